This design comes from an exercise in tuning for small area on the open sky130 flow, not from production work.
At most, simulation tests tie the RTL to the original design; equivalence was not proved.
Runs are listed by start time; runs that overlapped did not see each other's results, and the first one shown may already differ from the original design.
Some runs may be left out. An edit can pass the tests and still lose a function that they never use.
Only the layout flow was run in runs 4 to 6; the RTL was not checked for function there.
The flow treats the clock pin as an ideal source, which a real chip does not have.
Power and IR drop assume default switching activity.

File: flow/design.v
module adctest
(
	input         clk,
	input         reset,
	input         scandouble,
	input  [23:0] adc_value,
	input         range,
	output reg    ce_pix,
	output reg    HBlank,
	output reg    HSync,
	output reg    VBlank,
	output reg    VSync,
	output reg [7:0] video_r,
	output reg [7:0] video_g,
	output reg [7:0] video_b
);
reg   [9:0] hc;
reg   [9:0] vc;
reg [12*256-1:0] adc_sr_l;						 
reg [12*256-1:0] adc_sr_r;
wire [11:0] adc_val_l_0   = adc_sr_l[11:0];
wire [11:0] adc_val_l_1   = adc_sr_l[23:12];
wire [11:0] adc_val_l_255 = adc_sr_l[12*255 +: 12];
wire [11:0] adc_val_r_0   = adc_sr_r[11:0];
wire [11:0] adc_val_r_1   = adc_sr_r[23:12];
wire [11:0] adc_val_r_255 = adc_sr_r[12*255 +: 12];
reg [20:0] adc_total_l;
reg [20:0] adc_total_r;
reg [11:0] adc_avg_l;
reg [11:0] adc_avg_r;
localparam [8:0] left_edge_3v3 = 9'd159;
localparam [8:0] limit_3v3 = 9'd208;
localparam [8:0] pervolt_3v3 = 9'd63;
reg [8:0] start_l_3v3;
reg [8:0] end_l_3v3;
reg [8:0] start_r_3v3;
reg [8:0] end_r_3v3;
localparam [8:0] left_edge_audio = 9'd106;
localparam [8:0] red_zone_l_audio = 9'd152;
localparam [8:0] red_zone_r_audio = 9'd378;
localparam [8:0] limit_audio = 9'd318;
localparam [8:0] half_limit_audio = 9'd159;
reg [9:0] start_l_line;
reg [9:0] end_l_line;
reg [9:0] start_r_line;
reg [9:0] end_r_line;
reg[8:0] left_edge;
reg[8:0] limit;
always @(posedge clk) begin
	if(reset) ce_pix <= 0;
	else if(scandouble) ce_pix <= 1;
		else ce_pix <= ~ce_pix;
	if(reset) begin
		hc <= 0;
		vc <= 0;
		adc_sr_l <= 0;
		adc_sr_r <= 0;
		adc_total_l <= 0;
		adc_total_r <= 0;
		adc_avg_l <= 0;
		adc_avg_r <= 0;
	end
	else if(ce_pix) begin
		if(hc == 637) begin									 
			adc_total_l  <= adc_total_l - adc_val_l_255 + adc_value[11:0];
			adc_total_r  <= adc_total_r - adc_val_r_255 + adc_value[23:12];
			adc_sr_l <= {adc_sr_l[12*255-1:0], adc_value[11:0]};
			adc_sr_r <= {adc_sr_r[12*255-1:0], adc_value[23:12]};
			hc <= 0;
			if(vc == (scandouble ? 523 : 261)) begin
				vc <= 0;
				adc_avg_l <= adc_total_l[19:8];			 
				adc_avg_r <= adc_total_r[19:8];			 
			end
			else begin
				vc <= vc + 1'd1;
			end
		end
		else begin
			hc <= hc + 1'd1;
		end
	end
end
always @(posedge clk) begin
	if (reset) begin
		HBlank <= 0;
		HSync <= 0;
		VBlank <= 0;
		VSync <= 0;
		video_r <= 0;
		video_g <= 0;
		video_b <= 0;
		left_edge <= 0;
		limit <= 0;
		start_l_3v3 <= 0;
		end_l_3v3 <= 0;
		start_r_3v3 <= 0;
		end_r_3v3 <= 0;
		start_l_line <= 0;
		end_l_line <= 0;
		start_r_line <= 0;
		end_r_line <= 0;
	end
	else begin
	if (hc == 529)
		HBlank <= 1;
	else if (hc == 0)
		HBlank <= 0;
	if (hc == 544) begin
		HSync <= 1;
		if(vc == (scandouble ? 490 : 245)) VSync <= 1;
			else if (vc == (scandouble ? 496 : 248)) VSync <= 0;
		if(vc == (scandouble ? 480 : 240)) VBlank <= 1;
			else if (vc == 0) VBlank <= 0;
	end
	video_r <= 0;
	video_g <= 0;
	video_b <= 0;
	if (hc == 2) begin								 
		if (range == 0) begin
			limit			<= limit_3v3;
			left_edge	<= left_edge_3v3;
		end else begin
			limit			<= limit_audio;
			left_edge	<= left_edge_audio;
		end
	end
	if (hc == 3) begin								 
		start_l_3v3 <= adc_val_l_0[11:4] + left_edge_3v3;
		end_l_3v3   <= adc_val_l_1[11:4] + left_edge_3v3;
	   start_r_3v3 <= adc_val_r_0[11:4] + left_edge_3v3;
		end_r_3v3   <= adc_val_r_1[11:4] + left_edge_3v3;
		if (adc_val_l_0 > adc_avg_l) begin
			if (adc_val_l_0[11:2] - adc_avg_l[11:2] > half_limit_audio)
				start_l_line <= limit_audio + left_edge_audio;
			else
				start_l_line <= left_edge_audio + adc_val_l_0[11:2] - adc_avg_l[11:2] + half_limit_audio;
		end else begin
			if (adc_avg_l[11:2] - adc_val_l_0[11:2] > half_limit_audio)
				start_l_line <= left_edge_audio;
			else
				start_l_line <= left_edge_audio + adc_val_l_0[11:2] - adc_avg_l[11:2] + half_limit_audio;
		end
		if (adc_val_l_1 > adc_avg_l) begin
			if (adc_val_l_1[11:2] - adc_avg_l[11:2] > half_limit_audio)
				end_l_line <= limit_audio + left_edge_audio;
			else
				end_l_line <= left_edge_audio + adc_val_l_1[11:2] - adc_avg_l[11:2] + half_limit_audio;
		end else begin
			if (adc_avg_l[11:2] - adc_val_l_1[11:2] > half_limit_audio)
				end_l_line <= left_edge_audio;
			else
				end_l_line <= left_edge_audio + adc_val_l_1[11:2] - adc_avg_l[11:2] + half_limit_audio;
		end
		if (adc_val_r_0 > adc_avg_r) begin
			if (adc_val_r_0[11:2] - adc_avg_r[11:2] > half_limit_audio)
				start_r_line <= limit_audio + left_edge_audio;
			else
				start_r_line <= left_edge_audio + adc_val_r_0[11:2] - adc_avg_r[11:2] + half_limit_audio;
		end else begin
			if (adc_avg_r[11:2] - adc_val_r_0[11:2] > half_limit_audio)
				start_r_line <= left_edge_audio;
			else
				start_r_line <= left_edge_audio + adc_val_r_0[11:2] - adc_avg_r[11:2] + half_limit_audio;
		end
		if (adc_val_r_1 > adc_avg_r) begin
			if (adc_val_r_1[11:2] - adc_avg_r[11:2] > half_limit_audio)
				end_r_line <= limit_audio + left_edge_audio;
			else
				end_r_line <= left_edge_audio + adc_val_r_1[11:2] - adc_avg_r[11:2] + half_limit_audio;
		end else begin
			if (adc_avg_r[11:2] - adc_val_r_1[11:2] > half_limit_audio)
				end_r_line <= left_edge_audio;
			else
				end_r_line <= left_edge_audio + adc_val_r_1[11:2] - adc_avg_r[11:2] + half_limit_audio;
		end
	end
	if (hc == 4) begin						 
		if (start_l_3v3 > (left_edge_3v3 + limit_3v3))
		   start_l_3v3 <= (left_edge_3v3 + limit_3v3);
		if (end_l_3v3 > (left_edge_3v3 + limit_3v3))
		   end_l_3v3 <= (left_edge_3v3 + limit_3v3);
		if (start_r_3v3 > (left_edge_3v3 + limit_3v3))
		   start_r_3v3 <= (left_edge_3v3 + limit_3v3);
		if (end_r_3v3 > (left_edge_3v3 + limit_3v3))
		   end_r_3v3 <= (left_edge_3v3 + limit_3v3);		
	end
	if (hc == 5) begin						 
		if (start_l_3v3 > end_l_3v3) begin
			start_l_3v3 <= end_l_3v3;
			end_l_3v3   <= start_l_3v3;
		end
		if (start_r_3v3 > end_r_3v3) begin
			start_r_3v3 <= end_r_3v3;
			end_r_3v3   <= start_r_3v3;
		end
		if (start_l_line > end_l_line) begin
			end_l_line		<= start_l_line;
			start_l_line	<= end_l_line;
		end
		if (start_r_line > end_r_line) begin
			end_r_line		<= start_r_line;
			start_r_line	<= end_r_line;
		end
	end
	if (range == 0) begin				 
		if ((hc == left_edge_3v3 + pervolt_3v3) ||
			 (hc == left_edge_3v3 + (pervolt_3v3 << 1)) ||
			 (hc == left_edge_3v3 + (pervolt_3v3 << 1) + pervolt_3v3))							 
		begin
			video_r <= 8'h00;
			video_g <= 8'h3F;
			video_b <= 8'h00;
		end
		if (vc & 2) begin
			if ((hc == left_edge_3v3 + (pervolt_3v3 >> 1)) ||
			    (hc == left_edge_3v3 + pervolt_3v3 + (pervolt_3v3 >> 1)) ||
				 (hc == left_edge_3v3 + (pervolt_3v3 << 1) + (pervolt_3v3 >> 1)) )			 
			begin
				video_r <= 8'h00;
				video_g <= 8'h1F;
				video_b <= 8'h00;
			end
		end
		if (hc == (left_edge_3v3 + adc_avg_l[11:4])) begin											 
			video_r <= 8'h4F;
			video_g <= 8'h4F;
			video_b <= 8'h4F;
		end
		if (hc == (left_edge_3v3 + adc_avg_r[11:4])) begin											 
			video_r <= 8'h7F;
			video_g <= 8'h00;
			video_b <= 8'h00;
		end
		if ((hc >= start_l_3v3) && (hc <= end_l_3v3)) begin										 
			video_r <= 8'hBF;
			video_g <= 8'hBF;
			video_b <= 8'hBF;
		end
		if ((hc >= start_r_3v3) && (hc <= end_r_3v3)) begin										 
			video_r <= 8'hFF;
			video_g <= 8'h00;
			video_b <= 8'h00;
		end
	end
	else begin								 
		if ((vc & 2) && (hc == left_edge + (limit >> 1)) ) begin									 
			video_r <= 8'h00;
			video_g <= 8'h3F;
			video_b <= 8'h00;
		end
		if ((hc >= left_edge_audio) && (hc <= red_zone_l_audio)) begin							 
			video_r <= 8'h1F;
			video_g <= 8'h00;
			video_b <= 8'h00;
		end
		if ((hc >= red_zone_r_audio) && (hc <= (left_edge_audio + limit_audio))) begin	 
			video_r <= 8'h1F;
			video_g <= 8'h00;
			video_b <= 8'h00;
		end
		if ((hc >= start_l_line) && (hc <= end_l_line))														 
		begin
			video_r <= 8'hBF;
			video_g <= 8'hBF;
			video_b <= 8'hBF;
		end
		if ((hc >= start_r_line) && (hc <= end_r_line))														 
		begin
			video_r <= 8'hFF;
			video_g <= 8'h00;
			video_b <= 8'h00;
		end
	end
	if (hc == left_edge) begin				 
		video_r <= 8'hFF;
		video_g <= 8'hFF;
		video_b <= 8'h00;
	end
	if (hc == left_edge + limit) begin	 
		video_r <= 8'hFF;
		video_g <= 8'hFF;
		video_b <= 8'h00;
	end
	if (hc == 590) HSync <= 0;
	end
end
endmodule
File: flow/run.sh
#!/bin/bash
# synth_recipe.tcl (not shown) runs the flow's synth.tcl, then flattens the netlist and writes it again
# the make line also repeats each setting of config.mk as NAME=value (left out here)
make -C /OpenROAD-flow-scripts/flow DESIGN_CONFIG=/design/flow/config.mk WORK_HOME=/design/flow/orfs CLKGATE_MAP_FILE= SYNTH_SCRIPT=/design/flow/synth_recipe.tcl finish
File: flow/config.mk
export PLATFORM = sky130hd
export DESIGN_NAME = adctest
export DESIGN_NICKNAME = adctest
export VERILOG_FILES = /design/flow/design.v
export SDC_FILE = /design/flow/constraint.sdc
export NUM_CORES = 4
export LEC_CHECK = 0
export CAP_MARGIN = 20
export CORE_MARGIN = 2
export CORE_UTILIZATION = 45
export PLACE_DENSITY = 0.6
export SLEW_MARGIN = 20
File: flow/constraint.sdc
create_clock -name core_clock -period 10.0 [get_ports {clk}]
set_input_delay 2.0000 -clock core_clock [delete_from_list [all_inputs] [get_ports {clk}]]
set_output_delay 2.0000 -clock core_clock [all_outputs]
set_load 0.01 [all_outputs]
==> results.toml, run 1 <==
[run_status]
status = "finished clean"

[die]
placement_rows = 261
die_area_sq_mm = 0.513
die_extent_in_x_um = 716
io_pins = 57
core_sq_mm = 0.505
chipHeight_um = 716
initial_utilization = 0.452

[clock_tree]
clock_latency_ns = 1.07
postCtsSetupBuffers = 0
tritoncts.num_buffers = 651
cts.reportedPaths.clkPinSlew_ns = 0.06
cts_resized = 0
cts_max_level = 6
clk_path_buf_depth = 4
clock_tree_from_tritoncts = "built"
cts_sinks = 6325
ctsRootBufferMaster = "clkbuf_16"
cts-hold-fix-buffers = 0

[synth]
synth.yosys.warnings = 1
synth_top_flop_cell = "dfxtp_1"
synth_async_sr_flop_share = 0
netlist-cell-type-count = 87
synth-seq-cells = 6325
synth_edf_count = 0
synthesis.area_sq_mm = 0.228
portion_of_the_post_synthesis_area_used_by_sequential_elements = 0.555
postSynthNetCount = 29626
synthCells = 29232
avgSynthCellArea_sq_um = 7.81

[worst_setup_path]
crit-reg2reg-capture = "adc_sr_l[1457]"
critical_path.reg2reg.startpoint = "ce_pix"
worst_setup_path_start_kind = "primary input"
critPathCaptureType = "flip-flop"
critPathArrivalTime_ns = 5.71
worst-path-max-fanout = 3
critPathRequiredTime_ns = 10.98
setup.worst_path.class = "in -> reg"
ff2ff_path_depth = 7
timing.reg2reg.setup_slack_ns = 5.60

[final_layout]
layout.nets = 28337
final_area_sq_mm = 0.253
area_growth_syn_to_layout_pct = 10.7
final.fill_count = 48414
layout-drive-gt1-share = 0.0431

[sta]
finalCriticalPeriod_ns = 4.73
fmaxAchievable_ghz = 0.211
tightest_slew_ns = 1.23
setup_tns_ns = 0
post-route-worst-setup-slack_ns = 5.27
slew_headroom = 0.177
clock_skew_ns = 0.0576
grt_setup_unrepaired = "no"
setup_viol = 0
finalHoldViolations = 0
drv_slew = 0
post-route-period-util = 0.473

[grt]
grt_pass1_wl_um = 738000
grt_antenna_before_repair = 2
groute.usage.overall = 0.159
grt_start_max_net_pins = 253
number_of_global_route_vias_before_repair = 161041
grt_remaining_overflow = 0

[placement]
placement.cell_area_sq_mm = 0.231
numPortBuffers = 56
dp_worst_setup_slack_ns = 4.15
place_hpwl_um = 223000
weighted_congestion_reported_at_the_end_of_routability_driven_placement = 0.828

[worst_hold_path]
whs_endpoint = "adc_sr_l[1613]"
hold_path.startpoint = "adc_sr_l[1601]"
min_delay_path_depth = 2
hp-class = "reg -> reg"

[detailed_routing]
finalWirelength_um = 425000
drcViolationCount = 0
drt-vias-per-instance = 4.96
drt-wirelength-per-cell_um = 12.1
drt_iter0_drc = 12629
drt-pass1-iter-count = 6
via_count = 174538
ant_nets = 0

[pwr]
static-leakage-power_uw = 0.0809
vdd_drop_max_mv = 0.180
p_per_area_mw_per_mm2 = 199

[flow_run]
timing.max_cap.violations = 0
## worst max-delay path by stage
stage / end / slack, ns / from
2_1_floorplan: adc_total_l[18] / 5.18 / adc_value[1]
3_3_place_gp: adc_total_r[16] / 4.10 / adc_value[13]
3_5_place_dp: adc_total_r[16] / 4.15 / adc_value[13]
4_1_cts: adc_total_r[16] / 5.31 / adc_value[13]
5_1_grt: adc_total_r[16] / 5.06 / adc_value[13]
6_report: adc_total_r[16] / 5.27 / adc_value[13]
## logic make-up after synthesis
group / after synthesis / synth area share
flip-flops: 6325 / 0.555
adder cells (fa/ha/maj): 366 / 0.0222
AO/OA/AOI/OAI: 6823 / 0.155
buffers and inverters: 2503 / 0.0441
XOR/XNOR: 147 / 0.00564
AND/OR/NAND/NOR: 13057 / 0.218
multiplexers: 11 / 0.000504
## synth_stat cells, types with 8 or more instances
library cell  count  area, sq um
inv_1           325         1220
a211oi_1         68          510
clkbuf_1       1576         5920
o31ai_1          16          120
nor4_1           15         93.8
o21bai_1         13         97.6
or3_1            24          150
xnor2_1          93          815
a21oi_1        6346        31800
a41oi_1           8         70.1
and3_1           19          119
nand4_1          39          244
buf_1            83          312
nand2_1       12529        47000
xor2_1           54          473
a31oi_1          27          169
a221oi_1         14          123
nor2_1          170          638
inv_2            10         37.5
nor2b_1          31          194
o211ai_1         40          300
a211o_1          11         96.3
nand3_1          61          305
fa_1             64         1280
mux2i_1          10          100
ha_1            302         3780
and2_1           10         62.6
o21ai_1          30          150
buf_4            15          113
a21o_1           51          383
o21ai_0          59          295
nor3_1           80          400
dfxtp_1        6325       127000
nor4b_1          10         87.6
nand2b_1         30          188
buf_2           492         2460
o22ai_1          17          106
o21a_1           20          150
o2111ai_1        17          149
## metrics by stage
stage | instances | hold WS [ns] | util | power [uW]
3_5_place_dp | 33995 | 0.443 | 0.457 | 26500
2_1_floorplan | 29232 | 0.432 | - | 26300
3_3_place_gp | 33995 | 0.438 | 0.457 | 26500
5_1_grt | 35170 | 0.434 | 0.500 | 52200
4_1_cts | 35168 | 0.414 | 0.500 | 51200
6_report | 35170 | 0.415 | 0.500 | 50300
## critical path, stage by stage
cell             delay, ns
clkdlybuf4s50_1       0.70
inv_1                 0.15
fa_1                  0.55
fa_1                  0.45
nand2b_1              0.19
a21oi_1               0.27
o221ai_1              0.25
o21ai_1               0.28
a211oi_1              0.15
o31ai_1               0.30
xnor2_1               0.16
nand2_1               0.06
a21oi_1               0.17
## area by class of cell
class | instances | area [sq um] | share of cell area
diodes | 1 | 2.50 | 0.00000990
clock buffers | 972 | 19300 | 0.0762
clock inverters | 201 | 2690 | 0.0107
inverters | 337 | 1270 | 0.00502
multi-input cells | 20404 | 91600 | 0.363
flip-flops and latches | 6325 | 127000 | 0.501
well taps | 6706 | 8390 | 0.0332
repair buffers | 224 | 2850 | 0.0113
## registers in the layout, indices dropped and copies added (netlist names), 3 cells and up
| signal | count |
|---|---|
| left_edge | 3 |
| start_r_line | 10 |
| start_r_3v3 | 9 |
| end_r_line | 10 |
| adc_sr_r | 3072 |
| video_b | 3 |
| adc_total_l | 20 |
| hc | 10 |
| adc_avg_r | 12 |
| adc_avg_l | 12 |
| video_r | 5 |
| vc | 10 |
| end_r_3v3 | 9 |
| start_l_line | 10 |
| end_l_line | 10 |
| video_g | 5 |
| start_l_3v3 | 9 |
| adc_sr_l | 3072 |
| end_l_3v3 | 9 |
| adc_total_r | 20 |
## cell usage in the layout, fill, tap and decap left out, types with 64 or more instances in the layout
master,n
xnor2_1,93
nor3_1,80
a211oi_1,68
nand2_1,12528
dfxtp_1,6325
clkbuf_1,154
clkinv_2,97
nor2_1,169
a21oi_1,6346
ha_1,302
fa_1,64
clkbuf_16,659
clkbuf_8,159
buf_12,79
inv_1,325
buf_4,87
## layer usage
layer,share of wire,vias up,GRT usage,wire (um)
met5,0,-,0,0
met2,0.45,1790,0.269,190000
li1,-,91472,-,-
met3,0.035,694,0.0229,14800
met1,0.49,80582,0.211,209000
met4,0.025,0,0.0430,10600
## power breakdown
part | total (uW) | switching [uW] | leakage (uW) | internal [uW]
Sequential | 25200 | 17.8 | 0.0509 | 25200
Combinational | 753 | 576 | 0.0192 | 176
Clock | 24400 | 10000 | 0.0108 | 14300
==> run 2: changes to the inputs <==
--- a/flow/design.v
+++ b/flow/design.v
@@ -16,16 +16,12 @@
 );
 reg   [9:0] hc;
 reg   [9:0] vc;
-reg [12*256-1:0] adc_sr_l;						 
-reg [12*256-1:0] adc_sr_r;
-wire [11:0] adc_val_l_0   = adc_sr_l[11:0];
-wire [11:0] adc_val_l_1   = adc_sr_l[23:12];
-wire [11:0] adc_val_l_255 = adc_sr_l[12*255 +: 12];
-wire [11:0] adc_val_r_0   = adc_sr_r[11:0];
-wire [11:0] adc_val_r_1   = adc_sr_r[23:12];
-wire [11:0] adc_val_r_255 = adc_sr_r[12*255 +: 12];
-reg [20:0] adc_total_l;
-reg [20:0] adc_total_r;
+reg [11:0] adc_val_l_0;
+reg [11:0] adc_val_l_1;
+reg [11:0] adc_val_r_0;
+reg [11:0] adc_val_r_1;
+reg [19:0] adc_total_l;
+reg [19:0] adc_total_r;
 reg [11:0] adc_avg_l;
 reg [11:0] adc_avg_r;
 localparam [8:0] left_edge_3v3 = 9'd159;
@@ -53,19 +49,26 @@
 	if(reset) begin
 		hc <= 0;
 		vc <= 0;
-		adc_sr_l <= 0;
-		adc_sr_r <= 0;
-		adc_total_l <= 0;
-		adc_total_r <= 0;
+		adc_val_l_0 <= 0;
+		adc_val_l_1 <= 0;
+		adc_val_r_0 <= 0;
+		adc_val_r_1 <= 0;
 		adc_avg_l <= 0;
 		adc_avg_r <= 0;
 	end
 	else if(ce_pix) begin
 		if(hc == 637) begin									 
-			adc_total_l  <= adc_total_l - adc_val_l_255 + adc_value[11:0];
-			adc_total_r  <= adc_total_r - adc_val_r_255 + adc_value[23:12];
-			adc_sr_l <= {adc_sr_l[12*255-1:0], adc_value[11:0]};
-			adc_sr_r <= {adc_sr_r[12*255-1:0], adc_value[23:12]};
+			if(vc == 5 || vc == 267) begin
+				adc_total_l <= adc_value[11:0];
+				adc_total_r <= adc_value[23:12];
+			end else begin
+				adc_total_l <= adc_total_l + adc_value[11:0];
+				adc_total_r <= adc_total_r + adc_value[23:12];
+			end
+			adc_val_l_0 <= adc_value[11:0];
+			adc_val_l_1 <= adc_val_l_0;
+			adc_val_r_0 <= adc_value[23:12];
+			adc_val_r_1 <= adc_val_r_0;
 			hc <= 0;
 			if(vc == (scandouble ? 523 : 261)) begin
 				vc <= 0;
==> results.toml, run 2 <==
[run_status]
status = "finished clean"

[worst_setup_path]
critPathRequiredTime_ns = 10.30
timing.critical_path.slowest_stage_cell = "clkdlybuf4s50_1"
ff2ff_path_depth = 8
timing.reg2reg.setup_slack_ns = 6.04
critical_path.reg2reg.startpoint = "hc[8]"
critPathArrivalTime_ns = 4.87
setup.worst_path.class = "in -> reg"
critical_path.cell_chain = "clkdlybuf4s50_1 -> ha_1 -> inv_1 -> fa_1 -> nor2b_1 -> o21ai_0 -> a21boi_0 -> o211ai_1 -> a31oi_1 -> nand3_1 -> xor2_1 -> nor2_1"
crit-reg2reg-capture = "start_r_line[5]"
critical_path.max_stage_delay_ns = 0.51
worst-path-max-fanout = 4
critPathCaptureType = "flip-flop"
worst_setup_path_start_kind = "primary input"

[sta]
setup_viol = 0
fmaxAchievable_ghz = 0.219
hold_ws_ns = 0.452
slew_headroom = 0.268
drv_slew = 0
grt_setup_unrepaired = "no"
finalHoldViolations = 0
clock_skew_ns = 0.0127
setup_tns_ns = 0
finalCriticalPeriod_ns = 4.56
tightest_slew_ns = 1.09
post-route-period-util = 0.456

[final_layout]
layout-drive-gt1-share = 0.0428
regs_by_ff_count = "adc_total_l x20, adc_total_r x20"
count_of_antenna_diodes_in_the_layout = 0
layout.nets = 2906
most-common-layout-cells = "ha_1 (287), nand2_1 (272), inv_1 (227)"
fin_cells = 3168
commonest_non_fill_non_tap_cell_in_the_layout = "ha_1"
area_growth_syn_to_layout_pct = 9.50

[detailed_routing]
drt-wirelength-per-cell_um = 18.5
drt_iter0_drc = 1282
uppermost_routed_layer = "met4"
met2WireLength_um = 25700
route.layer.met1.wl_um = 28000
finalWirelength_um = 58600
met3_wire_length_um = 3990
drcViolationCount = 0
ant_nets = 0
via_count = 18263
drt-vias-per-instance = 5.76
drt-pass1-iter-count = 7

[clock_tree]
ctsRootBufferMaster = "clkbuf_16"
tritoncts.num_buffers = 29
cts_max_level = 1
cts-hold-fix-buffers = 0
cts_sinks = 229
cts.reportedPaths.clkPinSlew_ns = 0.06
clk_path_buf_depth = 3
postCtsSetupBuffers = 0
clock_latency_ns = 0.57
clock_tree_from_tritoncts = "built"
cts_resized = 0

[placement]
weighted_congestion_reported_at_the_end_of_routability_driven_placement = 0.907
placed_cells_incl_taps = 3118
numPortBuffers = 56
place_hpwl_um = 44300

[die]
initial_utilization = 0.455
chipHeight_um = 218
die_area_sq_mm = 0.0474
die_extent_in_x_um = 218
io_pins = 57
placement_rows = 78
core_sq_mm = 0.0452

[flow_run]
timing.max_cap.violations = 0

[synth]
yosys.area.top_type = "dfxtp_1"
synth_largest_type_area_fraction = 0.184
synth_top_cells_by_count = "ha_1 (287), nand2_1 (273), inv_1 (227)"
synthesis.area_sq_mm = 0.0205
synth_async_sr_flop_share = 0
synthCells = 2562
avgSynthCellArea_sq_um = 8.02
synth.most_common_cell = "ha_1"
post_synth_main_area_contributors = "dfxtp_1 (18%), ha_1 (17%), edfxtp_1 (5.8%), a21oi_1 (5.4%), nand2_1 (5.0%)"
synth.yosys.warnings = 1
portion_of_the_post_synthesis_area_used_by_sequential_elements = 0.243
synth_top_flop_cell = "dfxtp_1"
postSynthNetCount = 2919
netlist-cell-type-count = 84
synth-seq-cells = 229
synth_edf_count = 40

[grt]
grt_start_max_net_pins = 76
groute.usage.overall = 0.245
grt_pass1_wl_um = 94100
grt_antenna_before_repair = 0
grt_remaining_overflow = 0
number_of_global_route_vias_before_repair = 17517

[worst_hold_path]
min_delay_path_depth = 2
hp-class = "reg -> reg"
whs_endpoint = "adc_val_l_1[0]"
hold_path.startpoint = "adc_val_l_1[0]"

[pwr]
totalPowerFinal_uw = 2350
p_per_area_mw_per_mm2 = 104
vdd_drop_max_mv = 0.115
static-leakage-power_uw = 0.00897
[run 2: cell count changes in the layout (fill, tap and decap cells not counted), moves of 147 or more]
cell       change
nand2_1    -12256
dfxtp_1     -6136
a21oi_1     -6124
clkbuf_16    -630
clkbuf_8     -153
clkbuf_1     -147
[run 2: area by class of cell]
cell class,instances,area [sq um]
Tap cell,600,751
Multi-Input combinational cell,1983,14300
Sequential cell,229,4980
Inverter,229,860
Timing Repair Buffer,77,719
Fill cell,4435,22700
Clock inverter,8,100
Clock buffer,42,835
[run 2: critical path: cells and delay by family]
family | cells | cell delay, ns
AOI/OAI and AO/OA | 4 | 1.20
xor gates and xnor gates | 1 | 0.17
buffers and inverters | 2 | 0.57
adders and majority gates | 2 | 0.57
and+or+nand+nor | 3 | 0.34
[run 2: cell families after synthesis]
group / count (synthesis) / synth area share
buffers and inverters: 350 / 0.0666
adders and majority gates: 329 / 0.216
DFF: 229 / 0.243
muxes: 23 / 0.0114
AOI/OAI and AO/OA: 667 / 0.210
and+or+nand+nor: 807 / 0.187
xor gates and xnor gates: 157 / 0.0669
[run 2: layer usage]
metal	GRT usage	up-vias
met5	0	-
met3	0.0410	64
met2	0.388	502
met1	0.351	8683
met4	0.0454	0
li1	-	9014
[run 2: worst max-delay path by stage]
| stage | from | to | slack [ns] | depth (start not counted) |
|---|---|---|---|---|
| floorplan | reset | adc_total_l[0] | 5.11 | 5 |
| global placement | adc_value[12] | adc_total_r[16] | 5.00 | 12 |
| detailed placement | adc_value[12] | adc_total_r[16] | 4.90 | 12 |
| CTS | adc_value[12] | adc_total_r[16] | 5.50 | 12 |
| global route | adc_value[13] | adc_total_r[19] | 5.19 | 10 |
| finish | adc_value[12] | adc_total_r[16] | 5.44 | 12 |
[run 2: power breakdown]
group	internal [uW]	switching, uW	total, uW
registers	960	21.5	982
clock network	624	418	1040
logic	144	179	323
total	1730	619	2350
[run 2: stage by stage]
stage               setup WS, ns   util  area [sq um]
floorplan                   5.11      -         20500
global placement            5.00  0.477         21600
detailed placement          4.90  0.477         21600
CTS                         5.50  0.498         22500
global route                5.19  0.498         22500
finish                      5.44  0.498         22500
==> run 3: changes to the inputs <==
==> flow/design.v (replaced) <==
module adctest
(
	input         clk,
	input         reset,
	input         scandouble,
	input  [23:0] adc_value,
	input         range,
	output reg    ce_pix,
	output reg    HBlank,
	output reg    HSync,
	output reg    VBlank,
	output reg    VSync,
	output reg [7:0] video_r,
	output reg [7:0] video_g,
	output reg [7:0] video_b
);
function [12:0] add13(input [12:0] a, input [12:0] b);
	integer i;
	reg c;
	begin
		c = 1'b0;
		for (i = 0; i < 13; i = i + 1) begin
			add13[i] = a[i] ^ b[i] ^ c;
			c = (a[i] & b[i]) | (a[i] & c) | (b[i] & c);
		end
	end
endfunction
function [19:0] add20(input [19:0] a, input [11:0] b);
	integer i;
	reg c, bb;
	begin
		c = 1'b0;
		for (i = 0; i < 20; i = i + 1) begin
			bb = (i < 12) ? b[i] : 1'b0;
			add20[i] = a[i] ^ bb ^ c;
			c = (a[i] & bb) | (a[i] & c) | (bb & c);
		end
	end
endfunction
function [9:0] inc10(input [9:0] a);
	integer i;
	reg c;
	begin
		c = 1'b1;
		for (i = 0; i < 10; i = i + 1) begin
			inc10[i] = a[i] ^ c;
			c = a[i] & c;
		end
	end
endfunction
function ge12(input [11:0] a, input [11:0] b);
	integer i;
	reg br;
	begin
		br = 1'b0;
		for (i = 0; i < 12; i = i + 1)
			br = (~a[i] & b[i]) | (~(a[i] ^ b[i]) & br);
		ge12 = ~br;
	end
endfunction
reg  [9:0] hc;
reg  [9:0] vc;
wire hc_end = (hc == 10'd637);
wire samp   = ce_pix & hc_end;				 
wire vc_end = (vc == (scandouble ? 10'd523 : 10'd261));
reg [19:0] acc_l;
reg [19:0] acc_r;
wire acc_restart = (vc == 10'd5) | (vc == 10'd267);
reg  [9:0] avg_l;
reg  [9:0] avg_r;
reg  [9:0] s0_l, s1_l, s0_r, s1_r;
always @(posedge clk) begin
	if (reset) ce_pix <= 1'b0;
	else ce_pix <= scandouble | ~ce_pix;
	if (reset) begin
		hc <= 10'd0;
		vc <= 10'd0;
		avg_l <= 10'd0;
		avg_r <= 10'd0;
		s0_l <= 10'd0;
		s1_l <= 10'd0;
		s0_r <= 10'd0;
		s1_r <= 10'd0;
	end
	else if (ce_pix) begin
		if (hc_end) begin
			hc <= 10'd0;
			if (vc_end) begin
				vc <= 10'd0;
				avg_l <= acc_l[19:10];
				avg_r <= acc_r[19:10];
			end
			else vc <= inc10(vc);
			s0_l <= adc_value[11:2];
			s1_l <= s0_l;
			s0_r <= adc_value[23:14];
			s1_r <= s0_r;
		end
		else hc <= inc10(hc);
	end
	if (samp) begin
		acc_l <= add20(acc_restart ? 20'd0 : acc_l, adc_value[11:0]);
		acc_r <= add20(acc_restart ? 20'd0 : acc_r, adc_value[23:12]);
	end
end
reg le_set;
reg le_aud;
always @(posedge clk) begin
	if (reset) begin
		le_set <= 1'b0;
		le_aud <= 1'b0;
	end
	else if (hc == 10'd2) begin
		le_set <= 1'b1;
		le_aud <= range;
	end
end
wire [12:0] pb   = range ? ({3'b000, hc} + 13'd759) : ({1'b0, hc, 2'b00} + 13'd391);
wire [12:0] xb_l = add13(pb, {3'b000, avg_l & {10{range}}});
wire [12:0] xb_r = add13(pb, {3'b000, avg_r & {10{range}}});
wire s_lt_l = ~ge12({2'b00, s0_l}, {2'b00, s1_l});
wire s_lt_r = ~ge12({2'b00, s0_r}, {2'b00, s1_r});
wire [9:0] mn_l = s_lt_l ? s0_l : s1_l;
wire [9:0] mx_l = s_lt_l ? s1_l : s0_l;
wire [9:0] mn_r = s_lt_r ? s0_r : s1_r;
wire [9:0] mx_r = s_lt_r ? s1_r : s0_r;
wire [9:0] mxo_l = mx_l | {8'd0, {2{~range}}};
wire [9:0] mxo_r = mx_r | {8'd0, {2{~range}}};
wire ge_l = ~xb_l[12] & ge12(xb_l[11:0], {2'b01, mn_l});
wire le_l =  ~xb_l[12] & ge12({2'b01, mxo_l}, xb_l[11:0]);
wire ge_r = ~xb_r[12] & ge12(xb_r[11:0], {2'b01, mn_r});
wire le_r =  ~xb_r[12] & ge12({2'b01, mxo_r}, xb_r[11:0]);
wire seg_ok   = range ? (hc >= 10'd106 && hc <= 10'd424) : (hc <= 10'd367);
wire seg_hi   = range ? (hc == 10'd424) : (hc == 10'd367);
wire seg_lo   = range & (hc == 10'd106);
wire draw_l = seg_ok & (seg_hi | ge_l) & (seg_lo | le_l);
wire draw_r = seg_ok & (seg_hi | ge_r) & (seg_lo | le_r);
wire [9:0] y = hc - 10'd159;
wire mark_l = (y == {2'b00, avg_l[9:2]});
wire mark_r = (y == {2'b00, avg_r[9:2]});
wire [8:0] left_edge = le_set ? (le_aud ? 9'd106 : 9'd159) : 9'd0;
wire [8:0] limit     = le_set ? (le_aud ? 9'd318 : 9'd208) : 9'd0;
always @(posedge clk) begin
	if (reset) begin
		HBlank <= 0;
		HSync <= 0;
		VBlank <= 0;
		VSync <= 0;
		video_r <= 0;
		video_g <= 0;
		video_b <= 0;
	end
	else begin
	HBlank <= (hc >= 10'd529);
	HSync  <= (hc >= 10'd544) && (hc < 10'd590);
	if (hc == 544) begin
		if(vc == (scandouble ? 490 : 245)) VSync <= 1;
			else if (vc == (scandouble ? 496 : 248)) VSync <= 0;
		if(vc == (scandouble ? 480 : 240)) VBlank <= 1;
			else if (vc == 0) VBlank <= 0;
	end
	video_r <= 0;
	video_g <= 0;
	video_b <= 0;
	if (range == 0) begin
		if ((hc == 222) || (hc == 285) || (hc == 348)) begin
			video_r <= 8'h00;
			video_g <= 8'h3F;
			video_b <= 8'h00;
		end
		if (vc[1]) begin
			if ((hc == 190) || (hc == 253) || (hc == 316)) begin
				video_r <= 8'h00;
				video_g <= 8'h1F;
				video_b <= 8'h00;
			end
		end
		if (mark_l) begin
			video_r <= 8'h4F;
			video_g <= 8'h4F;
			video_b <= 8'h4F;
		end
		if (mark_r) begin
			video_r <= 8'h7F;
			video_g <= 8'h00;
			video_b <= 8'h00;
		end
	end
	else begin
		if (vc[1] && (hc == left_edge + (limit >> 1))) begin
			video_r <= 8'h00;
			video_g <= 8'h3F;
			video_b <= 8'h00;
		end
		if ((hc >= 106 && hc <= 152) || (hc >= 378 && hc <= 424)) begin
			video_r <= 8'h1F;
			video_g <= 8'h00;
			video_b <= 8'h00;
		end
	end
	if (draw_l) begin
		video_r <= 8'hBF;
		video_g <= 8'hBF;
		video_b <= 8'hBF;
	end
	if (draw_r) begin
		video_r <= 8'hFF;
		video_g <= 8'h00;
		video_b <= 8'h00;
	end
	if ((hc == left_edge) || (hc == left_edge + limit)) begin
		video_r <= 8'hFF;
		video_g <= 8'hFF;
		video_b <= 8'h00;
	end
	end
end
endmodule
--- a/flow/config.mk
+++ b/flow/config.mk
@@ -5,6 +5,7 @@
 export SDC_FILE = /design/flow/constraint.sdc
 export NUM_CORES = 4
 export LEC_CHECK = 0
+export ABC_AREA = 1
 export CAP_MARGIN = 20
 export CORE_MARGIN = 2
 export CORE_UTILIZATION = 45
==> results.toml, run 3 <==
[pwr]
p_int_uw = 1020
switchingPower_uw = 439
switching_power_as_a_share_of_total_power = 0.301
p_clk_frac = 0.430
totalPowerFinal_uw = 1460
vdd_drop_max_mv = 0.0957
power.combinational.fraction = 0.151
static-leakage-power_uw = 0.00499
p_per_area_mw_per_mm2 = 132
share_seq_of_total_power = 0.419

[worst_setup_path]
critPathArrivalTime_ns = 8.34
crit_top_cell = "fa_1"
critPathCaptureType = "flip-flop"
timing.critical_path.slowest_stage_cell = "clkdlybuf4s50_1"
critical_path.cell_chain = "clkdlybuf4s50_1 -> ha_1 -> fa_1 -> fa_1 -> fa_1 -> fa_1 -> fa_1 -> fa_1 -> fa_1 -> fa_1 -> fa_1 -> fa_1 -> fa_1 -> ha_1 -> ha_1 -> ha_1 -> ha_1 -> ha_1 -> ha_1 -> ha_1 -> xnor2_1"
path_buf_inv = 1
setup.worst_path.class = "in -> reg"
critical_path.max_stage_delay_ns = 0.41
critical-path-top-delay-family = "adder cells"
critPathRequiredTime_ns = 10.18
critical_path.reg2reg.startpoint = "vc[4]"
worst_setup_path_start_kind = "primary input"
crit_start = "adc_value[0]"
worst-path-max-fanout = 1

[placement]
numPortBuffers = 56
place_hpwl_um = 17800
weighted_congestion_reported_at_the_end_of_routability_driven_placement = 0.917

[synth]
postSynthNetCount = 1453
yosys.area.top_type = "dfxtp_1"
synth_edf_count = 40
avgSynthCellArea_sq_um = 7.61
synth-seq-cells = 140
netlist-cell-type-count = 41
synth.most_common_cell = "nand2_1"
synth_async_sr_flop_share = 0
post_synth_main_area_contributors = "dfxtp_1 (20%), ha_1 (13%), edfxtp_1 (12%), nand2_1 (10%), inv_1 (9.1%)"
synth_top_cells_by_count = "nand2_1 (269), inv_1 (237), nor2_1 (132)"
synthCells = 1284
synth.yosys.warnings = 1
portion_of_the_post_synthesis_area_used_by_sequential_elements = 0.328
synth_top_flop_cell = "dfxtp_1"
synthesis.area_sq_mm = 0.00978
synth_largest_type_area_fraction = 0.205

[grt]
grt_remaining_overflow = 0
number_of_global_route_vias_before_repair = 7369
grt_start_max_net_pins = 47
grt_antenna_before_repair = 0
grt_pass1_wl_um = 38500
groute.usage.overall = 0.218

[clock_tree]
clk_path_buf_depth = 2
ctsRootBufferMaster = "clkbuf_16"
clock_latency_ns = 0.43
postCtsSetupBuffers = 0
cts_max_level = 4
cts_resized = 0
cts_sinks = 140
cts.reportedPaths.clkPinSlew_ns = 0.07
cts-hold-fix-buffers = 0
tritoncts.num_buffers = 17
clock_tree_from_tritoncts = "built"

[sta]
finalCriticalPeriod_ns = 8.16
fmaxAchievable_ghz = 0.123
clock_skew_ns = 0.0117
grt_setup_unrepaired = "no"
setup_viol = 0
post-route-period-util = 0.816
setup_tns_ns = 0
slew_headroom = 0.332
tightest_slew_ns = 1.00
finalHoldViolations = 0
drv_slew = 0

[final_layout]
area_growth_syn_to_layout_pct = 13.1
commonest_non_fill_non_tap_cell_in_the_layout = "nand2_1"
count_of_antenna_diodes_in_the_layout = 0
layout-drive-gt1-share = 0.0424
most-common-layout-cells = "nand2_1 (268), inv_1 (237), nor2_1 (130)"
layout.nets = 1477
regs_by_ff_count = "acc_l x20, acc_r x20"
final.fill_count = 2090

[die]
io_pins = 57
initial_utilization = 0.462
die_extent_in_x_um = 151
die_area_sq_mm = 0.0229
chipHeight_um = 151
core_sq_mm = 0.0212
placement_rows = 53

[detailed_routing]
ant_nets = 0
drt-vias-per-instance = 5.04
drt-wirelength-per-cell_um = 14.7
finalWirelength_um = 23500
via_count = 8050
drcViolationCount = 0
drt_iter0_drc = 618
drt-pass1-iter-count = 5

[worst_hold_path]
hp-class = "reg -> reg"
hold_path.startpoint = "VSync"

[run_status]
status = "finished clean"

[flow_run]
timing.max_cap.violations = 0
[run 3: cell types whose count changed after synthesis, sizes merged, moves of 27 or more]
cell,previous run,this run
a21oi,222,22
dfxtp,189,100
a31oi,29,2
xnor2,90,10
nor2,198,133
a21o,32,0
nor3,69,17
a211oi,66,28
o21a,28,0
clkbuf,90,39
ha,287,101
nor2b,46,0
xor2,67,18
[run 3: stage by stage]
| step | worst slack, ns | utilization | cells | hold slack (ns) | cell area, sq um |
|---|---|---|---|---|---|
| floorplan | 2.08 | - | 1284 | 0.472 | 9780 |
| global placement | 1.44 | 0.495 | 1564 | 0.471 | 10500 |
| detailed placement | 1.37 | 0.495 | 1564 | 0.475 | 10500 |
| CTS | 1.82 | 0.523 | 1596 | 0.484 | 11100 |
| global route | 1.61 | 0.523 | 1596 | 0.506 | 11100 |
| finish | 1.84 | 0.523 | 1596 | 0.484 | 11100 |
[run 3: logic make-up (layout without fill, tap and decap cells)]
group | count (synthesis) | in the layout | share of synthesized area
simple gates | 498 | 498 | 0.210
fa+ha+maj | 141 | 141 | 0.211
xor+xnor | 28 | 28 | 0.0251
buf+inv | 299 | 336 | 0.119
compound gates | 178 | 178 | 0.107
flops | 140 | 140 | 0.328
[run 3: final timing paths]
check	endpoint	slack (ns)	depth (start not counted)
worst min-delay path	VSync	0.48	2
worst max register to register	acc_l[19]	2.18	24
worst max-delay path	acc_l[19]	1.84	21
worst min register to register	VSync	0.48	2
[run 3: power by group through the flow]
stage	clock, uW	combinational, uW	sequential [uW]
after global routing	670	249	612
after detailed placement	0	221	623
after CTS	643	222	610
after floorplan	0	143	617
after global placement	0	218	623
final	627	219	611
[run 3: worst register-to-register path, cell delays in order, from the launching register on]
cell,delay [ns]
dfxtp_1,0.34
nor4_1,0.58
nand2_1,0.19
inv_1,0.44
nor2_1,0.09
ha_1,0.21
fa_1,0.39
fa_1,0.39
fa_1,0.39
fa_1,0.39
fa_1,0.39
fa_1,0.40
fa_1,0.40
fa_1,0.39
fa_1,0.40
fa_1,0.39
fa_1,0.39
ha_1,0.20
ha_1,0.18
ha_1,0.18
ha_1,0.18
ha_1,0.18
ha_1,0.18
ha_1,0.19
xnor2_1,0.12
[run 3: metal layers]
layer  GRT usage  share of wire  wire (um)
met1       0.332           0.51      11900
met2       0.323           0.43      10100
met3      0.0268          0.049       1140
met4      0.0636          0.014        329
met5           0              0          0
[run 3: final cells by class]
type                    count  area (sq um)  share of cell area
clock buffers              17           425              0.0385
clock inverters            15           151              0.0137
inverters                 241           905              0.0818
multi-input cells         845          5420               0.490
flip-flops and latches    140          3200               0.290
well taps                 275           344              0.0311
repair buffers             63           608              0.0550
==> run 4: changes to the inputs <==
--- a/flow/design.v
+++ b/flow/design.v
@@ -25,18 +25,6 @@
 		end
 	end
 endfunction
-function [19:0] add20(input [19:0] a, input [11:0] b);
-	integer i;
-	reg c, bb;
-	begin
-		c = 1'b0;
-		for (i = 0; i < 20; i = i + 1) begin
-			bb = (i < 12) ? b[i] : 1'b0;
-			add20[i] = a[i] ^ bb ^ c;
-			c = (a[i] & bb) | (a[i] & c) | (bb & c);
-		end
-	end
-endfunction
 function [9:0] inc10(input [9:0] a);
 	integer i;
 	reg c;
@@ -54,7 +42,7 @@
 	begin
 		br = 1'b0;
 		for (i = 0; i < 12; i = i + 1)
-			br = (~a[i] & b[i]) | (~(a[i] ^ b[i]) & br);
+			br = (~a[i] & b[i]) | (~a[i] & br) | (b[i] & br);
 		ge12 = ~br;
 	end
 endfunction
@@ -63,20 +51,31 @@
 wire hc_end = (hc == 10'd637);
 wire samp   = ce_pix & hc_end;				 
 wire vc_end = (vc == (scandouble ? 10'd523 : 10'd261));
-reg [19:0] acc_l;
-reg [19:0] acc_r;
-wire acc_restart = (vc == 10'd5) | (vc == 10'd267);
 reg  [9:0] avg_l;
 reg  [9:0] avg_r;
 reg  [9:0] s0_l, s1_l, s0_r, s1_r;
+reg  [1:0] s0lo_l, s0lo_r;
+reg  [4:0] ph;
+reg        pend;			 
+reg        act;				 
+reg        snp;				 
+reg [19:0] ring_l, ring_r;
+reg        cy_l, cy_r;
+wire ph_last = (ph == 5'd19);
+wire snap_now = act & snp & (ph == 5'd0);
+wire restart = (vc == 10'd6) | (vc == 10'd268);		 
+wire [11:0] smp_l = {s0_l, s0lo_l};
+wire [11:0] smp_r = {s0_r, s0lo_r};
+wire sb_l = (ph < 5'd12) & smp_l[ph[3:0]];
+wire sb_r = (ph < 5'd12) & smp_r[ph[3:0]];
+wire ra_l = ring_l[0] & ~(act & restart);
+wire ra_r = ring_r[0] & ~(act & restart);
 always @(posedge clk) begin
 	if (reset) ce_pix <= 1'b0;
 	else ce_pix <= scandouble | ~ce_pix;
 	if (reset) begin
 		hc <= 10'd0;
 		vc <= 10'd0;
-		avg_l <= 10'd0;
-		avg_r <= 10'd0;
 		s0_l <= 10'd0;
 		s1_l <= 10'd0;
 		s0_r <= 10'd0;
@@ -85,11 +84,7 @@
 	else if (ce_pix) begin
 		if (hc_end) begin
 			hc <= 10'd0;
-			if (vc_end) begin
-				vc <= 10'd0;
-				avg_l <= acc_l[19:10];
-				avg_r <= acc_r[19:10];
-			end
+			if (vc_end) vc <= 10'd0;
 			else vc <= inc10(vc);
 			s0_l <= adc_value[11:2];
 			s1_l <= s0_l;
@@ -99,9 +94,39 @@
 		else hc <= inc10(hc);
 	end
 	if (samp) begin
-		acc_l <= add20(acc_restart ? 20'd0 : acc_l, adc_value[11:0]);
-		acc_r <= add20(acc_restart ? 20'd0 : acc_r, adc_value[23:12]);
-	end
+		s0lo_l <= adc_value[1:0];
+		s0lo_r <= adc_value[13:12];
+	end
+	if (reset) begin
+		ph <= 5'd0;
+		pend <= 1'b0;
+		act <= 1'b0;
+		snp <= 1'b0;
+		cy_l <= 1'b0;
+		cy_r <= 1'b0;
+		avg_l <= 10'd0;
+		avg_r <= 10'd0;
+	end
+	else begin
+		ph <= ph_last ? 5'd0 : ph + 5'd1;
+		if (samp) begin
+			pend <= 1'b1;
+			snp <= vc_end;
+		end
+		else begin
+			if (ph_last) pend <= 1'b0;
+			if (snap_now) snp <= 1'b0;
+		end
+		if (ph_last) act <= pend;
+		cy_l <= act & ((ra_l & sb_l) | (ra_l & cy_l) | (sb_l & cy_l));
+		cy_r <= act & ((ra_r & sb_r) | (ra_r & cy_r) | (sb_r & cy_r));
+		if (snap_now) begin
+			avg_l <= ring_l[19:10];
+			avg_r <= ring_r[19:10];
+		end
+	end
+	ring_l <= {act ? (ra_l ^ sb_l ^ cy_l) : ring_l[0], ring_l[19:1]};
+	ring_r <= {act ? (ra_r ^ sb_r ^ cy_r) : ring_r[0], ring_r[19:1]};
 end
 reg le_set;
 reg le_aud;
==> results.toml, run 4 <==
[sta]
grt_setup_unrepaired = "no"
drv_slew = 0
setup_viol = 0
hold_ws_ns = 0.319
finalCriticalPeriod_ns = 7.86
post-route-period-util = 0.786
fmaxAchievable_ghz = 0.127
tightest_slew_ns = 0.980
clock_skew_ns = 0.0126
setup_tns_ns = 0
finalHoldViolations = 0
post-route-worst-setup-slack_ns = 2.14
slew_headroom = 0.345

[synth]
postSynthNetCount = 1314
synth_top_flop_cell = "dfxtp_1"
post_synth_main_area_contributors = "dfxtp_1 (34%), nand2_1 (11%), inv_1 (8.2%), o21ai_0 (6.4%), nand3_1 (4.8%)"
synth_edf_count = 4
synth_top_cells_by_count = "nand2_1 (268), inv_1 (190), dfxtp_1 (150)"
synth_async_sr_flop_share = 0
yosys.area.top_type = "dfxtp_1"
synth_largest_type_area_fraction = 0.343
avgSynthCellArea_sq_um = 7.07
synth.yosys.warnings = 1
synthesis.area_sq_mm = 0.00875
synthCells = 1237
synth.most_common_cell = "nand2_1"
portion_of_the_post_synthesis_area_used_by_sequential_elements = 0.357
netlist-cell-type-count = 53
synth-seq-cells = 154

[worst_setup_path]
critical_path.max_stage_delay_ns = 0.90
timing.reg2reg.setup_slack_ns = 3.26
crit_start = "range"
critical-path-top-delay-family = "adder cells"
wp_depth = 25
critical_path.reg2reg.startpoint = "hc[0]"
worst-path-max-fanout = 22
crit-reg2reg-capture = "video_r[3]"
worst_setup_path_start_kind = "primary input"
timing.critical_path.to = "video_r[3]"
ff2ff_path_depth = 25
critPathRequiredTime_ns = 10.36
critPathCaptureType = "flip-flop"
timing.critical_path.slowest_stage_cell = "clkdlybuf4s50_1"
crit_top_cell = "fa_1"
critPathArrivalTime_ns = 8.22
path_buf_inv = 5
setup.worst_path.class = "in -> reg"

[detailed_routing]
drt_iter0_drc = 578
drt-pass1-iter-count = 5
ant_nets = 0
drcViolationCount = 0
via_count = 8124
drt-vias-per-instance = 5.29
finalWirelength_um = 23800
drt-wirelength-per-cell_um = 15.5

[pwr]
share_seq_of_total_power = 0.427
static-leakage-power_uw = 0.00443
p_per_area_mw_per_mm2 = 151
switchingPower_uw = 431
vdd_drop_max_mv = 0.124
p_int_uw = 1080
p_clk_frac = 0.436
switching_power_as_a_share_of_total_power = 0.285
totalPowerFinal_uw = 1510
power.combinational.fraction = 0.137

[grt]
groute.usage.overall = 0.239
grt_remaining_overflow = 0
grt.busiest_layer = "met2"
grt_antenna_before_repair = 0
grtUsageMet1 = 0.332
global_route.usage.met3 = 0.0373
grt_pass1_wl_um = 38300
grt_start_max_net_pins = 64
number_of_global_route_vias_before_repair = 7518
gr-usage-met2 = 0.381

[placement]
weighted_congestion_reported_at_the_end_of_routability_driven_placement = 0.994
dp_worst_setup_slack_ns = 1.70
numPortBuffers = 56
place_hpwl_um = 17300

[clock_tree]
cts-hold-fix-buffers = 0
cts_max_level = 4
cts_sinks = 154
clock_tree_from_tritoncts = "built"
cts_resized = 0
clock_latency_ns = 0.42
tritoncts.num_buffers = 17
cts.reportedPaths.clkPinSlew_ns = 0.07
postCtsSetupBuffers = 0
clk_path_buf_depth = 2
ctsRootBufferMaster = "clkbuf_16"

[final_layout]
commonest_non_fill_non_tap_cell_in_the_layout = "nand2_1"
most-common-layout-cells = "nand2_1 (268), inv_1 (190), dfxtp_1 (150)"
layout.nets = 1340
regs_by_ff_count = "ring_l x20, ring_r x20"
layout-drive-gt1-share = 0.0525
area_growth_syn_to_layout_pct = 14.4
count_of_antenna_diodes_in_the_layout = 0

[worst_hold_path]
hp-class = "reg -> reg"

[die]
placement_rows = 50
initial_utilization = 0.463
io_pins = 57
core_sq_mm = 0.0189
die_area_sq_mm = 0.0206
chipHeight_um = 143
die_extent_in_x_um = 143

[flow_run]
timing.max_cap.violations = 0

[run_status]
status = "finished clean"
## run 4: cell count changes after synthesis, sizes merged, moves of 32 or more
cell    before  now
nor2       133   82
inv        239  200
nand3       46   85
ha         101   29
dfxtp      100  150
o21ai       90  127
a21oi       22   54
edfxtp      40    4
## run 4: metal layers
layer	share of wire	up-vias	wire, um
met5	0	-	0
met4	0.024	0	561
met3	0.053	35	1250
met2	0.44	243	10500
li1	-	4113	-
met1	0.48	3733	11500
## run 4: layout make-up
class	count	area (sq um)
fillers	1867	8880
multi-input cells	825	4590
flip-flops and latches	154	3120
inverters	203	762
repair buffers	62	606
clock buffers	19	454
well taps	260	325
clock inverters	13	150
## run 4: logic make-up after synthesis
kind of cell / count (synthesis) / share of synthesized area
compound gates: 271 / 0.180
simple gates: 488 / 0.240
buf+inv: 258 / 0.119
flops: 154 / 0.357
fa+ha+maj: 49 / 0.0872
xor+xnor: 17 / 0.0170
## run 4: how the worst min path moves through the flow
| stage | startpoint | to | cells past startpoint |
|---|---|---|---|
| 5_1_grt | ring_r[8] | ring_r[7] | 0 |
| 6_report | ring_r[8] | ring_r[7] | 0 |
| 2_1_floorplan | ring_l[1] | ring_l[0] | 0 |
| 3_3_place_gp | ring_l[6] | ring_l[5] | 0 |
| 3_5_place_dp | ring_r[3] | ring_r[2] | 0 |
| 4_1_cts | ring_r[8] | ring_r[7] | 0 |
## run 4: power by group through the flow
stage	Sequential (uW)	Clock, uW	Combinational (uW)
final	647	659	207
after floorplan	654	0	138
after global routing	648	700	231
after global placement	661	0	205
after CTS	646	673	206
after detailed placement	660	0	205
## run 4: worst reg2reg max path, stage by stage, from the launching register on
cell	delay [ns]
dfxtp_1	0.76
inv_1	0.34
ha_1	0.61
nand2_1	0.11
inv_1	0.13
fa_1	0.19
inv_1	0.06
fa_1	0.40
fa_1	0.40
fa_1	0.40
fa_1	0.39
fa_1	0.40
fa_1	0.40
fa_1	0.40
fa_1	0.38
ha_1	0.19
ha_1	0.18
xor2_1	0.18
inv_1	0.06
nor2_1	0.09
nand2_1	0.08
a21boi_2	0.14
nand2_2	0.13
nand2_2	0.10
nand2_2	0.08
nand4_1	0.11
## run 4: through the flow
stage                     utilization  area, sq um  instances
after global placement          0.498         9400       1504
after floorplan                     -         8750       1237
after detailed placement        0.498         9400       1504
final                           0.530        10000       1536
after CTS                       0.530        10000       1536
after global routing            0.530        10000       1536
==> run 5: changes to the inputs <==
--- a/flow/design.v
+++ b/flow/design.v
@@ -10,17 +10,17 @@
 	output reg    HSync,
 	output reg    VBlank,
 	output reg    VSync,
-	output reg [7:0] video_r,
-	output reg [7:0] video_g,
-	output reg [7:0] video_b
+	output     [7:0] video_r,
+	output     [7:0] video_g,
+	output     [7:0] video_b
 );
-function [12:0] add13(input [12:0] a, input [12:0] b);
+function [11:0] add12(input [11:0] a, input [11:0] b);
 	integer i;
 	reg c;
 	begin
 		c = 1'b0;
-		for (i = 0; i < 13; i = i + 1) begin
-			add13[i] = a[i] ^ b[i] ^ c;
+		for (i = 0; i < 12; i = i + 1) begin
+			add12[i] = a[i] ^ b[i] ^ c;
 			c = (a[i] & b[i]) | (a[i] & c) | (b[i] & c);
 		end
 	end
@@ -140,9 +140,9 @@
 		le_aud <= range;
 	end
 end
-wire [12:0] pb   = range ? ({3'b000, hc} + 13'd759) : ({1'b0, hc, 2'b00} + 13'd391);
-wire [12:0] xb_l = add13(pb, {3'b000, avg_l & {10{range}}});
-wire [12:0] xb_r = add13(pb, {3'b000, avg_r & {10{range}}});
+wire [11:0] pb   = range ? ({2'b00, hc} + 12'd759) : ({hc, 2'b00} + 12'd391);
+wire [11:0] xb_l = add12(pb, {2'b00, avg_l & {10{range}}});
+wire [11:0] xb_r = add12(pb, {2'b00, avg_r & {10{range}}});
 wire s_lt_l = ~ge12({2'b00, s0_l}, {2'b00, s1_l});
 wire s_lt_r = ~ge12({2'b00, s0_r}, {2'b00, s1_r});
 wire [9:0] mn_l = s_lt_l ? s0_l : s1_l;
@@ -151,29 +151,53 @@
 wire [9:0] mx_r = s_lt_r ? s1_r : s0_r;
 wire [9:0] mxo_l = mx_l | {8'd0, {2{~range}}};
 wire [9:0] mxo_r = mx_r | {8'd0, {2{~range}}};
-wire ge_l = ~xb_l[12] & ge12(xb_l[11:0], {2'b01, mn_l});
-wire le_l =  ~xb_l[12] & ge12({2'b01, mxo_l}, xb_l[11:0]);
-wire ge_r = ~xb_r[12] & ge12(xb_r[11:0], {2'b01, mn_r});
-wire le_r =  ~xb_r[12] & ge12({2'b01, mxo_r}, xb_r[11:0]);
+wire ge_l = ge12(xb_l, {2'b01, mn_l});
+wire le_l = ge12({2'b01, mxo_l}, xb_l);
+wire ge_r = ge12(xb_r, {2'b01, mn_r});
+wire le_r = ge12({2'b01, mxo_r}, xb_r);
 wire seg_ok   = range ? (hc >= 10'd106 && hc <= 10'd424) : (hc <= 10'd367);
 wire seg_hi   = range ? (hc == 10'd424) : (hc == 10'd367);
 wire seg_lo   = range & (hc == 10'd106);
 wire draw_l = seg_ok & (seg_hi | ge_l) & (seg_lo | le_l);
 wire draw_r = seg_ok & (seg_hi | ge_r) & (seg_lo | le_r);
-wire [9:0] y = hc - 10'd159;
-wire mark_l = (y == {2'b00, avg_l[9:2]});
-wire mark_r = (y == {2'b00, avg_r[9:2]});
+wire mark_l = (pb[11:2] == {2'b01, avg_l[9:2]});
+wire mark_r = (pb[11:2] == {2'b01, avg_r[9:2]});
 wire [8:0] left_edge = le_set ? (le_aud ? 9'd106 : 9'd159) : 9'd0;
 wire [8:0] limit     = le_set ? (le_aud ? 9'd318 : 9'd208) : 9'd0;
+localparam [3:0] C_K  = 4'd0,		 
+                 C_G3 = 4'd1,		 
+                 C_G1 = 4'd2,		 
+                 C_GR = 4'd3,		 
+                 C_R7 = 4'd4,		 
+                 C_W  = 4'd5,		 
+                 C_RF = 4'd6,		 
+                 C_RZ = 4'd7,		 
+                 C_Y  = 4'd8;		 
+reg [3:0] col;
+reg [23:0] rgb;
+always @* begin
+	case (col)
+		C_G3:    rgb = 24'h003F00;
+		C_G1:    rgb = 24'h001F00;
+		C_GR:    rgb = 24'h4F4F4F;
+		C_R7:    rgb = 24'h7F0000;
+		C_W:     rgb = 24'hBFBFBF;
+		C_RF:    rgb = 24'hFF0000;
+		C_RZ:    rgb = 24'h1F0000;
+		C_Y:     rgb = 24'hFFFF00;
+		default: rgb = 24'h000000;
+	endcase
+end
+assign video_r = rgb[23:16];
+assign video_g = rgb[15:8];
+assign video_b = rgb[7:0];
 always @(posedge clk) begin
 	if (reset) begin
 		HBlank <= 0;
 		HSync <= 0;
 		VBlank <= 0;
 		VSync <= 0;
-		video_r <= 0;
-		video_g <= 0;
-		video_b <= 0;
+		col <= C_K;
 	end
 	else begin
 	HBlank <= (hc >= 10'd529);
@@ -184,60 +208,29 @@
 		if(vc == (scandouble ? 480 : 240)) VBlank <= 1;
 			else if (vc == 0) VBlank <= 0;
 	end
-	video_r <= 0;
-	video_g <= 0;
-	video_b <= 0;
+	col <= C_K;
 	if (range == 0) begin
-		if ((hc == 222) || (hc == 285) || (hc == 348)) begin
-			video_r <= 8'h00;
-			video_g <= 8'h3F;
-			video_b <= 8'h00;
-		end
-		if (vc[1]) begin
-			if ((hc == 190) || (hc == 253) || (hc == 316)) begin
-				video_r <= 8'h00;
-				video_g <= 8'h1F;
-				video_b <= 8'h00;
-			end
-		end
-		if (mark_l) begin
-			video_r <= 8'h4F;
-			video_g <= 8'h4F;
-			video_b <= 8'h4F;
-		end
-		if (mark_r) begin
-			video_r <= 8'h7F;
-			video_g <= 8'h00;
-			video_b <= 8'h00;
-		end
+		if ((hc == 222) || (hc == 285) || (hc == 348))
+			col <= C_G3;
+		if (vc[1] && ((hc == 190) || (hc == 253) || (hc == 316)))
+			col <= C_G1;
+		if (mark_l)
+			col <= C_GR;
+		if (mark_r)
+			col <= C_R7;
 	end
 	else begin
-		if (vc[1] && (hc == left_edge + (limit >> 1))) begin
-			video_r <= 8'h00;
-			video_g <= 8'h3F;
-			video_b <= 8'h00;
-		end
-		if ((hc >= 106 && hc <= 152) || (hc >= 378 && hc <= 424)) begin
-			video_r <= 8'h1F;
-			video_g <= 8'h00;
-			video_b <= 8'h00;
-		end
-	end
-	if (draw_l) begin
-		video_r <= 8'hBF;
-		video_g <= 8'hBF;
-		video_b <= 8'hBF;
-	end
-	if (draw_r) begin
-		video_r <= 8'hFF;
-		video_g <= 8'h00;
-		video_b <= 8'h00;
-	end
-	if ((hc == left_edge) || (hc == left_edge + limit)) begin
-		video_r <= 8'hFF;
-		video_g <= 8'hFF;
-		video_b <= 8'h00;
-	end
+		if (vc[1] && (hc == left_edge + (limit >> 1)))
+			col <= C_G3;
+		if ((hc >= 106 && hc <= 152) || (hc >= 378 && hc <= 424))
+			col <= C_RZ;
+	end
+	if (draw_l)
+		col <= C_W;
+	if (draw_r)
+		col <= C_RF;
+	if ((hc == left_edge) || (hc == left_edge + limit))
+		col <= C_Y;
 	end
 end
 endmodule
--- a/flow/config.mk
+++ b/flow/config.mk
@@ -9,5 +9,6 @@
 export CAP_MARGIN = 20
 export CORE_MARGIN = 2
 export CORE_UTILIZATION = 45
+export CTS_BUF_LIST = sky130_fd_sc_hd__clkbuf_8
 export PLACE_DENSITY = 0.6
 export SLEW_MARGIN = 20
==> results.toml, run 5 <==
[detailed_routing]
via_count = 8017
finalWirelength_um = 23200
drt_iter0_drc = 557
drcViolationCount = 0
drt-vias-per-instance = 5.18
drt-wirelength-per-cell_um = 15.0
ant_nets = 0
drt-pass1-iter-count = 5

[worst_setup_path]
timing.critical_path.to = "col[2]"
worst-path-max-fanout = 39
critical-path-top-delay-family = "adder cells"
critPathRequiredTime_ns = 10.38
critical_path.max_stage_delay_ns = 0.54
timing.reg2reg.setup_slack_ns = 3.59
critPathCaptureType = "flip-flop"
timing.critical_path.slowest_stage_cell = "fa_1"
critPathArrivalTime_ns = 7.82
crit_top_cell = "fa_1"
worst_setup_path_start_kind = "primary input"
crit-reg2reg-capture = "col[2]"
wp_depth = 20
path_buf_inv = 3
crit_start = "range"
critical_path.cell_chain = "clkdlybuf4s50_1 -> buf_4 -> inv_1 -> a21oi_1 -> o21ai_0 -> o21ai_0 -> fa_1 -> fa_1 -> fa_1 -> fa_1 -> fa_1 -> fa_1 -> fa_1 -> fa_1 -> ha_1 -> xnor2_1 -> nor2_1 -> a21boi_1 -> nand2_1 -> a21oi_1"
ff2ff_path_depth = 20
critical_path.reg2reg.startpoint = "hc[0]"
setup.worst_path.class = "in -> reg"

[clock_tree]
ctsRootBufferMaster = "clkbuf_8"
cts_sinks = 145
clock_tree_from_tritoncts = "built"
cts_max_level = 4
cts_resized = 0
clock_latency_ns = 0.45
tritoncts.num_buffers = 17
postCtsSetupBuffers = 0
clk_path_buf_depth = 2
cts.reportedPaths.clkPinSlew_ns = 0.10
cts-hold-fix-buffers = 0

[die]
chipHeight_um = 143
core_sq_mm = 0.0188
io_pins = 57
die_area_sq_mm = 0.0204
placement_rows = 50
die_extent_in_x_um = 143
initial_utilization = 0.461

[worst_hold_path]
hp-class = "reg -> reg"
hold_path.startpoint = "ring_l[6]"

[synth]
postSynthNetCount = 1328
synth_simple_gate_area_frac = 0.229
synth.yosys.warnings = 1
synthCells = 1249
netlist-cell-type-count = 55
synth_edf_count = 4
adder_cell_area_share_of_the_yosys_netlist = 0.0909
synth_largest_type_area_fraction = 0.325
synth-seq-cells = 145
post_synth_main_area_contributors = "dfxtp_1 (33%), nand2_1 (11%), inv_1 (9.0%), o21ai_0 (6.1%), fa_1 (4.6%)"
synth_top_family_by_area = "simple AND/OR/NAND/NOR gates"
synth_compound_gate_area_share = 0.191
synth_xor_xnor_area_share = 0.0192
portion_of_the_post_synthesis_area_used_by_sequential_elements = 0.339
synth_top_flop_cell = "dfxtp_1"
yosys.area.top_type = "dfxtp_1"
avgSynthCellArea_sq_um = 6.95
synth_top_cells_by_count = "nand2_1 (261), inv_1 (209), dfxtp_1 (141)"
synthesis.area_sq_mm = 0.00867
synth_async_sr_flop_share = 0
synthMuxAreaShare = 0
synth.most_common_cell = "nand2_1"

[placement]
place_hpwl_um = 17300
weighted_congestion_reported_at_the_end_of_routability_driven_placement = 0.967
numPortBuffers = 56
placed_cells_incl_taps = 1516

[grt]
grt_pass1_wl_um = 38600
grt_remaining_overflow = 0
grt_antenna_before_repair = 2
grt_start_max_net_pins = 55
groute.usage.overall = 0.239
number_of_global_route_vias_before_repair = 7612

[final_layout]
area_growth_syn_to_layout_pct = 12.1
layout-drive-gt1-share = 0.0489
layout.nets = 1354
commonest_non_fill_non_tap_cell_in_the_layout = "nand2_1"
regs_by_ff_count = "ring_l x20, ring_r x20"
fin_cells = 1548
count_of_antenna_diodes_in_the_layout = 0
most-common-layout-cells = "nand2_1 (261), inv_1 (209), dfxtp_1 (141)"

[sta]
post-route-period-util = 0.744
clock_skew_ns = 0.0191
tightest_slew_ns = 0.808
drv_slew = 0
finalHoldViolations = 0
grt_setup_unrepaired = "no"
setup_tns_ns = 0
fmaxAchievable_ghz = 0.134
setup_viol = 0
finalCriticalPeriod_ns = 7.44
slew_headroom = 0.456

[run_status]
status = "finished clean"

[pwr]
p_per_area_mw_per_mm2 = 135
static-leakage-power_uw = 0.00429
vdd_drop_max_mv = 0.108

[flow_run]
timing.max_cap.violations = 0
run 5: cell count changes after synthesis, sizes merged, moves of 3 or more:
cell	before	now
a21oi	54	63
buf	23	27
clkbuf	32	28
dfxtp	150	141
inv	200	217
nand2	276	266
nand3	85	76
nand3b	4	1
nor2	82	90
o21a	1	4
o22ai	40	43
xor2	13	16
run 5: final cells by class:
type                            instances  area [sq um]
Clock buffer                           17           234
Clock inverter                         15           173
Fill cell                            1909          9110
Inverter                              222           833
Multi-Input combinational cell        827          4610
Sequential cell                       145          2940
Tap cell                              260           325
Timing Repair Buffer                   62           606
run 5: power breakdown:
part	internal (uW)	total (uW)	switching, uW
Sequential	586	605	18.7
Combinational	93.2	227	133
Clock	211	477	267
Total	890	1310	418
run 5: metrics by stage:
step | setup WS, ns | utilization | power [uW] | hold WS, ns | instance area, sq um
finish | 2.56 | 0.516 | 1310 | 0.321 | 9720
CTS | 2.58 | 0.516 | 1320 | 0.331 | 9710
global route | 2.16 | 0.516 | 1370 | 0.336 | 9720
floorplan | 2.79 | - | 762 | 0.310 | 8670
detailed placement | 2.05 | 0.494 | 843 | 0.312 | 9310
global placement | 2.21 | 0.494 | 844 | 0.311 | 9310
run 5: worst min-delay path by stage:
stage | cells past startpoint | slack (ns) | endpoint
floorplan | 0 | 0.31 | ring_l[0]
global placement | 0 | 0.31 | ring_l[1]
detailed placement | 0 | 0.31 | ring_l[8]
CTS | 0 | 0.33 | ring_l[5]
global route | 0 | 0.34 | ring_l[5]
finish | 0 | 0.32 | ring_l[5]
run 5: worst register-to-register path, delay by kind of cell (launching register included):
kind | cells | cell delay (ns)
AND/OR/NAND/NOR | 2 | 0.18
AO/OA/AOI/OAI | 5 | 0.88
flip-flops | 1 | 0.75
adder cells (fa/ha/maj) | 10 | 3.83
XOR/XNOR | 1 | 0.20
buffers and inverters | 2 | 0.50
run 5: kinds of logic (layout without fill, tap and decap cells):
| logic type | after synthesis | count (layout) |
|---|---|---|
| fa+ha+maj | 51 | 51 |
| compound gates | 285 | 285 |
| flops | 145 | 145 |
| xor+xnor | 19 | 19 |
| buf+inv | 277 | 316 |
| simple gates | 472 | 472 |
run 5: per-layer routing:
metal  track usage  vias up  part of all wire
met5             0        -           0.00052
met4        0.0631        2             0.017
met3        0.0490       29             0.056
met2         0.402      193              0.47
met1         0.315     3683              0.46
li1              -     4110                 -
==> run 6: changes to the inputs <==
--- a/flow/config.mk
+++ b/flow/config.mk
@@ -9,6 +9,6 @@
 export CAP_MARGIN = 20
 export CORE_MARGIN = 2
 export CORE_UTILIZATION = 45
-export CTS_BUF_LIST = sky130_fd_sc_hd__clkbuf_8
+export CTS_BUF_LIST = sky130_fd_sc_hd__clkbuf_4 sky130_fd_sc_hd__clkbuf_8
 export PLACE_DENSITY = 0.6
 export SLEW_MARGIN = 20
==> results.toml, run 6 <==
[placement]
dp_worst_setup_slack_ns = 2.05
placed_cells_incl_taps = 1516
placement.cell_area_sq_mm = 0.00931
numPortBuffers = 56
place_hpwl_um = 17300
weighted_congestion_reported_at_the_end_of_routability_driven_placement = 0.967

[synth]
synthesis.area_sq_mm = 0.00867
synthMuxAreaShare = 0
synth_compound_gate_area_share = 0.191
yosys.area.top_type = "dfxtp_1"
synth.most_common_cell = "nand2_1"
synth_simple_gate_area_frac = 0.229
synth_top_flop_cell = "dfxtp_1"
adder_cell_area_share_of_the_yosys_netlist = 0.0909
post_synth_main_area_contributors = "dfxtp_1 (33%), nand2_1 (11%), inv_1 (9.0%), o21ai_0 (6.1%), fa_1 (4.6%)"
synth_largest_type_area_fraction = 0.325
netlist-cell-type-count = 55
avgSynthCellArea_sq_um = 6.95
synth_top_cells_by_count = "nand2_1 (261), inv_1 (209), dfxtp_1 (141)"
synth-seq-cells = 145
synth_xor_xnor_area_share = 0.0192
synth_edf_count = 4
synth_async_sr_flop_share = 0
synth_top_family_by_area = "simple AND/OR/NAND/NOR gates"
synth.yosys.warnings = 1
synthCells = 1249
postSynthNetCount = 1328
portion_of_the_post_synthesis_area_used_by_sequential_elements = 0.339

[die]
chipHeight_um = 143
placement_rows = 50
io_pins = 57
die_area_sq_mm = 0.0204
initial_utilization = 0.461
die_extent_in_x_um = 143
core_sq_mm = 0.0188

[detailed_routing]
drt-wirelength-per-cell_um = 15.0
drt-vias-per-instance = 5.18
drt_iter0_drc = 557
uppermost_routed_layer = "met5"
finalWirelength_um = 23200
ant_nets = 0
drt-pass1-iter-count = 5
via_count = 8017
route.layer.met1.wl_um = 10600
drcViolationCount = 0
met2WireLength_um = 10900
met3_wire_length_um = 1300

[final_layout]
finish.utilization = 0.516
most-common-layout-cells = "nand2_1 (261), inv_1 (209), dfxtp_1 (141)"
regs_by_ff_count = "ring_l x20, ring_r x20"
layout-drive-gt1-share = 0.0489
fin_cells = 1548
final_area_sq_mm = 0.00972
count_of_antenna_diodes_in_the_layout = 0
area_growth_syn_to_layout_pct = 12.1
commonest_non_fill_non_tap_cell_in_the_layout = "nand2_1"
layout.nets = 1354

[sta]
grt_setup_unrepaired = "no"
slew_headroom = 0.456
fmaxAchievable_ghz = 0.134
setup_tns_ns = 0
finalHoldViolations = 0
drv_slew = 0
finalCriticalPeriod_ns = 7.44
post-route-worst-setup-slack_ns = 2.56
tightest_slew_ns = 0.808
clock_skew_ns = 0.0191
post-route-period-util = 0.744
setup_viol = 0

[clock_tree]
tritoncts.num_buffers = 17
cts_max_level = 4
postCtsSetupBuffers = 0
clk_path_buf_depth = 2
clock_tree_from_tritoncts = "built"
cts-hold-fix-buffers = 0
cts.reportedPaths.clkPinSlew_ns = 0.10
ctsRootBufferMaster = "clkbuf_8"
clock_latency_ns = 0.45
cts_resized = 0
cts_sinks = 145

[worst_hold_path]
hp-class = "reg -> reg"

[worst_setup_path]
worst-path-max-fanout = 39
critPathRequiredTime_ns = 10.38
timing.reg2reg.setup_slack_ns = 3.59
ff2ff_path_depth = 20
timing.critical_path.slowest_stage_cell = "fa_1"
timing.critical_path.to = "col[2]"
setup.worst_path.class = "in -> reg"
crit_start = "range"
crit-reg2reg-capture = "col[2]"
critical_path.max_stage_delay_ns = 0.54
worst_setup_path_start_kind = "primary input"
critPathArrivalTime_ns = 7.82
critical_path.reg2reg.startpoint = "hc[0]"
critical_path.cell_chain = "clkdlybuf4s50_1 -> buf_4 -> inv_1 -> a21oi_1 -> o21ai_0 -> o21ai_0 -> fa_1 -> fa_1 -> fa_1 -> fa_1 -> fa_1 -> fa_1 -> fa_1 -> fa_1 -> ha_1 -> xnor2_1 -> nor2_1 -> a21boi_1 -> nand2_1 -> a21oi_1"
crit_top_cell = "fa_1"
critPathCaptureType = "flip-flop"

[pwr]
share_seq_of_total_power = 0.462
switching_power_as_a_share_of_total_power = 0.320
vdd_drop_max_mv = 0.108
p_clk_frac = 0.365
p_int_uw = 890
power.combinational.fraction = 0.173
switchingPower_uw = 418
static-leakage-power_uw = 0.00429
p_per_area_mw_per_mm2 = 135

[grt]
grt_start_max_net_pins = 55
grt_antenna_before_repair = 2
grt_pass1_wl_um = 38600
grt_remaining_overflow = 0
number_of_global_route_vias_before_repair = 7612
groute.usage.overall = 0.239

[flow_run]
timing.max_cap.violations = 0

[run_status]
status = "finished clean"
[run 6: final cells by class]
type	count	area, sq um
repair buffers	62	606
flip-flops and latches	145	2940
multi-input cells	827	4610
well taps	260	325
inverters	222	833
fillers	1909	9110
clock buffers	17	234
clock inverters	15	173
[run 6: power groups by stage]
stage          registers [uW]  logic (uW)  clock network [uW]
6_report                  605         227                 477
5_1_grt                   606         255                 514
4_1_cts                   604         227                 489
3_5_place_dp              618         225                   0
3_3_place_gp              618         226                   0
2_1_floorplan             606         156                   0
[run 6: how the worst min path moves through the flow]
| stage | startpoint | end | slack (ns) | cells past startpoint |
|---|---|---|---|---|
| after global placement | ring_l[2] | ring_l[1] | 0.31 | 0 |
| after global routing | ring_l[6] | ring_l[5] | 0.34 | 0 |
| after floorplan | ring_l[1] | ring_l[0] | 0.31 | 0 |
| after CTS | ring_l[6] | ring_l[5] | 0.33 | 0 |
| final | ring_l[6] | ring_l[5] | 0.32 | 0 |
| after detailed placement | ring_l[9] | ring_l[8] | 0.31 | 0 |
[run 6: per-layer routing]
layer	vias up	track usage
li1	4110	-
met3	29	0.0490
met4	2	0.0631
met5	-	0
met1	3683	0.315
met2	193	0.402
[run 6: cell families after synthesis]
| logic type | Yosys count |
|---|---|
| AND/OR/NAND/NOR | 472 |
| AO/OA/AOI/OAI | 285 |
| buffers and inverters | 277 |
| flip-flops | 145 |
| adder cells (fa/ha/maj) | 51 |
| XOR/XNOR | 19 |
[run 6: metrics by stage]
| step | power [uW] | hold slack [ns] |
|---|---|---|
| after floorplan | 762 | 0.310 |
| after global placement | 844 | 0.311 |
| after detailed placement | 843 | 0.312 |
| after CTS | 1320 | 0.331 |
| after global routing | 1370 | 0.336 |
| final | 1310 | 0.321 |
[run 6: critical path, delay by kind of cell]
| kind | cells | cell delay (ns) |
|---|---|---|
| adder cells (fa/ha/maj) | 9 | 3.53 |
| buffers and inverters | 3 | 1.02 |
| AO/OA/AOI/OAI | 5 | 0.85 |
| XOR/XNOR | 1 | 0.20 |
| AND/OR/NAND/NOR | 2 | 0.18 |
==> run 7: changes to the inputs <==
--- a/flow/design.v
+++ b/flow/design.v
@@ -143,18 +143,12 @@
 wire [11:0] pb   = range ? ({2'b00, hc} + 12'd759) : ({hc, 2'b00} + 12'd391);
 wire [11:0] xb_l = add12(pb, {2'b00, avg_l & {10{range}}});
 wire [11:0] xb_r = add12(pb, {2'b00, avg_r & {10{range}}});
-wire s_lt_l = ~ge12({2'b00, s0_l}, {2'b00, s1_l});
-wire s_lt_r = ~ge12({2'b00, s0_r}, {2'b00, s1_r});
-wire [9:0] mn_l = s_lt_l ? s0_l : s1_l;
-wire [9:0] mx_l = s_lt_l ? s1_l : s0_l;
-wire [9:0] mn_r = s_lt_r ? s0_r : s1_r;
-wire [9:0] mx_r = s_lt_r ? s1_r : s0_r;
-wire [9:0] mxo_l = mx_l | {8'd0, {2{~range}}};
-wire [9:0] mxo_r = mx_r | {8'd0, {2{~range}}};
-wire ge_l = ge12(xb_l, {2'b01, mn_l});
-wire le_l = ge12({2'b01, mxo_l}, xb_l);
-wire ge_r = ge12(xb_r, {2'b01, mn_r});
-wire le_r = ge12({2'b01, mxo_r}, xb_r);
+wire [11:0] xl_l = {xb_l[11:2], xb_l[1:0] & {2{range}}};
+wire [11:0] xl_r = {xb_r[11:2], xb_r[1:0] & {2{range}}};
+wire ge_l = ge12(xb_l, {2'b01, s0_l}) | ge12(xb_l, {2'b01, s1_l});
+wire le_l = ge12({2'b01, s0_l}, xl_l) | ge12({2'b01, s1_l}, xl_l);
+wire ge_r = ge12(xb_r, {2'b01, s0_r}) | ge12(xb_r, {2'b01, s1_r});
+wire le_r = ge12({2'b01, s0_r}, xl_r) | ge12({2'b01, s1_r}, xl_r);
 wire seg_ok   = range ? (hc >= 10'd106 && hc <= 10'd424) : (hc <= 10'd367);
 wire seg_hi   = range ? (hc == 10'd424) : (hc == 10'd367);
 wire seg_lo   = range & (hc == 10'd106);
--- a/flow/config.mk
+++ b/flow/config.mk
@@ -9,6 +9,6 @@
 export CAP_MARGIN = 20
 export CORE_MARGIN = 2
 export CORE_UTILIZATION = 45
-export CTS_BUF_LIST = sky130_fd_sc_hd__clkbuf_4 sky130_fd_sc_hd__clkbuf_8
+export CTS_BUF_LIST = sky130_fd_sc_hd__clkbuf_8
 export PLACE_DENSITY = 0.6
 export SLEW_MARGIN = 20
==> results.toml, run 7 <==
[die]
io_pins = 57
chipHeight_um = 140
die_area_sq_mm = 0.0196
die_extent_in_x_um = 140
initial_utilization = 0.461
core_sq_mm = 0.0181
placement_rows = 49

[placement]
weighted_congestion_reported_at_the_end_of_routability_driven_placement = 0.995
numPortBuffers = 56
placement.cell_area_sq_mm = 0.00895
placed_cells_incl_taps = 1436
place_hpwl_um = 17200
dp_worst_setup_slack_ns = 2.59

[clock_tree]
cts_max_level = 4
clock_latency_ns = 0.46
cts_sinks = 145
clock_tree_from_tritoncts = "built"
cts-hold-fix-buffers = 0
tritoncts.num_buffers = 17
cts.reportedPaths.clkPinSlew_ns = 0.08
postCtsSetupBuffers = 0
cts_resized = 0
ctsRootBufferMaster = "clkbuf_8"
clk_path_buf_depth = 2

[sta]
finalHoldViolations = 0
tightest_slew_ns = 0.936
clock_skew_ns = 0.0114
fmaxAchievable_ghz = 0.143
drv_slew = 0
post-route-period-util = 0.697
finalCriticalPeriod_ns = 6.97
post-route-worst-setup-slack_ns = 3.03
setup_viol = 0
setup_tns_ns = 0
grt_setup_unrepaired = "no"
slew_headroom = 0.376

[worst_setup_path]
crit_top_cell = "fa_1"
path_buf_inv = 2
critPathRequiredTime_ns = 10.35
critical-path-top-delay-family = "adder cells"
critPathArrivalTime_ns = 7.32
timing.critical_path.slowest_stage_cell = "buf_2"
critical_path.cell_chain = "buf_2 -> o21a_1 -> inv_1 -> fa_1 -> fa_1 -> fa_1 -> fa_1 -> fa_1 -> fa_1 -> fa_1 -> fa_1 -> nor2_1 -> nor2_1 -> nand2_1 -> nand2_1 -> nand2_1 -> nand2_1 -> a21oi_1 -> nand2_1 -> nand2_1 -> a21oi_1"
critical_path.max_stage_delay_ns = 0.70
critPathCaptureType = "flip-flop"
worst_setup_path_start_kind = "primary input"
setup.worst_path.class = "in -> reg"
worst-path-max-fanout = 48

[synth]
post_synth_main_area_contributors = "dfxtp_1 (34%), nand2_1 (12%), inv_1 (6.8%), nand3_1 (5.8%), o21ai_0 (5.5%)"
synth_top_family_by_area = "simple AND/OR/NAND/NOR gates"
synth_compound_gate_area_share = 0.144
synth_top_flop_cell = "dfxtp_1"
synth_edf_count = 4
synth_simple_gate_area_frac = 0.276
synth.most_common_cell = "nand2_1"
synth_largest_type_area_fraction = 0.338
adder_cell_area_share_of_the_yosys_netlist = 0.0897
synthCells = 1199
synth_xor_xnor_area_share = 0.0273
portion_of_the_post_synthesis_area_used_by_sequential_elements = 0.353
synth-seq-cells = 145
postSynthNetCount = 1276
synth_async_sr_flop_share = 0
yosys.area.top_type = "dfxtp_1"
synthMuxAreaShare = 0
synth_top_cells_by_count = "nand2_1 (268), inv_1 (152), dfxtp_1 (141)"
avgSynthCellArea_sq_um = 6.96
synthesis.area_sq_mm = 0.00834
netlist-cell-type-count = 48
synth.yosys.warnings = 1

[grt]
grt_pass1_wl_um = 37500
grt_start_max_net_pins = 73
grt_antenna_before_repair = 0
grt_remaining_overflow = 0
number_of_global_route_vias_before_repair = 7347
groute.usage.overall = 0.241

[detailed_routing]
finalWirelength_um = 23300
drcViolationCount = 0
ant_nets = 0
met3_wire_length_um = 1070
met2WireLength_um = 10500
uppermost_routed_layer = "met4"
drt-pass1-iter-count = 21
route.layer.met1.wl_um = 11000
drt-wirelength-per-cell_um = 15.9
via_count = 7712
drt-vias-per-instance = 5.26
drt_iter0_drc = 583

[final_layout]
layout-drive-gt1-share = 0.0574
final.fill_count = 1826
area_growth_syn_to_layout_pct = 12.1
final_area_sq_mm = 0.00935
regs_by_ff_count = "ring_l x20, ring_r x20"
layout.nets = 1303
fin_cells = 1467
count_of_antenna_diodes_in_the_layout = 0
most-common-layout-cells = "nand2_1 (268), inv_1 (153), dfxtp_1 (141)"
commonest_non_fill_non_tap_cell_in_the_layout = "nand2_1"

[pwr]
static-leakage-power_uw = 0.00406
totalPowerFinal_uw = 1340
vdd_drop_max_mv = 0.0973
p_per_area_mw_per_mm2 = 143

[worst_hold_path]
hp-class = "reg -> reg"

[flow_run]
timing.max_cap.violations = 0

[run_status]
status = "finished clean"
## run 7: stage by stage
stage          hold WS [ns]  utilization
4_1_cts               0.335        0.517
3_3_place_gp          0.311        0.495
2_1_floorplan         0.310            -
6_report              0.332        0.517
3_5_place_dp          0.313        0.495
5_1_grt               0.339        0.517
## run 7: final cells by class
cell class	count	area, sq um	share of cell area
Clock buffer	18	248	0.0265
Clock inverter	13	153	0.0163
Inverter	170	638	0.0682
Multi-Input combinational cell	830	4480	0.479
Sequential cell	145	2940	0.315
Tap cell	229	287	0.0306
Timing Repair Buffer	62	601	0.0642
## run 7: worst reg2reg max path, cell delays in order (launching register included)
cell	delay, ns
dfxtp_1	0.65
inv_2	0.19
ha_1	0.30
nand2_1	0.08
nand2_1	0.10
nand2_1	0.08
o21a_1	0.22
inv_1	0.12
fa_1	0.45
fa_1	0.39
fa_1	0.38
fa_1	0.41
fa_1	0.39
fa_1	0.39
fa_1	0.39
fa_1	0.51
nor2_1	0.17
nor2_1	0.06
nand2_1	0.07
nand2_1	0.05
nand2_1	0.06
nand2_1	0.05
a21oi_1	0.11
nand2_1	0.12
nand2_1	0.08
a21oi_1	0.06
## run 7: report_power, final
| group | leakage, uW | internal [uW] | total [uW] | switching (uW) |
|---|---|---|---|---|
| Clock | 0.000203 | 233 | 480 | 247 |
| Sequential | 0.00117 | 586 | 604 | 18.2 |
| Combinational | 0.00268 | 102 | 255 | 153 |
## run 7: cells by family after synthesis
family                   count (synthesis)
flip-flops                             145
adder cells (fa/ha/maj)                 49
AND/OR/NAND/NOR                        543
buffers and inverters                  224
AO/OA/AOI/OAI                          212
XOR/XNOR                                26
## run 7: per-layer routing
metal	vias up	track usage
li1	3928	-
met1	3557	0.323
met2	187	0.389
met3	40	0.0400
met4	0	0.0930
met5	-	0
## run 7: worst paths after layout
check                           startpoint         to  slack, ns  depth (start not counted)
worst max-delay path                 range     col[1]       3.03                         21
worst min-delay path             ring_r[1]  ring_r[0]       0.33                          0
worst max register to register       hc[0]     col[1]       3.99                         25
worst min register to register   ring_r[1]  ring_r[0]       0.33                          0
==> run 8: changes to the inputs <==
--- a/flow/config.mk
+++ b/flow/config.mk
@@ -10,5 +10,7 @@
 export CORE_MARGIN = 2
 export CORE_UTILIZATION = 45
 export CTS_BUF_LIST = sky130_fd_sc_hd__clkbuf_8
+export CTS_CLUSTER_DIAMETER = 80
+export CTS_CLUSTER_SIZE = 30
 export PLACE_DENSITY = 0.6
 export SLEW_MARGIN = 20
==> results.toml, run 8 <==
[final_layout]
regArea_sq_mm = 0.00294
multi_input_area_sq_mm = 0.00448
regs_by_ff_count = "ring_l x20, ring_r x20"
area_growth_syn_to_layout_pct = 12.1
finish.utilization = 0.517
commonest_non_fill_non_tap_cell_in_the_layout = "nand2_1"
layout-drive-gt1-share = 0.0574
count_of_antenna_diodes_in_the_layout = 0
final_area_sq_mm = 0.00935
layout.nets = 1303
most-common-layout-cells = "nand2_1 (268), inv_1 (153), dfxtp_1 (141)"
final.fill_count = 1826

[synth]
portion_of_the_post_synthesis_area_used_by_sequential_elements = 0.353
synthCells = 1199
synth_top_flop_cell = "dfxtp_1"
netlist-cell-type-count = 48
synth_largest_type_area_fraction = 0.338
synth-seq-cells = 145
synthesis.area_sq_mm = 0.00834
post_synth_main_area_contributors = "dfxtp_1 (34%), nand2_1 (12%), inv_1 (6.8%), nand3_1 (5.8%), o21ai_0 (5.5%)"
yosys.area.top_type = "dfxtp_1"
avgSynthCellArea_sq_um = 6.96
synth_top_cells_by_count = "nand2_1 (268), inv_1 (152), dfxtp_1 (141)"
synth.yosys.warnings = 1
synth_async_sr_flop_share = 0
postSynthNetCount = 1276
synth_edf_count = 4
synth.most_common_cell = "nand2_1"

[pwr]
p_per_area_mw_per_mm2 = 143
switching_power_as_a_share_of_total_power = 0.313
vdd_drop_max_mv = 0.0973
p_clk_frac = 0.358
static-leakage-power_uw = 0.00406
share_seq_of_total_power = 0.451
p_int_uw = 920
switchingPower_uw = 419
power.combinational.fraction = 0.190

[sta]
grt_setup_unrepaired = "no"
drv_slew = 0
tightest_slew_ns = 0.936
clock_skew_ns = 0.0114
post-route-period-util = 0.697
slew_headroom = 0.376
finalHoldViolations = 0
finalCriticalPeriod_ns = 6.97
setup_viol = 0
hold_ws_ns = 0.332
fmaxAchievable_ghz = 0.143
setup_tns_ns = 0

[placement]
place_hpwl_um = 17200
numPortBuffers = 56
weighted_congestion_reported_at_the_end_of_routability_driven_placement = 0.995
placement.cell_area_sq_mm = 0.00895

[worst_setup_path]
critical_path.cell_chain = "buf_2 -> o21a_1 -> inv_1 -> fa_1 -> fa_1 -> fa_1 -> fa_1 -> fa_1 -> fa_1 -> fa_1 -> fa_1 -> nor2_1 -> nor2_1 -> nand2_1 -> nand2_1 -> nand2_1 -> nand2_1 -> a21oi_1 -> nand2_1 -> nand2_1 -> a21oi_1"
critPathCaptureType = "flip-flop"
critPathRequiredTime_ns = 10.35
critical_path.reg2reg.startpoint = "hc[0]"
worst-path-max-fanout = 48
timing.reg2reg.setup_slack_ns = 3.99
ff2ff_path_depth = 25
setup.worst_path.class = "in -> reg"
worst_setup_path_start_kind = "primary input"
critical_path.max_stage_delay_ns = 0.70
path_buf_inv = 2
crit_top_cell = "fa_1"
crit_start = "range"
timing.critical_path.slowest_stage_cell = "buf_2"
critical-path-top-delay-family = "adder cells"
wp_depth = 21
critPathArrivalTime_ns = 7.32

[worst_hold_path]
hp-class = "reg -> reg"
min_delay_path_depth = 0
hold_path.startpoint = "ring_r[1]"

[clock_tree]
clock_latency_ns = 0.46
tritoncts.num_buffers = 17
cts_max_level = 4
cts.reportedPaths.clkPinSlew_ns = 0.08
ctsRootBufferMaster = "clkbuf_8"
clock_tree_from_tritoncts = "built"
postCtsSetupBuffers = 0
cts-hold-fix-buffers = 0
cts_resized = 0
clk_path_buf_depth = 2
cts_sinks = 145

[flow_run]
timing.max_cap.violations = 0

[detailed_routing]
via_count = 7712
drt-wirelength-per-cell_um = 15.9
ant_nets = 0
drt-vias-per-instance = 5.26
drt_iter0_drc = 583
finalWirelength_um = 23300
drcViolationCount = 0
drt-pass1-iter-count = 21

[die]
initial_utilization = 0.461
io_pins = 57
die_area_sq_mm = 0.0196
die_extent_in_x_um = 140
placement_rows = 49
chipHeight_um = 140
core_sq_mm = 0.0181

[grt]
groute.usage.overall = 0.241
grt_remaining_overflow = 0
grt_pass1_wl_um = 37500
grt_start_max_net_pins = 73
number_of_global_route_vias_before_repair = 7347
grt_antenna_before_repair = 0

[run_status]
status = "finished clean"
## run 8: cell counts after synthesis
Identical to the previous run, type by type.
## run 8: cell families (layout without fill, tap and decap cells)
| family | count (synthesis) | after routing | share of synthesized area |
|---|---|---|---|
| flip-flops | 145 | 145 | 0.353 |
| adder cells (fa/ha/maj) | 49 | 49 | 0.0897 |
| XOR/XNOR | 26 | 26 | 0.0273 |
| AO/OA/AOI/OAI | 212 | 212 | 0.144 |
| AND/OR/NAND/NOR | 543 | 543 | 0.276 |
| buffers and inverters | 224 | 263 | 0.110 |
## run 8: layer usage
layer / part of all wire / GRT usage / up-vias
met4: 0.030 / 0.0930 / 0
met5: 0 / 0 / -
met2: 0.45 / 0.389 / 187
met1: 0.47 / 0.323 / 3557
met3: 0.046 / 0.0400 / 40
li1: - / - / 3928
## run 8: final timing paths
path / endpoint
worst min-delay path: ring_r[0]
worst max register to register: col[1]
worst max-delay path: col[1]
worst min register to register: ring_r[0]
## run 8: final cells by class
type	count	share of cell area
multi-input cells	830	0.479
well taps	229	0.0306
flip-flops and latches	145	0.315
clock buffers	18	0.0265
inverters	170	0.0682
clock inverters	13	0.0163
repair buffers	62	0.0642
## run 8: power by group through the flow
stage | clock network (uW) | logic, uW | registers, uW
2_1_floorplan | 0 | 178 | 606
6_report | 480 | 255 | 604
3_5_place_dp | 0 | 251 | 617
4_1_cts | 491 | 254 | 604
5_1_grt | 515 | 282 | 606
3_3_place_gp | 0 | 252 | 618
## run 8: per-stage QoR
stage	total power (uW)	setup slack (ns)	cells
after detailed placement	869	2.59	1436
final	1340	3.03	1467
after CTS	1350	3.09	1467
after global placement	870	2.71	1436
after floorplan	784	2.89	1199
after global routing	1400	2.67	1467
==> run 9: changes to the inputs <==
==> flow/flow/run.sh (new file) <==
#!/bin/bash
# Own layout flow: the standard ORFS flow (standard.sh), unchanged except for
#  - the port buffers, which are the smallest buffer (buf_1) instead of the resizer's pick;
#  - clock tree synthesis without dummy loads, from clkbuf_4/clkbuf_8.
# Every tool's full output goes to own_flow.log in the work folder.
set -euo pipefail
W=$PWD
cp config.mk own_config.mk
cat >> own_config.mk <<'EOC'
export BUFFER_PORTS_ARGS = -buffer_cell sky130_fd_sc_hd__buf_1
export CTS_ARGS = -sink_clustering_enable -repair_clock_nets -dont_use_dummy_load -buf_list {sky130_fd_sc_hd__clkbuf_4 sky130_fd_sc_hd__clkbuf_8} -sink_clustering_buffer sky130_fd_sc_hd__clkbuf_4 -root_buf sky130_fd_sc_hd__clkbuf_8 -tree_buf sky130_fd_sc_hd__clkbuf_8
EOC
sed "s#DESIGN_CONFIG=[^ ]*#DESIGN_CONFIG=$W/own_config.mk#" standard.sh > own_standard.sh
bash own_standard.sh finish > own_flow.log 2>&1
==> flow/standard.sh (new file) <==
#!/bin/bash
# synth_recipe.tcl (not shown) runs the flow's synth.tcl, then flattens the netlist and writes it again
# the make line also repeats each setting of config.mk as NAME=value (left out here)
make -C /OpenROAD-flow-scripts/flow DESIGN_CONFIG=/design/flow/config.mk WORK_HOME=/design/flow/orfs CLKGATE_MAP_FILE= SYNTH_SCRIPT=/design/flow/synth_recipe.tcl "${@:-finish}"
--- a/flow/config.mk
+++ b/flow/config.mk
@@ -10,7 +10,5 @@
 export CORE_MARGIN = 2
 export CORE_UTILIZATION = 45
 export CTS_BUF_LIST = sky130_fd_sc_hd__clkbuf_8
-export CTS_CLUSTER_DIAMETER = 80
-export CTS_CLUSTER_SIZE = 30
 export PLACE_DENSITY = 0.6
 export SLEW_MARGIN = 20
removed: flow/run.sh
==> results.toml, run 9 <==
[run_status]
status = "finished clean"

[grt]
grt_start_max_net_pins = 73
groute.usage.overall = 0.242
grt_antenna_before_repair = 0
grt_pass1_wl_um = 37500
number_of_global_route_vias_before_repair = 7182
grt_remaining_overflow = 0

[die]
initial_utilization = 0.461
core_sq_mm = 0.0181
io_pins = 57
placement_rows = 49
die_area_sq_mm = 0.0196
die_extent_in_x_um = 140
chipHeight_um = 140

[synth]
synth_largest_type_area_fraction = 0.338
avgSynthCellArea_sq_um = 6.96
synth_edf_count = 4
synth.yosys.warnings = 1
post_synth_main_area_contributors = "dfxtp_1 (34%), nand2_1 (12%), inv_1 (6.8%), nand3_1 (5.8%), o21ai_0 (5.5%)"
synth_top_flop_cell = "dfxtp_1"
synth-seq-cells = 145
netlist-cell-type-count = 48
synthCells = 1199
portion_of_the_post_synthesis_area_used_by_sequential_elements = 0.353
synth.most_common_cell = "nand2_1"
synthesis.area_sq_mm = 0.00834
yosys.area.top_type = "dfxtp_1"
synth_async_sr_flop_share = 0
synth_top_cells_by_count = "nand2_1 (268), inv_1 (152), dfxtp_1 (141)"
postSynthNetCount = 1276

[detailed_routing]
drt_iter0_drc = 539
drt-pass1-iter-count = 27
drt-vias-per-instance = 5.28
drcViolationCount = 0
drt-wirelength-per-cell_um = 15.8
finalWirelength_um = 22900
ant_nets = 0
via_count = 7677

[worst_setup_path]
critPathArrivalTime_ns = 6.84
worst-path-max-fanout = 36
critPathCaptureType = "flip-flop"
worst_setup_path_start_kind = "primary input"
setup.worst_path.class = "in -> reg"
critPathRequiredTime_ns = 10.34

[pwr]
vdd_drop_max_mv = 0.0819
p_per_area_mw_per_mm2 = 133
static-leakage-power_uw = 0.00384

[final_layout]
final_area_sq_mm = 0.00885
regs_by_ff_count = "ring_l x20, ring_r x20"
layout.nets = 1304
count_of_antenna_diodes_in_the_layout = 0
commonest_non_fill_non_tap_cell_in_the_layout = "nand2_1"
area_growth_syn_to_layout_pct = 6.09
final.fill_count = 1867
layout-drive-gt1-share = 0.0482
most-common-layout-cells = "nand2_1 (268), inv_1 (152), dfxtp_1 (141)"
finish.utilization = 0.489

[placement]
dp_worst_setup_slack_ns = 3.09
weighted_congestion_reported_at_the_end_of_routability_driven_placement = 0.980
numPortBuffers = 56
placement.cell_area_sq_mm = 0.00861
place_hpwl_um = 17200

[clock_tree]
clock_tree_from_tritoncts = "built"
cts-hold-fix-buffers = 0
postCtsSetupBuffers = 0
clk_path_buf_depth = 2
ctsRootBufferMaster = "clkbuf_8"
clock_latency_ns = 0.46
cts_max_level = 4
cts_sinks = 145
cts.reportedPaths.clkPinSlew_ns = 0.08
cts_resized = 0
tritoncts.num_buffers = 17

[sta]
post-route-period-util = 0.650
finalHoldViolations = 0
slew_headroom = 0.367
clock_skew_ns = 0.0300
post-route-worst-setup-slack_ns = 3.50
finalCriticalPeriod_ns = 6.50
drv_slew = 0
grt_setup_unrepaired = "no"
tightest_slew_ns = 0.941
setup_viol = 0
fmaxAchievable_ghz = 0.154
setup_tns_ns = 0
hold_ws_ns = 0.332

[flow_run]
timing.max_cap.violations = 0

[worst_hold_path]
hp-class = "reg -> reg"
run 9: report_power, final:
| group | total, uW | leakage [uW] | internal, uW | switching [uW] |
|---|---|---|---|---|
| registers | 605 | 0.00117 | 587 | 18.4 |
| clock network | 347 | 0.000122 | 150 | 198 |
| logic | 222 | 0.00254 | 70.7 | 151 |
run 9: path summary, 6_finish.rpt:
kind,startpoint,to,slack (ns),depth (start not counted)
worst max-delay path,range,col[2],3.50,23
worst min-delay path,ring_r[6],ring_r[5],0.33,0
worst max register to register,hc[0],col[2],4.07,26
worst min register to register,ring_r[6],ring_r[5],0.33,0
run 9: cells by family after synthesis:
group	after synthesis	share of synthesized area
AO/OA/AOI/OAI	212	0.144
buffers and inverters	224	0.110
adder cells (fa/ha/maj)	49	0.0897
XOR/XNOR	26	0.0273
AND/OR/NAND/NOR	543	0.276
flip-flops	145	0.353
run 9: area by class of cell:
type,count,area [sq um],share of cell area
inverter,170,638,0.0721
sequential,145,2940,0.333
multi-input combinational,830,4480,0.507
timing repair buffer,63,264,0.0298
clock buffer,17,234,0.0264
tap,229,287,0.0324
run 9: stage by stage:
stage | power [uW] | cells
6_report | 1170 | 1454
5_1_grt | 1230 | 1454
4_1_cts | 1180 | 1454
2_1_floorplan | 784 | 1199
3_3_place_gp | 838 | 1437
3_5_place_dp | 837 | 1437
run 9: metal layers:
layer	up-vias	global-route usage	part of all wire
met5	-	0	0
met4	0	0.0909	0.029
met3	32	0.0417	0.039
met2	195	0.396	0.46
met1	3521	0.320	0.47
li1	3929	-	-
run 9: critical path, cell delays in order:
cell      delay [ns]
clkbuf_2        0.25
buf_4           0.44
nand3_1         0.17
o21ai_2         0.12
inv_2           0.10
fa_1            0.46
fa_1            0.40
fa_1            0.39
fa_1            0.39
fa_1            0.39
fa_1            0.39
fa_1            0.57
nor2_1          0.08
nor2_1          0.10
nand2_1         0.05
nand2_1         0.05
nand2_1         0.05
nand2_1         0.05
a21oi_1         0.05
nand2_1         0.12
nand3_1         0.09
nand2_1         0.06
inv_1           0.04
==> run 10: changes to the inputs <==
--- a/flow/flow/run.sh
+++ b/flow/flow/run.sh
@@ -8,7 +8,7 @@
 cp config.mk own_config.mk
 cat >> own_config.mk <<'EOC'
 export BUFFER_PORTS_ARGS = -buffer_cell sky130_fd_sc_hd__buf_1
-export CTS_ARGS = -sink_clustering_enable -repair_clock_nets -dont_use_dummy_load -buf_list {sky130_fd_sc_hd__clkbuf_4 sky130_fd_sc_hd__clkbuf_8} -sink_clustering_buffer sky130_fd_sc_hd__clkbuf_4 -root_buf sky130_fd_sc_hd__clkbuf_8 -tree_buf sky130_fd_sc_hd__clkbuf_8
+export CTS_ARGS = -sink_clustering_enable -repair_clock_nets -dont_use_dummy_load -buf_list {sky130_fd_sc_hd__clkbuf_4 sky130_fd_sc_hd__clkbuf_8}
 EOC
 sed "s#DESIGN_CONFIG=[^ ]*#DESIGN_CONFIG=$W/own_config.mk#" standard.sh > own_standard.sh
 bash own_standard.sh finish > own_flow.log 2>&1
==> results.toml, run 10 <==
[die]
chipHeight_um = 140
io_pins = 57
placement_rows = 49
initial_utilization = 0.461
core_sq_mm = 0.0181
die_area_sq_mm = 0.0196
die_extent_in_x_um = 140

[final_layout]
count_of_antenna_diodes_in_the_layout = 0
final.fill_count = 1867
area_growth_syn_to_layout_pct = 6.09
layout.nets = 1304
layout-drive-gt1-share = 0.0482
most-common-layout-cells = "nand2_1 (268), inv_1 (152), dfxtp_1 (141)"
regs_by_ff_count = "ring_l x20, ring_r x20"
commonest_non_fill_non_tap_cell_in_the_layout = "nand2_1"

[clock_tree]
cts_max_level = 4
cts.reportedPaths.clkPinSlew_ns = 0.08
clk_path_buf_depth = 2
clock_tree_from_tritoncts = "built"
cts_resized = 0
ctsRootBufferMaster = "clkbuf_8"
cts-hold-fix-buffers = 0
postCtsSetupBuffers = 0
cts_sinks = 145
tritoncts.num_buffers = 17
clock_latency_ns = 0.46

[grt]
grtUsageMet1 = 0.320
grt.busiest_layer = "met2"
global_route.usage.met3 = 0.0417
grt_start_max_net_pins = 73
number_of_global_route_vias_before_repair = 7182
grt_antenna_before_repair = 0
gr-usage-met2 = 0.396
groute.usage.overall = 0.242
grt_pass1_wl_um = 37500
grt_remaining_overflow = 0

[pwr]
static-leakage-power_uw = 0.00384
vdd_drop_max_mv = 0.0819
p_per_area_mw_per_mm2 = 133
totalPowerFinal_uw = 1170

[sta]
tightest_slew_ns = 0.941
finalHoldViolations = 0
finalCriticalPeriod_ns = 6.50
drv_slew = 0
setup_viol = 0
slew_headroom = 0.367
clock_skew_ns = 0.0300
fmaxAchievable_ghz = 0.154
grt_setup_unrepaired = "no"
post-route-period-util = 0.650
setup_tns_ns = 0

[worst_setup_path]
critical_path.reg2reg.startpoint = "hc[0]"
critical_path.max_stage_delay_ns = 0.57
ff2ff_path_depth = 26
timing.critical_path.to = "col[2]"
critPathCaptureType = "flip-flop"
worst_setup_path_start_kind = "primary input"
setup.worst_path.class = "in -> reg"
critPathArrivalTime_ns = 6.84
critPathRequiredTime_ns = 10.34
worst-path-max-fanout = 36
crit_top_cell = "fa_1"
timing.critical_path.slowest_stage_cell = "fa_1"
crit_start = "range"
crit-reg2reg-capture = "col[2]"
timing.reg2reg.setup_slack_ns = 4.07
critical_path.cell_chain = "clkbuf_2 -> buf_4 -> nand3_1 -> o21ai_2 -> inv_2 -> fa_1 -> fa_1 -> fa_1 -> fa_1 -> fa_1 -> fa_1 -> fa_1 -> nor2_1 -> nor2_1 -> nand2_1 -> nand2_1 -> nand2_1 -> nand2_1 -> a21oi_1 -> nand2_1 -> nand3_1 -> nand2_1 -> inv_1"

[detailed_routing]
finalWirelength_um = 22900
drt-vias-per-instance = 5.28
via_count = 7677
drcViolationCount = 0
drt_iter0_drc = 539
drt-pass1-iter-count = 27
drt-wirelength-per-cell_um = 15.8
ant_nets = 0

[worst_hold_path]
hp-class = "reg -> reg"
hold_path.startpoint = "ring_r[6]"

[synth]
synth.yosys.warnings = 1
synth_async_sr_flop_share = 0
yosys.area.top_type = "dfxtp_1"
synth.most_common_cell = "nand2_1"
synth_edf_count = 4
synth-seq-cells = 145
postSynthNetCount = 1276
post_synth_main_area_contributors = "dfxtp_1 (34%), nand2_1 (12%), inv_1 (6.8%), nand3_1 (5.8%), o21ai_0 (5.5%)"
synth_top_flop_cell = "dfxtp_1"
synth_top_cells_by_count = "nand2_1 (268), inv_1 (152), dfxtp_1 (141)"
portion_of_the_post_synthesis_area_used_by_sequential_elements = 0.353
netlist-cell-type-count = 48
avgSynthCellArea_sq_um = 6.96
synthesis.area_sq_mm = 0.00834
synth_largest_type_area_fraction = 0.338
synthCells = 1199

[flow_run]
timing.max_cap.violations = 0

[placement]
weighted_congestion_reported_at_the_end_of_routability_driven_placement = 0.980
place_hpwl_um = 17200
numPortBuffers = 56

[run_status]
status = "finished clean"
-- run 10: cell counts after synthesis --
Identical to the previous run, type by type.
-- run 10: report_power, final --
part | leakage, uW | internal (uW) | switching [uW] | total [uW]
clock | 0.000122 | 150 | 198 | 347
combinational | 0.00254 | 70.7 | 151 | 222
sequential | 0.00117 | 587 | 18.4 | 605
-- run 10: worst min-delay path by stage --
stage	to	slack, ns	cells after the start
floorplan	ring_l[0]	0.31	0
global placement	ring_l[7]	0.31	0
detailed placement	ring_r[5]	0.31	0
CTS	ring_r[3]	0.33	0
global route	ring_r[5]	0.35	0
finish	ring_r[5]	0.33	0
-- run 10: critical path, delay by kind of cell --
kind | cells | cell delay (ns)
AOI/OAI and AO/OA | 2 | 0.17
adders and majority gates | 7 | 2.99
buffers and inverters | 4 | 0.83
and+or+nand+nor | 10 | 0.82
-- run 10: cell families after synthesis --
logic type               synth area share
AO/OA/AOI/OAI                       0.144
XOR/XNOR                           0.0273
adder cells (fa/ha/maj)            0.0897
buffers and inverters               0.110
flip-flops                          0.353
AND/OR/NAND/NOR                     0.276
-- run 10: routing by layer --
| metal | vias to the layer above | routed length [um] |
|---|---|---|
| met2 | 195 | 10500 |
| met3 | 32 | 895 |
| met4 | 0 | 667 |
| li1 | 3929 | - |
| met1 | 3521 | 10900 |
| met5 | - | 0 |
-- run 10: metrics by stage --
stage	worst slack (ns)	hold WS (ns)	util	instance area (sq um)	cells
finish	3.50	0.332	0.489	8850	1454
global route	3.20	0.345	0.489	8850	1454
CTS	3.55	0.333	0.489	8850	1454
detailed placement	3.09	0.312	0.476	8610	1437
global placement	3.22	0.312	0.476	8610	1437
floorplan	2.89	0.310	-	8340	1199
-- run 10: cell type report --
| cell class | instances | area [sq um] | share of cell area |
|---|---|---|---|
| Clock buffer | 17 | 234 | 0.0264 |
| Inverter | 170 | 638 | 0.0721 |
| Multi-Input combinational cell | 830 | 4480 | 0.507 |
| Sequential cell | 145 | 2940 | 0.333 |
| Tap cell | 229 | 287 | 0.0324 |
| Timing Repair Buffer | 63 | 264 | 0.0298 |
==> run 11: changes to the inputs <==
--- a/flow/design.v
+++ b/flow/design.v
@@ -46,6 +46,11 @@
 		ge12 = ~br;
 	end
 endfunction
+function ge10(input [9:0] a, input [9:0] b);
+	begin
+		ge10 = ge12({2'b00, a}, {2'b00, b});
+	end
+endfunction
 reg  [9:0] hc;
 reg  [9:0] vc;
 wire hc_end = (hc == 10'd637);
@@ -62,12 +67,13 @@
 reg [19:0] ring_l, ring_r;
 reg        cy_l, cy_r;
 wire ph_last = (ph == 5'd19);
+wire [9:0] ph_inc = inc10({5'd0, ph});
 wire snap_now = act & snp & (ph == 5'd0);
 wire restart = (vc == 10'd6) | (vc == 10'd268);		 
 wire [11:0] smp_l = {s0_l, s0lo_l};
 wire [11:0] smp_r = {s0_r, s0lo_r};
-wire sb_l = (ph < 5'd12) & smp_l[ph[3:0]];
-wire sb_r = (ph < 5'd12) & smp_r[ph[3:0]];
+wire sb_l = ~ge10({5'd0, ph}, 10'd12) & smp_l[ph[3:0]];
+wire sb_r = ~ge10({5'd0, ph}, 10'd12) & smp_r[ph[3:0]];
 wire ra_l = ring_l[0] & ~(act & restart);
 wire ra_r = ring_r[0] & ~(act & restart);
 always @(posedge clk) begin
@@ -108,7 +114,7 @@
 		avg_r <= 10'd0;
 	end
 	else begin
-		ph <= ph_last ? 5'd0 : ph + 5'd1;
+		ph <= ph_last ? 5'd0 : ph_inc[4:0];
 		if (samp) begin
 			pend <= 1'b1;
 			snp <= vc_end;
@@ -140,7 +146,7 @@
 		le_aud <= range;
 	end
 end
-wire [11:0] pb   = range ? ({2'b00, hc} + 12'd759) : ({hc, 2'b00} + 12'd391);
+wire [11:0] pb   = range ? add12({2'b00, hc}, 12'd759) : add12({hc, 2'b00}, 12'd391);
 wire [11:0] xb_l = add12(pb, {2'b00, avg_l & {10{range}}});
 wire [11:0] xb_r = add12(pb, {2'b00, avg_r & {10{range}}});
 wire [11:0] xl_l = {xb_l[11:2], xb_l[1:0] & {2{range}}};
@@ -149,15 +155,15 @@
 wire le_l = ge12({2'b01, s0_l}, xl_l) | ge12({2'b01, s1_l}, xl_l);
 wire ge_r = ge12(xb_r, {2'b01, s0_r}) | ge12(xb_r, {2'b01, s1_r});
 wire le_r = ge12({2'b01, s0_r}, xl_r) | ge12({2'b01, s1_r}, xl_r);
-wire seg_ok   = range ? (hc >= 10'd106 && hc <= 10'd424) : (hc <= 10'd367);
+wire seg_ok   = range ? (ge10(hc, 10'd106) & ge10(10'd424, hc)) : ge10(10'd367, hc);
 wire seg_hi   = range ? (hc == 10'd424) : (hc == 10'd367);
 wire seg_lo   = range & (hc == 10'd106);
 wire draw_l = seg_ok & (seg_hi | ge_l) & (seg_lo | le_l);
 wire draw_r = seg_ok & (seg_hi | ge_r) & (seg_lo | le_r);
 wire mark_l = (pb[11:2] == {2'b01, avg_l[9:2]});
 wire mark_r = (pb[11:2] == {2'b01, avg_r[9:2]});
-wire [8:0] left_edge = le_set ? (le_aud ? 9'd106 : 9'd159) : 9'd0;
-wire [8:0] limit     = le_set ? (le_aud ? 9'd318 : 9'd208) : 9'd0;
+wire yel = le_set ? (le_aud ? (hc == 10'd106) | (hc == 10'd424) : (hc == 10'd159) | (hc == 10'd367)) : (hc == 10'd0);
+wire mid = le_set ? (le_aud ? (hc == 10'd265) : (hc == 10'd263)) : (hc == 10'd0);
 localparam [3:0] C_K  = 4'd0,		 
                  C_G3 = 4'd1,		 
                  C_G1 = 4'd2,		 
@@ -194,8 +200,8 @@
 		col <= C_K;
 	end
 	else begin
-	HBlank <= (hc >= 10'd529);
-	HSync  <= (hc >= 10'd544) && (hc < 10'd590);
+	HBlank <= ge10(hc, 10'd529);
+	HSync  <= ge10(hc, 10'd544) & ~ge10(hc, 10'd590);
 	if (hc == 544) begin
 		if(vc == (scandouble ? 490 : 245)) VSync <= 1;
 			else if (vc == (scandouble ? 496 : 248)) VSync <= 0;
@@ -214,16 +220,16 @@
 			col <= C_R7;
 	end
 	else begin
-		if (vc[1] && (hc == left_edge + (limit >> 1)))
+		if (vc[1] && mid)
 			col <= C_G3;
-		if ((hc >= 106 && hc <= 152) || (hc >= 378 && hc <= 424))
+		if ((ge10(hc, 10'd106) & ge10(10'd152, hc)) | (ge10(hc, 10'd378) & ge10(10'd424, hc)))
 			col <= C_RZ;
 	end
 	if (draw_l)
 		col <= C_W;
 	if (draw_r)
 		col <= C_RF;
-	if ((hc == left_edge) || (hc == left_edge + limit))
+	if (yel)
 		col <= C_Y;
 	end
 end
==> results.toml, run 11 <==
[pwr]
p_clk_frac = 0.306
switching_power_as_a_share_of_total_power = 0.300
p_int_uw = 796
switchingPower_uw = 342
totalPowerFinal_uw = 1140
power.combinational.fraction = 0.167
share_seq_of_total_power = 0.526
static-leakage-power_uw = 0.00362
vdd_drop_max_mv = 0.0862
p_per_area_mw_per_mm2 = 134

[synth]
portion_of_the_post_synthesis_area_used_by_sequential_elements = 0.370
synth_top_cells_by_count = "nand2_1 (241), inv_1 (161), dfxtp_1 (141)"
post_synth_main_area_contributors = "dfxtp_1 (36%), nand2_1 (11%), inv_1 (7.6%), ha_1 (7.2%), o21ai_0 (6.6%)"
synth_top_flop_cell = "dfxtp_1"
synth_largest_type_area_fraction = 0.355
synth.most_common_cell = "nand2_1"
netlist-cell-type-count = 47
synth-seq-cells = 145
yosys.area.top_type = "dfxtp_1"
synthCells = 1103
synth_async_sr_flop_share = 0
avgSynthCellArea_sq_um = 7.20
synth_edf_count = 4
postSynthNetCount = 1195
synth.yosys.warnings = 1
synthesis.area_sq_mm = 0.00794

[grt]
grt_antenna_before_repair = 0
grt_remaining_overflow = 0
grt_start_max_net_pins = 52
grt_pass1_wl_um = 33500
groute.usage.overall = 0.237
number_of_global_route_vias_before_repair = 6534

[worst_setup_path]
setup.worst_path.class = "in -> reg"
critPathCaptureType = "flip-flop"
critPathRequiredTime_ns = 10.33
crit_top_cell = "fa_1"
timing.critical_path.slowest_stage_cell = "fa_1"
critPathArrivalTime_ns = 7.18
critical_path.max_stage_delay_ns = 0.56
worst-path-max-fanout = 51
worst_setup_path_start_kind = "primary input"
ff2ff_path_depth = 24

[clock_tree]
clock_latency_ns = 0.47
ctsRootBufferMaster = "clkbuf_8"
clock_tree_from_tritoncts = "built"
cts_sinks = 145
cts_resized = 0
cts_max_level = 4
clk_path_buf_depth = 2
tritoncts.num_buffers = 17
postCtsSetupBuffers = 0
cts-hold-fix-buffers = 0
cts.reportedPaths.clkPinSlew_ns = 0.08

[sta]
finalHoldViolations = 0
hold_ws_ns = 0.334
slew_headroom = 0.344
setup_viol = 0
setup_tns_ns = 0
tightest_slew_ns = 0.982
finalCriticalPeriod_ns = 6.85
drv_slew = 0
clock_skew_ns = 0.0396
grt_setup_unrepaired = "no"
fmaxAchievable_ghz = 0.146
post-route-period-util = 0.685

[worst_hold_path]
hp-class = "reg -> reg"
min_delay_path_depth = 0

[die]
die_extent_in_x_um = 137
initial_utilization = 0.459
core_sq_mm = 0.0173
placement_rows = 48
die_area_sq_mm = 0.0187
chipHeight_um = 137
io_pins = 57

[final_layout]
area_growth_syn_to_layout_pct = 6.74
layout.nets = 1234
fin_cells = 1365
commonest_non_fill_non_tap_cell_in_the_layout = "nand2_1"
regs_by_ff_count = "ring_l x20, ring_r x20"
count_of_antenna_diodes_in_the_layout = 0
layout-drive-gt1-share = 0.0298
most-common-layout-cells = "nand2_1 (241), inv_1 (161), dfxtp_1 (141)"
final.fill_count = 1778

[detailed_routing]
finalWirelength_um = 21100
via_count = 7020
drt-vias-per-instance = 5.14
drt_iter0_drc = 411
ant_nets = 0
drt-wirelength-per-cell_um = 15.4
drcViolationCount = 0
drt-pass1-iter-count = 5

[run_status]
status = "finished clean"

[placement]
place_hpwl_um = 15700
numPortBuffers = 56
weighted_congestion_reported_at_the_end_of_routability_driven_placement = 0.892
placed_cells_incl_taps = 1348

[flow_run]
timing.max_cap.violations = 0
==> run 11: cell types whose count changed after synthesis, sizes merged, moves of 4 or more <==
cell,previous run,this run
a21oi,59,50
buf,31,16
ha,31,46
inv,167,163
nand2,271,244
nand3,96,73
nor2,129,111
o21ai,104,110
xor2,24,11
==> run 11: final timing paths <==
check	from	end	slack (ns)
min reg2reg	ring_l[1]	ring_l[0]	0.33
max reg2reg	hc[0]	col[2]	4.12
min	ring_l[1]	ring_l[0]	0.33
max	range	col[2]	3.15
==> run 11: critical path: cells and delay by family <==
family / cells / cell delay (ns)
compound gates: 2 / 0.18
buf+inv: 4 / 0.60
fa+ha+maj: 9 / 3.54
simple gates: 10 / 0.83
==> run 11: metal layers <==
layer,up-vias,wire (um),GRT usage
li1,3638,-,-
met1,3150,9920,0.318
met2,190,9270,0.374
met3,42,1210,0.0459
met4,0,687,0.0985
met5,-,0,0
==> run 11: power groups by stage <==
stage,registers (uW),logic [uW],clock network (uW)
final,599,191,349
after global routing,600,218,382
after global placement,613,191,0
after floorplan,607,147,0
after detailed placement,612,190,0
after CTS,599,191,361
==> run 11: layout make-up <==
class / instances / area (sq um) / area share
multi-input combinational: 750 / 4150 / 0.489
tap: 225 / 282 / 0.0332
timing repair buffer: 61 / 249 / 0.0294
clock buffer: 17 / 234 / 0.0276
sequential: 145 / 2940 / 0.347
inverter: 167 / 627 / 0.0739
==> run 11: logic make-up (layout without fill, tap and decap cells) <==
logic type,Yosys count,count (layout),share of synthesized area
AOI/OAI and AO/OA,204,204,0.145
xor gates and xnor gates,14,14,0.0154
adders and majority gates,64,64,0.118
buffers and inverters,208,245,0.108
DFF,145,145,0.370
and+or+nand+nor,468,468,0.244
==> run 11: per-stage QoR <==
step	area (sq um)	util	worst slack, ns
floorplan	7940	-	3.12
finish	8480	0.490	3.15
global placement	8250	0.477	2.83
global route	8480	0.490	2.81
CTS	8480	0.490	3.19
detailed placement	8250	0.477	2.73
==> run 12: changes to the inputs <==
--- a/flow/config.mk
+++ b/flow/config.mk
@@ -8,7 +8,7 @@
 export ABC_AREA = 1
 export CAP_MARGIN = 20
 export CORE_MARGIN = 2
-export CORE_UTILIZATION = 45
+export CORE_UTILIZATION = 70
 export CTS_BUF_LIST = sky130_fd_sc_hd__clkbuf_8
-export PLACE_DENSITY = 0.6
+export PLACE_DENSITY = 0.8
 export SLEW_MARGIN = 20
==> results.toml, run 12 <==
[sta]
finalCriticalPeriod_ns = 7.04
drv_slew = 0
hold_ws_ns = 0.329
setup_tns_ns = 0
tightest_slew_ns = 0.943
finalHoldViolations = 0
fmaxAchievable_ghz = 0.142
setup_viol = 0
clock_skew_ns = 0.0354
slew_headroom = 0.365
post-route-period-util = 0.704
post-route-worst-setup-slack_ns = 2.96
grt_setup_unrepaired = "no"

[pwr]
share_seq_of_total_power = 0.535
switching_power_as_a_share_of_total_power = 0.289
p_per_area_mw_per_mm2 = 134
switchingPower_uw = 324
power.combinational.fraction = 0.168
p_int_uw = 796
static-leakage-power_uw = 0.00362
vdd_drop_max_mv = 0.167
p_clk_frac = 0.297

[synth]
synth_edf_count = 4
synth.yosys.warnings = 1
yosys.area.top_type = "dfxtp_1"
postSynthNetCount = 1195
synth_top_cells_by_count = "nand2_1 (241), inv_1 (161), dfxtp_1 (141)"
synth-seq-cells = 145
synth.most_common_cell = "nand2_1"
synth_top_flop_cell = "dfxtp_1"
synthCells = 1103
synthesis.area_sq_mm = 0.00794
portion_of_the_post_synthesis_area_used_by_sequential_elements = 0.370
avgSynthCellArea_sq_um = 7.20
post_synth_main_area_contributors = "dfxtp_1 (36%), nand2_1 (11%), inv_1 (7.6%), ha_1 (7.2%), o21ai_0 (6.6%)"
synth_largest_type_area_fraction = 0.355
netlist-cell-type-count = 47
synth_async_sr_flop_share = 0

[clock_tree]
cts_max_level = 4
clock_tree_from_tritoncts = "built"
tritoncts.num_buffers = 17
cts-hold-fix-buffers = 0
clk_path_buf_depth = 2
postCtsSetupBuffers = 0
ctsRootBufferMaster = "clkbuf_8"
cts_sinks = 145
clock_latency_ns = 0.46
cts_resized = 0
cts.reportedPaths.clkPinSlew_ns = 0.09

[final_layout]
layout.nets = 1233
most-common-layout-cells = "nand2_1 (241), inv_1 (161), dfxtp_1 (141)"
layout-drive-gt1-share = 0.0290
regArea_sq_mm = 0.00294
final.fill_count = 891
multi_input_area_sq_mm = 0.00415
commonest_non_fill_non_tap_cell_in_the_layout = "nand2_1"
regs_by_ff_count = "ring_l x20, ring_r x20"
count_of_antenna_diodes_in_the_layout = 0
area_growth_syn_to_layout_pct = 5.31

[die]
initial_utilization = 0.726
die_area_sq_mm = 0.0122
chipHeight_um = 111
core_sq_mm = 0.0109
placement_rows = 38
die_extent_in_x_um = 111
io_pins = 57

[placement]
dp_worst_setup_slack_ns = 2.59
weighted_congestion_reported_at_the_end_of_routability_driven_placement = 1.02
numPortBuffers = 56
place_hpwl_um = 14500

[worst_setup_path]
critPathRequiredTime_ns = 10.33
critPathCaptureType = "flip-flop"
setup.worst_path.class = "in -> reg"
worst_setup_path_start_kind = "primary input"
critPathArrivalTime_ns = 7.37
worst-path-max-fanout = 51

[flow_run]
timing.max_cap.violations = 0

[grt]
grt_antenna_before_repair = 0
grt_pass1_wl_um = 31700
number_of_global_route_vias_before_repair = 6658
groute.usage.overall = 0.321
grt_start_max_net_pins = 52
grt_remaining_overflow = 0

[detailed_routing]
drt-vias-per-instance = 5.66
drcViolationCount = 0
drt-pass1-iter-count = 5
via_count = 7244
drt_iter0_drc = 894
ant_nets = 0
finalWirelength_um = 19400
drt-wirelength-per-cell_um = 15.2

[worst_hold_path]
hp-class = "reg -> reg"

[run_status]
status = "finished clean"
## run 12: per-layer routing
metal | track usage | vias to the layer above | routed length [um]
met1 | 0.429 | 3295 | 8580
li1 | - | 3622 | -
met4 | 0.124 | 0 | 493
met5 | 0 | - | 0
met3 | 0.0719 | 43 | 1520
met2 | 0.508 | 284 | 8810
## run 12: metrics by stage
| stage | util | std cells | cell area, sq um | total power (uW) |
|---|---|---|---|---|
| 2_1_floorplan | - | 1103 | 7940 | 753 |
| 3_3_place_gp | 0.744 | 1262 | 8130 | 794 |
| 3_5_place_dp | 0.744 | 1262 | 8130 | 797 |
| 4_1_cts | 0.765 | 1279 | 8370 | 1120 |
| 5_1_grt | 0.765 | 1279 | 8370 | 1170 |
| 6_report | 0.765 | 1279 | 8370 | 1120 |
## run 12: final timing paths
path                    from          to  slack, ns  cells past startpoint
setup / recovery       range      col[2]       2.96                     24
hold / removal    ring_l[14]  ring_l[13]       0.33                      0
setup reg to reg       hc[0]      col[2]       4.10                     24
hold reg to reg   ring_l[14]  ring_l[13]       0.33                      0
## run 12: logic make-up after synthesis
| family | share of synthesized area |
|---|---|
| AND/OR/NAND/NOR | 0.244 |
| buffers and inverters | 0.108 |
| AO/OA/AOI/OAI | 0.145 |
| flip-flops | 0.370 |
| adder cells (fa/ha/maj) | 0.118 |
| XOR/XNOR | 0.0154 |
## run 12: layout make-up
class,count,share of cell area
well taps,140,0.0209
inverters,167,0.0749
clock buffers,17,0.0280
flip-flops and latches,145,0.352
repair buffers,60,0.0289
multi-input cells,750,0.496
## run 12: power by group through the flow
stage | combinational, uW | sequential [uW] | clock (uW)
floorplan | 147 | 607 | 0
global placement | 182 | 611 | 0
detailed placement | 186 | 611 | 0
CTS | 187 | 598 | 337
global route | 213 | 600 | 357
finish | 188 | 599 | 333
## run 12: critical path, stage by stage
cell and delay (ns):
clkbuf_2 0.67, nand2_1 0.11, inv_1 0.09, ha_1 0.19, a21boi_0 0.14, fa_1 0.42, fa_1 0.40, fa_1 0.40
fa_1 0.39, fa_1 0.39, fa_1 0.39, fa_1 0.42, fa_1 0.57, nor2_1 0.08, nor2_1 0.11, nand2_1 0.06
nand2_1 0.06, nand2_1 0.05, nand2_1 0.06, a21oi_1 0.06, nand2_1 0.12, nand3_1 0.08, nand2_1 0.07, inv_1 0.04
==> run 13: changes to the inputs <==
==> flow/flow/run.sh (replaced) <==
#!/bin/bash
# Own layout flow: the standard ORFS flow (standard.sh), unchanged except for
#  - the port buffers, which are the smallest buffer (buf_1) instead of the resizer's pick;
#  - clock tree synthesis without dummy loads, from clkbuf_4, then clock buffers upsized
#    where their output slew is high (flow/post_cts.tcl).
# Every tool's full output goes to own_flow.log in the work folder.
set -euo pipefail
W=$PWD
cp config.mk own_config.mk
cat >> own_config.mk <<EOC
export BUFFER_PORTS_ARGS = -buffer_cell sky130_fd_sc_hd__buf_1
export CTS_ARGS = -sink_clustering_enable -repair_clock_nets -dont_use_dummy_load -buf_list sky130_fd_sc_hd__clkbuf_4
export POST_CTS_TCL = $W/flow/post_cts.tcl
EOC
sed "s#DESIGN_CONFIG=[^ ]*#DESIGN_CONFIG=$W/own_config.mk#" standard.sh > own_standard.sh
bash own_standard.sh finish > own_flow.log 2>&1
==> flow/flow/post_cts.tcl (new file) <==
# After clock tree synthesis (built from clkbuf_4): upsize the clock buffers whose output
# slew is too high at placement parasitics, root first, then legalize again.
proc own_clk_slew { inst } {
  set out [get_pins -of_objects $inst -filter "direction==output"]
  return [get_property $out slew_max]
}
proc own_fix_clock_buffers { } {
  set sizes { sky130_fd_sc_hd__clkbuf_4 sky130_fd_sc_hd__clkbuf_8 sky130_fd_sc_hd__clkbuf_16 }
  estimate_parasitics -placement
  set root [get_cells clkbuf_0_clk]
  while { [own_clk_slew $root] > 0.090 } {
    set i [lsearch $sizes [get_property $root ref_name]]
    if { $i < 0 || $i >= [llength $sizes] - 1 } { break }
    replace_cell $root [lindex $sizes [expr {$i + 1}]]
    estimate_parasitics -placement
  }
  puts "own_fix_clock_buffers: root [get_property $root ref_name] slew [own_clk_slew $root]"
  foreach inst [get_cells clkbuf_*_clk] {
    if { [get_property $inst full_name] eq "clkbuf_0_clk" } { continue }
    while { [own_clk_slew $inst] > 0.095 } {
      set i [lsearch $sizes [get_property $inst ref_name]]
      if { $i < 0 || $i >= [llength $sizes] - 1 } { break }
      replace_cell $inst [lindex $sizes [expr {$i + 1}]]
      estimate_parasitics -placement
    }
    puts "own_fix_clock_buffers: [get_property $inst full_name] [get_property $inst ref_name] slew [own_clk_slew $inst]"
  }
  detailed_placement
  check_placement -verbose
  estimate_parasitics -placement
}
own_fix_clock_buffers
==> results.toml, run 13 <==
[die]
die_extent_in_x_um = 111
die_area_sq_mm = 0.0122
core_sq_mm = 0.0109
io_pins = 57
initial_utilization = 0.726
chipHeight_um = 111
placement_rows = 38

[synth]
yosys.area.top_type = "dfxtp_1"
synth_edf_count = 4
post_synth_main_area_contributors = "dfxtp_1 (36%), nand2_1 (11%), inv_1 (7.6%), ha_1 (7.2%), o21ai_0 (6.6%)"
synth_top_flop_cell = "dfxtp_1"
synthCells = 1103
synthesis.area_sq_mm = 0.00794
synth-seq-cells = 145
synth_async_sr_flop_share = 0
avgSynthCellArea_sq_um = 7.20
netlist-cell-type-count = 47
synth_largest_type_area_fraction = 0.355
portion_of_the_post_synthesis_area_used_by_sequential_elements = 0.370
synth_top_cells_by_count = "nand2_1 (241), inv_1 (161), dfxtp_1 (141)"
synth.yosys.warnings = 1
postSynthNetCount = 1195
synth.most_common_cell = "nand2_1"

[sta]
fmaxAchievable_ghz = 0.141
setup_viol = 0
post-route-period-util = 0.710
post-route-worst-setup-slack_ns = 2.90
grt_setup_unrepaired = "no"
finalCriticalPeriod_ns = 7.10
slew_headroom = 0.363
finalHoldViolations = 0
drv_slew = 0
setup_tns_ns = 0
tightest_slew_ns = 0.945
clock_skew_ns = 0.0288

[worst_hold_path]
hp-class = "reg -> reg"
hold_path.startpoint = "ring_r[8]"
min_delay_path_depth = 0

[pwr]
power.combinational.fraction = 0.173
vdd_drop_max_mv = 0.166
switchingPower_uw = 318
static-leakage-power_uw = 0.00360
share_seq_of_total_power = 0.548
p_clk_frac = 0.279
switching_power_as_a_share_of_total_power = 0.292
p_per_area_mw_per_mm2 = 131
p_int_uw = 773

[final_layout]
layout-drive-gt1-share = 0.0290
finish.utilization = 0.761
commonest_non_fill_non_tap_cell_in_the_layout = "nand2_1"
area_growth_syn_to_layout_pct = 4.82
regs_by_ff_count = "ring_l x20, ring_r x20"
most-common-layout-cells = "nand2_1 (241), inv_1 (161), dfxtp_1 (141)"
count_of_antenna_diodes_in_the_layout = 0
layout.nets = 1233
final_area_sq_mm = 0.00833

[grt]
grt_antenna_before_repair = 0
grt_pass1_wl_um = 31300
grt_remaining_overflow = 0
grt_start_max_net_pins = 52
groute.usage.overall = 0.317
number_of_global_route_vias_before_repair = 6575

[worst_setup_path]
crit_top_cell = "fa_1"
critPathArrivalTime_ns = 7.37
ff2ff_path_depth = 24
setup.worst_path.class = "in -> reg"
critPathCaptureType = "flip-flop"
critical_path.cell_chain = "clkbuf_2 -> nand2_1 -> inv_1 -> ha_1 -> a21boi_0 -> fa_1 -> fa_1 -> fa_1 -> fa_1 -> fa_1 -> fa_1 -> fa_1 -> fa_1 -> nor2_1 -> nor2_1 -> nand2_1 -> nand2_1 -> nand2_1 -> nand2_1 -> a21oi_1 -> nand2_1 -> nand3_1 -> nand2_1 -> inv_1"
worst-path-max-fanout = 51
critical_path.max_stage_delay_ns = 0.68
timing.critical_path.slowest_stage_cell = "clkbuf_2"
crit_start = "range"
critical_path.reg2reg.startpoint = "hc[0]"
critPathRequiredTime_ns = 10.27
worst_setup_path_start_kind = "primary input"

[placement]
weighted_congestion_reported_at_the_end_of_routability_driven_placement = 1.02
dp_worst_setup_slack_ns = 2.59
numPortBuffers = 56
place_hpwl_um = 14500
placement.cell_area_sq_mm = 0.00813

[detailed_routing]
ant_nets = 0
finalWirelength_um = 19300
drt_iter0_drc = 795
drt-pass1-iter-count = 6
drt-vias-per-instance = 5.61
via_count = 7180
drt-wirelength-per-cell_um = 15.1
drcViolationCount = 0

[clock_tree]
cts.reportedPaths.clkPinSlew_ns = 0.08
clock_tree_from_tritoncts = "built"
cts_sinks = 145
clock_latency_ns = 0.37

[run_status]
status = "finished clean"

[flow_run]
timing.max_cap.violations = 0
run 13: cell count changes in the layout (fill, tap and decap cells not counted):
cell	delta
clkbuf_8	-9
clkbuf_4	+8
clkbuf_16	+1
run 13: worst paths after layout:
kind	end	slack, ns
min	ring_r[7]	0.33
max reg2reg	col[2]	4.15
min reg2reg	ring_r[7]	0.33
max	col[2]	2.90
run 13: cells by family after synthesis:
kind of cell    synth area share
simple gates               0.244
buf+inv                    0.108
compound gates             0.145
flops                      0.370
fa+ha+maj                  0.118
xor+xnor                  0.0154
run 13: cell type report:
class	count	area (sq um)
timing repair buffer	60	241
fill	901	2610
multi-input combinational	750	4150
sequential	145	2940
inverter	167	627
tap	140	175
clock buffer	17	195
run 13: metal layers:
metal  part of all wire  track usage  vias up
li1                   -            -     3629
met4              0.020        0.105        0
met1               0.45        0.427     3263
met2               0.45        0.498      257
met3              0.078       0.0873       31
met5                  0            0        -
run 13: worst max-delay path: cells and delay by family:
kind,cells,cell delay (ns)
buffers and inverters,3,0.81
adders and majority gates,9,3.57
and+or+nand+nor,10,0.80
AOI/OAI and AO/OA,2,0.20
run 13: metrics by stage:
step	total power (uW)	hold slack, ns	std cells
2_1_floorplan	753	0.310	1103
3_3_place_gp	794	0.311	1262
3_5_place_dp	797	0.315	1262
5_1_grt	1140	0.338	1279
6_report	1090	0.332	1279
run 13: power by group through the flow:
stage / registers (uW) / logic, uW / clock network [uW]
detailed placement: 611 / 186 / 0
global placement: 611 / 182 / 0
global route: 599 / 213 / 333
floorplan: 607 / 147 / 0
finish: 598 / 188 / 304

-- port drivers added, routing unchanged --
The flow's constraints put no driver on any port. The routed layouts listed below were extracted and timed again, unchanged, in two steps. Step 1 sets driving cells, clkbuf_16 on the clock port and buf_2 on the other inputs (assumed; they add their load-dependent delay and slew). Step 2 times the ports against the registers' clock, not the clock port: input delays grow and output delays shrink by t, the midpoint of the rising clock arrivals with the driver on. a / b / c = no drivers / after step 1 / after step 2; a / b = the first two.
run	shift t [ns]	setup slack, ns	latest minus earliest clock arrival (ns)	slew at the worst register clock pin (ns)
run 1	1.162	5.268 / 5.306 / 4.144	0.079 / 0.078	0.07 / 0.07
run 2	0.625	5.436 / 5.468 / 4.844	0.012 / 0.013	0.06 / 0.06
run 3	0.465	1.844 / 1.867 / 1.402	0.015 / 0.014	0.07 / 0.07
run 4	0.465	2.139 / 2.154 / 1.689	0.013 / 0.013	0.07 / 0.07
run 5	0.486	2.559 / 2.579 / 2.092	0.020 / 0.019	0.10 / 0.10
run 6	0.486	2.559 / 2.579 / 2.092	0.020 / 0.019	0.10 / 0.10
run 7	0.494	3.029 / 3.037 / 2.543	0.012 / 0.012	0.09 / 0.09
run 8	0.494	3.029 / 3.037 / 2.543	0.012 / 0.012	0.09 / 0.09
run 9	0.481	3.500 / 3.514 / 3.033	0.030 / 0.030	0.09 / 0.09
run 10	0.481	3.500 / 3.514 / 3.033	0.030 / 0.030	0.09 / 0.09
run 11	0.488	3.150 / 3.162 / 2.675	0.045 / 0.045	0.10 / 0.10
run 12	0.475	2.961 / 2.976 / 2.501	0.035 / 0.036	0.09 / 0.09
run 13	0.399	2.897 / 2.917 / 2.518	0.029 / 0.029	0.09 / 0.09
After both steps setup and hold are still met in every run listed. The setup slack of run 1, which loses most, moves by +0.038 ns with the drivers and by -1.124 ns with both steps.
